This is an optimization exercise on Yosys and OpenROAD, whose aim is small area and a short achievable clock period, not a production implementation. Where RTL was checked, it was by simulation tests only, not by an equivalence proof against the original. Runs are listed by start time; runs that overlapped did not see each other's results, and the first one shown may already differ from the original design. Not every run is shown, and edits may drop behaviour that the tests do not exercise. Only the layout flow was run in run 3; the RTL was not checked for function there.

[config.mk]
export PLATFORM = sky130hd
export DESIGN_NAME = mul32
export DESIGN_NICKNAME = mul32
export VERILOG_FILES = /design/flow/design.v
export SDC_FILE = /design/flow/constraint.sdc
export NUM_CORES = 4
export LEC_CHECK = 0
export CAP_MARGIN = 20
export CORE_MARGIN = 2
export CORE_UTILIZATION = 40
export SLEW_MARGIN = 20
[constraint.sdc]
create_clock -name core_clock -period 10.5 [get_ports {clk}]
set_input_delay 2.1000 -clock core_clock [delete_from_list [all_inputs] [get_ports {clk}]]
set_output_delay 2.1000 -clock core_clock [all_outputs]
set_load 0.01 [all_outputs]
[design.v]
module mul32 (
    input  wire         clk,
    input  wire [31:0]  A,
    input  wire [31:0]  B,
    output reg  [63:0]  C
);
    wire signed [32:0] a_signed = {1'b0, A};
    wire signed [33:0] b_signed_padded = {{1'b0, B}, 1'b0};
    wire signed [65:0] pp [0:16];
    reg signed [65:0] stage1_sum_reg;
    reg signed [65:0] pp_stage2_reg [9:16]; 
    genvar i;
    generate
        for (i = 0; i < 16; i = i + 1) begin : booth_pp_gen
            assign pp[i] = (b_signed_padded[2*i+2:2*i] == 3'b000) ? 66'd0 :
                           (b_signed_padded[2*i+2:2*i] == 3'b001) ? {{33{a_signed[32]}}, a_signed} << (2*i) :
                           (b_signed_padded[2*i+2:2*i] == 3'b010) ? {{33{a_signed[32]}}, a_signed} << (2*i) :
                           (b_signed_padded[2*i+2:2*i] == 3'b011) ? {{32{a_signed[32]}}, a_signed, 1'b0} << (2*i) :
                           (b_signed_padded[2*i+2:2*i] == 3'b100) ? -({{32{a_signed[32]}}, a_signed, 1'b0} << (2*i)) :
                           (b_signed_padded[2*i+2:2*i] == 3'b101) ? -({{33{a_signed[32]}}, a_signed} << (2*i)) :
                           (b_signed_padded[2*i+2:2*i] == 3'b110) ? -({{33{a_signed[32]}}, a_signed} << (2*i)) :
                           66'd0;
        end
    endgenerate
    wire signed [2:0] final_window = {b_signed_padded[33], b_signed_padded[33], b_signed_padded[32]};
    assign pp[16] = (final_window == 3'b000) ? 66'd0 :
                    (final_window == 3'b001) ? {{33{a_signed[32]}}, a_signed} << 32 :
                    (final_window == 3'b010) ? {{33{a_signed[32]}}, a_signed} << 32 :
                    (final_window == 3'b011) ? {{32{a_signed[32]}}, a_signed, 1'b0} << 32 :
                    (final_window == 3'b100) ? -({{32{a_signed[32]}}, a_signed, 1'b0} << 32) :
                    (final_window == 3'b101) ? -({{33{a_signed[32]}}, a_signed} << 32) :
                    (final_window == 3'b110) ? -({{33{a_signed[32]}}, a_signed} << 32) :
                    66'd0;
    always @(posedge clk) begin
        stage1_sum_reg <= pp[0] + pp[1] + pp[2] + pp[3] + pp[4] +
                          pp[5] + pp[6] + pp[7] + pp[8];
        pp_stage2_reg[9]  <= pp[9];
        pp_stage2_reg[10] <= pp[10];
        pp_stage2_reg[11] <= pp[11];
        pp_stage2_reg[12] <= pp[12];
        pp_stage2_reg[13] <= pp[13];
        pp_stage2_reg[14] <= pp[14];
        pp_stage2_reg[15] <= pp[15];
        pp_stage2_reg[16] <= pp[16];
    end
    always @(posedge clk) begin
        C <= (stage1_sum_reg + pp_stage2_reg[9]  + pp_stage2_reg[10] + 
                               pp_stage2_reg[11] + pp_stage2_reg[12] +
                               pp_stage2_reg[13] + pp_stage2_reg[14] + 
                               pp_stage2_reg[15] + pp_stage2_reg[16]);
    end
endmodule
[run.sh]
#!/bin/bash
# synth_recipe.tcl (not shown) runs the flow's synth.tcl, then flattens the netlist and writes it again
# the make line also repeats each setting of config.mk as NAME=value (left out here)
make -C /OpenROAD-flow-scripts/flow DESIGN_CONFIG=/design/flow/config.mk WORK_HOME=/design/flow/orfs CLKGATE_MAP_FILE= SYNTH_SCRIPT=/design/flow/synth_recipe.tcl finish
==> flow_summary.ini, run 1 <==
[yosys]
synth_top_area_share_pct = 24.1
yosys.area_share.simple_pct = 11.6
synth_top_family_by_area = compound AO/OA/AOI/OAI gates
synth_top_area_cell = fa_1
seq_area_frac_synth_pct = 16.9
yosysWarnings = 2
synth_fa_ha_area_share_pct = 28.6
synth-compound-area-share_pct = 29.0
synthXorXnorAreaFrac_pct = 3.50
async_reset_ff_share_pct = 0
syn_area_per_cell_um2 = 7.97
synthFlopType = dfxtp_1
synth_edf_count = 0
synth_area_leaders = fa_1, dfxtp_1, o21ai_0, a21oi_1, clkbuf_1
synth_area_um2 = 52100
synth_seq_cells = 440
synth_cell_types = 86
synth_cells = 6534
synthMuxAreaShare_pct = 0.778

[sta]
finalSetupViolations = 0
hold_ws_ps = 326
finalClockSkew_ps = 27.3
timing.final.crit_share_pct = 96.4
layout_min_cycle_time_ps = 10120
layout_setup_ws_ps = 376
worst_slew_pin_slew_ps = 1220
max_freq_mhz = 98.8
slew_violations = 0
grt_setup_unrepaired = false
relSlewSlack_pct = 18.3
hold_viol_final = 0

[worst_setup_path]
crit_fanout = 6
critPathSlowestCell = or4_4
cp_common_cell = fa_1
cp-startpoint = A[13]
cp.arrival_ps = 10700
regToRegSetupSlack_ps = 4230
r2r-start = stage1_sum_reg[29]
slowest_delay_ps = 600
endpoint_kind = register
r2r_cells = 13
r2r-end = C[63]
startpoint_type = primary input
cp-endpoint = stage1_sum_reg[62]
cp_data_required_time_ps = 11080
worstSetupPathType = in -> reg

[route]
first_pass_iters = 9
drc = 0
avgRoutedWirePerCell_um = 29.0
drt-initial-drc-count = 8689
via_per_inst = 6.35
finalWirelength_um = 244000
final_antenna_net_count = 0
vias = 53500

[clock_tree]
insertion_delay_ps = 660
postCtsSetupBuffers = 0
htree_levels = 2
cts_hold_buf = 0
numCtsBuffers = 53
cts_buffer_depth = 3
cts_tree = done
cts_root_buffer = clkbuf_16
cts.sinks = 440
cts.clk_slew.worst_paths_ps = 60
cts_resized = 0

[run]
maxCapViolations = 0

[floorplanning]
dieArea_um2 = 133000
std_cell_rows = 132
fp.dieW_um = 365
io_pins = 129
floorplan.initialDensity_pct = 40.3
core_area_um2 = 129000
die_y_um = 365

[global_route]
grt_pass1_vias = 50800
antenna_found_initial = 9
grt_overflow = 0
grt_pass1_wl_um = 353000
grt_max_degree = 71
grt.total_usage_pct = 35.9

[placement]
placed_cells = 8319
post-place-ws_ps = -213
numPortBuffers = 128
place.gp.congestion = 1.02
detailed_place_hpwl_um = 182000

[layout]
area_growth_pct = 14.9
drive_gt1_share_pct = 13.4
final_nets = 7473
instances_no_fill = 8418
largest_reg_flops = 312

[status]
status = finished clean

[hold_path]
hold_class = reg -> reg
## how the worst min path moves through the flow
| stage | startpoint | to | slack (ps) | cells past startpoint |
|---|---|---|---|---|
| global placement | stage1_sum_reg[0] | C[0] | 310 | 0 |
| detailed placement | stage1_sum_reg[8] | C[8] | 310 | 0 |
| global route | stage1_sum_reg[10] | C[10] | 330 | 0 |
| finish | stage1_sum_reg[10] | C[10] | 330 | 0 |
| floorplan | stage1_sum_reg[0] | C[0] | 310 | 0 |
| CTS | stage1_sum_reg[8] | C[8] | 330 | 0 |
## synth_stat cells, types with 68 or more instances
master / count
nor2_1: 613
xor2_1: 72
xnor2_1: 127
a221o_1: 84
and2_1: 85
a211oi_1: 88
buf_1: 68
ha_1: 150
clkbuf_1: 643
nand2_1: 342
o22ai_1: 247
a21oi_1: 594
a22oi_1: 71
fa_1: 626
inv_1: 573
dfxtp_1: 440
a221oi_1: 183
o21ai_0: 623
## cells in the final DEF (no fill, tap or decap), drive strengths merged, types with 183 or more instances in the layout
cell | netlist | layout
o22ai | 247 | 247
inv | 574 | 578
fa | 626 | 626
nand2 | 342 | 342
nor2 | 613 | 613
o21ai | 638 | 638
dfxtp | 440 | 440
a21oi | 595 | 595
buf | 95 | 696
a221oi | 183 | 183
## worst max-delay path, delay by kind of cell
family | cells | cell delay, ps
xor gates and xnor gates | 1 | 340
AOI/OAI and AO/OA | 8 | 1710
and+or+nand+nor | 7 | 2760
buffers and inverters | 8 | 1360
adders and majority gates | 5 | 2410
## cells by family after synthesis
family / after synthesis
simple gates: 1353
buf+inv: 1315
mux: 39
xor+xnor: 204
compound gates: 2356
flops: 440
fa+ha+maj: 827
## per-layer routing
layer	vias to the layer above	global-route usage (%)	routed length [um]
met2	3814	53.6	102000
li1	23000	-	-
met4	8	15.2	12700
met5	-	0	55
met1	26000	49.3	99200
met3	633	8.63	29500
## final cells by class
type / count / area [um^2]
Sequential cell: 440 / 8810
Antenna cell: 1 / 2.50
Clock inverter: 33 / 448
Clock buffer: 65 / 1440
Tap cell: 1742 / 2180
Timing Repair Buffer: 781 / 6240
Inverter: 577 / 2170
Fill cell: 12800 / 69500
Multi-Input combinational cell: 4779 / 38600
## through the flow
step           setup TNS [ps]  utilization [%]  instance area (um^2)
2_1_floorplan               0                -                 52100
3_3_place_gp             -213             44.8                 57900
3_5_place_dp             -816             44.8                 57900
4_1_cts                     0             46.3                 59800
5_1_grt                     0             46.3                 59800
6_report                    0             46.3                 59800
Power of run 1 is not shown: the default activity estimate is doubtful for this run.
## Run 2: large edit since run 1, in outline
design.v: 52 -> 2815 lines; modules unchanged: 0
  mul32: edited, 52 -> 2811 lines, shown in part
  mul32_fa: new, 4 lines
==> module mul32 as of run 2, first 102 of 2811 lines <==
module mul32 (
    input  wire         clk,
    input  wire [31:0]  A,
    input  wire [31:0]  B,
    output wire [63:0]  C
);
    wire [33:0] bp = {2'b00, B};
    wire [32:0] bx = {B, 1'b0};
    reg  [31:0] ra;
    reg  [15:0] one, two, neg;
    reg         rb31;
    integer k;
    always @(posedge clk) begin
        ra   <= A;
        rb31 <= B[31];
        for (k = 0; k < 16; k = k + 1) begin
            one[k] <= bx[2*k+1] ^ bx[2*k];
            two[k] <= (bx[2*k+2] & ~bx[2*k+1] & ~bx[2*k]) | (~bx[2*k+2] & bx[2*k+1] & bx[2*k]);
            neg[k] <= bx[2*k+2];
        end
    end
    wire pp1;
    wire pp2;
    wire pp3;
    wire pp4;
    wire pp5;
    wire pp6;
    wire pp7;
    wire pp8;
    wire pp9;
    wire pp10;
    wire pp11;
    wire pp12;
    wire pp13;
    wire pp14;
    wire pp15;
    wire pp16;
    wire pp17;
    wire pp18;
    wire pp19;
    wire pp20;
    wire pp21;
    wire pp22;
    wire pp23;
    wire pp24;
    wire pp25;
    wire pp26;
    wire pp27;
    wire pp28;
    wire pp29;
    wire pp30;
    wire pp31;
    wire pp32;
    wire pp33;
    wire ns34;
    wire pp35;
    wire pp36;
    wire pp37;
    wire pp38;
    wire pp39;
    wire pp40;
    wire pp41;
    wire pp42;
    wire pp43;
    wire pp44;
    wire pp45;
    wire pp46;
    wire pp47;
    wire pp48;
    wire pp49;
    wire pp50;
    wire pp51;
    wire pp52;
    wire pp53;
    wire pp54;
    wire pp55;
    wire pp56;
    wire pp57;
    wire pp58;
    wire pp59;
    wire pp60;
    wire pp61;
    wire pp62;
    wire pp63;
    wire pp64;
    wire pp65;
    wire pp66;
    wire pp67;
    wire ns68;
    wire pp69;
    wire pp70;
    wire pp71;
    wire pp72;
    wire pp73;
    wire pp74;
    wire pp75;
    wire pp76;
    wire pp77;
    wire pp78;
    wire pp79;
    wire pp80;
    wire pp81;
==> module mul32_fa as of run 2 <==
module mul32_fa (input wire a, input wire b, input wire c, output wire s, output wire co);
    assign s = a ^ b ^ c;
    assign co = (a & b) | (a & c) | (b & c);
endmodule
--- a/config.mk
+++ b/config.mk
@@ -10,2 +10,4 @@
 export CORE_UTILIZATION = 40
+export SETUP_SLACK_MARGIN = 5
 export SLEW_MARGIN = 20
+export SYNTH_HIERARCHICAL = 1
==> run 2 against run 1 <==
Against the previous run:
- still clean
- setup slack improved by 4700 ps
- global-route usage down 9.8 points
- first-iteration DRC count decreased by 71%
- wire length fell by 63%
- critical path depth shrank 16
- flip-flop and latch count decreased by 255
- clock skew is 7.5 ps lower
- sequential share of layout area is 2.3 points lower
- worst hold slack gained 360 ps
- core utilization fell by 1.9 points
- area after synthesis shrank 47%
- register-to-register slack better by 860 ps
==> flow_summary.ini, run 2 <==
[yosys]
synth_cells = 2655
synth_top_area_share_pct = 34.8
synth_seq_cells = 185
yosysWarnings = 7
synthFlopType = dfxtp_1
syn_area_per_cell_um2 = 10.4
ys_top_cells_by_count = xnor2_1, a22oi_1, fa_1
synth_top_area_cell = fa_1
async_reset_ff_share_pct = 0
synth_most_common_cell = xnor2_1
synth_edf_count = 0
synth_area_um2 = 27700
synth_cell_types = 70
seq_area_frac_synth_pct = 13.4
synth_area_leaders = fa_1, xnor2_1, a22oi_1, dfxtp_1, ha_1

[route]
final_antenna_net_count = 0
via_per_inst = 6.13
finalWirelength_um = 91300
first_pass_iters = 6
vias = 21500
drc = 0
avgRoutedWirePerCell_um = 26.0
drt-initial-drc-count = 2539

[global_route]
grt_overflow = 0
grt_pass1_vias = 23700
antenna_found_initial = 2
grt.total_usage_pct = 26.1
grt_pass1_wl_um = 141000
grt_max_degree = 46

[hold_path]
hold_class = reg -> reg

[sta]
slew_violations = 0
grt_setup_unrepaired = true
worst_slew_pin_slew_ps = 1020
relSlewSlack_pct = 31.9
max_freq_mhz = 184
timing.final.crit_share_pct = 51.8
layout_setup_ws_ps = 5060
finalClockSkew_ps = 19.8
hold_viol_final = 0
finalSetupViolations = 0
layout_min_cycle_time_ps = 5440
tns_ps = 0
hold_ws_ps = 682

[worst_setup_path]
slowest_delay_ps = 330
endpoint_kind = output pin
critPathSlowestCell = dfxtp_2
startpoint_type = register
crit_family = compound AO/OA/AOI/OAI gates
cp.arrival_ps = 3340
worstSetupPathType = reg -> out
cp_data_required_time_ps = 8400
worstPathCellList = ha_4, a21o_1, or3_4, o2111a_2, o31ai_4, a21oi_4, buf_12, a311oi_4, buf_4, buf_4, nand4b_1, o311ai_1, buf_2
cp_common_cell = buf_4
crit_fanout = 4
cp.buffers_inverters = 4

[clock_tree]
insertion_delay_ps = 500
cts_root_buffer = clkbuf_16
htree_levels = 4
cts_buffer_depth = 2
cts_tree = done
numCtsBuffers = 17
cts.clk_slew.worst_paths_ps = 80
cts.sinks = 185
cts_hold_buf = 0

[floorplanning]
die_y_um = 267
io_pins = 129
dieArea_um2 = 71400
std_cell_rows = 96
fp.dieW_um = 267
core_area_um2 = 68600
floorplan.initialDensity_pct = 40.4

[layout]
final_nets = 3220
antenna_cells = 0
layout_commonest_cell = xnor2_1
area_growth_pct = 9.97
drive_gt1_share_pct = 8.33
layout_common_cells = xnor2_1, a22oi_1, fa_1
post-route-util_pct = 44.4

[placement]
place.gp.congestion = 0.868
numPortBuffers = 128
detailed_place_hpwl_um = 58300
post-place-ws_ps = 4540

[status]
status = finished clean

[run]
maxCapViolations = 0
-- run 2: cell count changes in the layout (fill, tap and decap cells not counted), moves of 245 or more --
| cell | change |
|---|---|
| a21oi_1 | -558 |
| inv_1 | -543 |
| o22ai_1 | -245 |
| buf_4 | -593 |
| xnor2_1 | +446 |
| nor2_1 | -571 |
| nand2_1 | -278 |
| o21ai_0 | -581 |
| a22oi_1 | +425 |
| dfxtp_1 | -305 |
-- run 2: per-module statistics from Yosys (local to each module, per instance) --
module	cells inside	times used
mul32	2175	1
mul32_fa	1	480
-- run 2: worst paths after layout --
kind	startpoint	endpoint	slack (ps)	cells past startpoint
max reg2reg	ra[7]	rlo[23]	5090	15
min reg2reg	neg[0]	rlo[0]	680	1
min	neg[0]	rlo[0]	680	1
max	rx[28]	C[57]	5060	13
-- run 2: per-stage QoR --
stage	std cells	area [um^2]
after floorplan	2668	27700
after global placement	3462	29400
after detailed placement	3462	29400
after CTS	3502	30200
after global routing	3511	30500
final	3511	30500
-- run 2: cell families (layout without fill, tap and decap cells) --
| group | after synthesis | count (layout) | share of synthesized area, % |
|---|---|---|---|
| fa+ha+maj | 588 | 588 | 39.6 |
| flops | 185 | 185 | 13.4 |
| simple gates | 231 | 231 | 4.43 |
| compound gates | 696 | 696 | 18.4 |
| mux | 2 | 2 | 0.0903 |
| other cells | 1 | 14 | 0.0135 |
| buf+inv | 355 | 267 | 5.21 |
| xor+xnor | 597 | 597 | 18.9 |
-- run 2: area by class of cell --
cell class	instances	area, um^2
Clock buffer	19	453
Tap cell	931	1160
Inverter	30	113
Sequential cell	185	3790
Fill cell	6387	38100
Clock inverter	13	131
Multi-Input combinational cell	2128	22800
Timing Repair Buffer	205	1960
-- run 2: layer usage --
metal / part of all wire [%] / GRT usage (%)
met1: 41 / 34.7
met2: 44 / 39.7
met3: 12 / 8.34
met4: 2.8 / 9.66
met5: 0.030 / 0
-- run 2: what timing repair did --
action                                  4_1_cts  5_1_grt
endpoints found under the setup margin       24       19
gates resized for setup                      67       47
pin swaps                                    17        9
buffers inserted                              8        9
Power of run 2 is not shown: the default activity estimate is doubtful for this run.
## Run 3: large edit since run 2, in outline
design.v: 2815 -> 2044 lines; modules unchanged: 0
  mul32: edited, 2811 -> 2034 lines, shown in part
  mul32_fa: edited, 4 -> 10 lines
==> module mul32, changes in run 3, first 66 of 3239 lines <==
@@ -6,16 +6,26 @@
 );
-    wire [33:0] bp = {2'b00, B};
-    wire [32:0] bx = {B, 1'b0};
     reg  [31:0] ra;
-    reg  [15:0] one, two, neg;
-    reg         rb31;
+    wire [35:0] bx = {3'b000, B, 1'b0};
+    reg  [33:0] r3a;
+    reg  [10:0] one, two, three, four;
+    reg  [9:0]  neg;
+    wire [32:0] yb;    
+    genvar gi;
+    generate
+        for (gi = 0; gi < 11; gi = gi + 1) begin : rec
+            assign yb[3*gi+2 -: 3] = bx[3*gi+2 -: 3] ^ {3{bx[3*gi+3]}};
+        end
+    endgenerate
     integer k;
     always @(posedge clk) begin
-        ra   <= A;
-        rb31 <= B[31];
-        for (k = 0; k < 16; k = k + 1) begin
-            one[k] <= bx[2*k+1] ^ bx[2*k];
-            two[k] <= (bx[2*k+2] & ~bx[2*k+1] & ~bx[2*k]) | (~bx[2*k+2] & bx[2*k+1] & bx[2*k]);
-            neg[k] <= bx[2*k+2];
+        ra  <= A;
+        r3a <= {2'b00, A} + {1'b0, A, 1'b0};
+        for (k = 0; k < 11; k = k + 1) begin
+            one[k]   <= ~yb[3*k+2] & (yb[3*k+1] ^ yb[3*k]);
+            two[k]   <= (yb[3*k+2] & ~yb[3*k+1] & ~yb[3*k]) | (~yb[3*k+2] & yb[3*k+1] & yb[3*k]);
+            three[k] <= yb[3*k+2] & (yb[3*k+1] ^ yb[3*k]);
+            four[k]  <= yb[3*k+2] & yb[3*k+1] & yb[3*k];
         end
+        for (k = 0; k < 10; k = k + 1)
+            neg[k] <= bx[3*k+3];
     end
@@ -54,4 +64,4 @@
     wire pp33;
-    wire ns34;
-    wire pp35;
+    wire pp34;
+    wire ns35;
     wire pp36;
@@ -88,5 +98,5 @@
     wire pp67;
-    wire ns68;
+    wire pp68;
     wire pp69;
-    wire pp70;
+    wire ns70;
     wire pp71;
@@ -122,6 +132,6 @@
     wire pp101;
-    wire ns102;
+    wire pp102;
     wire pp103;
     wire pp104;
-    wire pp105;
+    wire ns105;
     wire pp106;
@@ -156,3 +166,3 @@
     wire pp135;
-    wire ns136;
+    wire pp136;
     wire pp137;
==> module mul32_fa as of run 3 <==
module mul32_fa (
    input  wire a,
    input  wire b,
    input  wire c,
    output wire s,
    output wire co
);
    assign s  = a ^ b ^ c;
    assign co = (a & b) | (a & c) | (b & c);
endmodule
==> run 3 against run 2 <==
Against the previous run:
- die area fell by 4.6%
- critical endpoint is now C[50]
- still clean on timing, DRC and antenna
- critical path depth fell by 3
- wire length rose by 6.6%
- highest routed layer is now met4
- register-to-register slack improved by 500 ps
==> flow_summary.ini, run 3 <==
[yosys]
seq_area_frac_synth_pct = 14.8
synth_edf_count = 0
synth-compound-area-share_pct = 28.0
ys_top_cells_by_count = xnor2_1, clkbuf_1, a221oi_1
yosysWarnings = 7
synth_cells = 2758
synth_area_um2 = 26400
syn_area_per_cell_um2 = 9.58
synthXorXnorAreaFrac_pct = 15.3
synthFlopType = dfxtp_1
async_reset_ff_share_pct = 0
synth_fa_ha_area_share_pct = 29.4
synth_cell_types = 59
synth_most_common_cell = xnor2_1
synth_top_area_cell = fa_1
synth_top_area_share_pct = 21.7
synth_top_family_by_area = adder cells
synth_seq_cells = 195
yosys.area_share.simple_pct = 5.21
synth_area_leaders = fa_1, dfxtp_1, xnor2_1, a221oi_1, a22o_1
synthMuxAreaShare_pct = 0

[sta]
finalClockSkew_ps = 27.1
grt_setup_unrepaired = true
max_freq_mhz = 185
tns_ps = 0
hold_viol_final = 0
relSlewSlack_pct = 26.2
layout_min_cycle_time_ps = 5410
timing.final.crit_share_pct = 51.6
finalSetupViolations = 0
slew_violations = 0
worst_slew_pin_slew_ps = 1110

[global_route]
grt_pass1_wl_um = 147000
antenna_found_initial = 0
grt_pass1_vias = 23600
grt.total_usage_pct = 28.2
grt_overflow = 0
grt_max_degree = 37

[floorplanning]
dieArea_um2 = 68100
fp.dieW_um = 261
std_cell_rows = 94
core_area_um2 = 65500
die_y_um = 261
io_pins = 129
floorplan.initialDensity_pct = 40.3

[worst_setup_path]
cp.arrival_ps = 3310
crit_fanout = 6
startpoint_type = register
endpoint_kind = output pin
worstSetupPathType = reg -> out
cp_data_required_time_ps = 8400

[layout]
layout_commonest_cell = xnor2_1
drive_gt1_share_pct = 6.41
layout_common_cells = xnor2_1, a221oi_1, a22o_1
largest_reg_flops = 64
area_growth_pct = 8.26
antenna_cells = 0
final_nets = 3123

[clock_tree]
cts.clk_slew.worst_paths_ps = 90
cts.sinks = 195
numCtsBuffers = 17
cts_tree = done
htree_levels = 4
cts_buffer_depth = 2
cts_root_buffer = clkbuf_16
insertion_delay_ps = 530
cts_hold_buf = 0

[placement]
detailed_place_hpwl_um = 62200
place.gp.congestion = 0.910
numPortBuffers = 128

[route]
finalWirelength_um = 97300
vias = 23500
final_antenna_net_count = 0
first_pass_iters = 9
avgRoutedWirePerCell_um = 27.9
drc = 0
drt-initial-drc-count = 3264
via_per_inst = 6.75

[hold_path]
hold_class = reg -> reg

[status]
status = finished clean

[run]
maxCapViolations = 0
## run 3: cell count changes in the layout (fill, tap and decap cells not counted), moves of 28 or more
| cell | before | now |
|---|---|---|
| a22oi_1 | 496 | 57 |
| ha_1 | 97 | 164 |
| inv_1 | 30 | 125 |
| a221oi_1 | 2 | 309 |
| a22o_1 | 0 | 307 |
| xnor2_1 | 561 | 414 |
| and2_1 | 36 | 8 |
| fa_1 | 481 | 286 |
## run 3: timing repair
item / in CTS / in global routing
setup endpoints to repair: 21 / 8
pin swaps: 2 / 0
setup buffers: 1 / 0
resized for setup: 7 / 6
## run 3: routing by layer
metal / vias to the layer above / GRT usage [%] / part of all wire, %
met5: - / 0 / 0
met4: 0 / 11.3 / 3.9
met3: 312 / 11.8 / 14
met2: 1696 / 41.6 / 42
met1: 11700 / 36.6 / 40
li1: 9822 / - / -
## run 3: layout make-up
cell class                      count  area, um^2
Tap cell                          864        1080
Multi-Input combinational cell   2069       20600
Inverter                          125         469
Clock inverter                     15         204
Fill cell                        6213       36900
Timing Repair Buffer              200        1840
Sequential cell                   195        3950
Clock buffer                       17         425
## run 3: cells by family (layout without fill, tap and decap cells)
family,Yosys count,count (layout)
simple gates,253,253
buf+inv,494,357
compound gates,904,904
flops,195,195
fa+ha+maj,450,450
xor+xnor,462,462
## run 3: worst max-delay path, cell delays in order, from the launching register on
cell and delay [ps]:
dfxtp_1 360, and4_2 280, and3_4 210, o21ai_4 90, a211oi_4 290, buf_12 160, nor2_1 70, o21a_2 280
o31ai_1 310, xor2_1 170, clkdlybuf4s50_1 550
## run 3: worst paths after layout
kind | startpoint | slack [ps] | depth (start not counted) | endpoint
setup / recovery | s0[18] | 5090 | 10 | C[50]
hold / removal | neg[0] | 890 | 2 | s0[0]
setup reg to reg | ra[16] | 5590 | 14 | g[5]
hold reg to reg | neg[0] | 890 | 2 | s0[0]
## run 3: metrics by stage
step           worst slack [ps]  area [um^2]  hold WS, ps  cells  util, %
2_1_floorplan              6030        26400          548   2758        -
3_3_place_gp               5120        27900          876   3452     42.6
3_5_place_dp               5060        27900          890   3452     42.6
4_1_cts                    5010        28600          903   3485     43.6
5_1_grt                    4950        28600          917   3485     43.6
6_report                   5090        28600          886   3485     43.6
## run 3: per-module statistics from Yosys (local to each module, per instance)
module	cells	times used	cell area, um^2
mul32_fa	1	273	20.0
mul32	2485	1	20900
Power of run 3 is not shown: the default activity estimate is doubtful for this run.
==> inputs of run 4 (changes only) <==
--- a/design.v
+++ b/design.v
@@ -1861,56 +1861,28 @@
     reg  [63:0] s0;
-    reg  [11:0] g;
-    wire [16:0] bs0 = x[15:0] + y[15:0];
-    wire [4:0] bs1 = x[19:16] + y[19:16];
-    wire [4:0] bs2 = x[23:20] + y[23:20];
-    wire [4:0] bs3 = x[27:24] + y[27:24];
-    wire [4:0] bs4 = x[31:28] + y[31:28];
-    wire [4:0] bs5 = x[35:32] + y[35:32];
-    wire [4:0] bs6 = x[39:36] + y[39:36];
-    wire [4:0] bs7 = x[43:40] + y[43:40];
-    wire [4:0] bs8 = x[47:44] + y[47:44];
-    wire [4:0] bs9 = x[51:48] + y[51:48];
-    wire [4:0] bs10 = x[55:52] + y[55:52];
-    wire [4:0] bs11 = x[59:56] + y[59:56];
-    wire [4:0] bs12 = x[63:60] + y[63:60];
+    reg  [4:0] g;
+    wire [24:0] bs0 = x[23:0] + y[23:0];
+    wire [8:0] bs1 = x[31:24] + y[31:24];
+    wire [8:0] bs2 = x[39:32] + y[39:32];
+    wire [8:0] bs3 = x[47:40] + y[47:40];
+    wire [8:0] bs4 = x[55:48] + y[55:48];
+    wire [8:0] bs5 = x[63:56] + y[63:56];
     always @(posedge clk) begin
-        s0[15:0] <= bs0[15:0];
-        g[0] <= bs0[16];
-        s0[19:16] <= bs1[3:0];
-        g[1] <= bs1[4];
-        s0[23:20] <= bs2[3:0];
-        g[2] <= bs2[4];
-        s0[27:24] <= bs3[3:0];
-        g[3] <= bs3[4];
-        s0[31:28] <= bs4[3:0];
-        g[4] <= bs4[4];
-        s0[35:32] <= bs5[3:0];
-        g[5] <= bs5[4];
-        s0[39:36] <= bs6[3:0];
-        g[6] <= bs6[4];
-        s0[43:40] <= bs7[3:0];
-        g[7] <= bs7[4];
-        s0[47:44] <= bs8[3:0];
-        g[8] <= bs8[4];
-        s0[51:48] <= bs9[3:0];
-        g[9] <= bs9[4];
-        s0[55:52] <= bs10[3:0];
-        g[10] <= bs10[4];
-        s0[59:56] <= bs11[3:0];
-        g[11] <= bs11[4];
-        s0[63:60] <= bs12[3:0];
+        s0[23:0] <= bs0[23:0];
+        g[0] <= bs0[24];
+        s0[31:24] <= bs1[7:0];
+        g[1] <= bs1[8];
+        s0[39:32] <= bs2[7:0];
+        g[2] <= bs2[8];
+        s0[47:40] <= bs3[7:0];
+        g[3] <= bs3[8];
+        s0[55:48] <= bs4[7:0];
+        g[4] <= bs4[8];
+        s0[63:56] <= bs5[7:0];
     end
-    wire [11:0] p;
-    assign p[0] = &s0[15:0];
-    assign p[1] = &s0[19:16];
-    assign p[2] = &s0[23:20];
-    assign p[3] = &s0[27:24];
-    assign p[4] = &s0[31:28];
-    assign p[5] = &s0[35:32];
-    assign p[6] = &s0[39:36];
-    assign p[7] = &s0[43:40];
-    assign p[8] = &s0[47:44];
-    assign p[9] = &s0[51:48];
-    assign p[10] = &s0[55:52];
-    assign p[11] = &s0[59:56];
+    wire [4:0] p;
+    assign p[0] = &s0[23:0];
+    assign p[1] = &s0[31:24];
+    assign p[2] = &s0[39:32];
+    assign p[3] = &s0[47:40];
+    assign p[4] = &s0[55:48];
     wire g1_1 = g[1] | (p[1] & g[0]);
@@ -1922,16 +1894,2 @@
     wire p1_4 = p[4] & p[3];
-    wire g1_5 = g[5] | (p[5] & g[4]);
-    wire p1_5 = p[5] & p[4];
-    wire g1_6 = g[6] | (p[6] & g[5]);
-    wire p1_6 = p[6] & p[5];
-    wire g1_7 = g[7] | (p[7] & g[6]);
-    wire p1_7 = p[7] & p[6];
-    wire g1_8 = g[8] | (p[8] & g[7]);
-    wire p1_8 = p[8] & p[7];
-    wire g1_9 = g[9] | (p[9] & g[8]);
-    wire p1_9 = p[9] & p[8];
-    wire g1_10 = g[10] | (p[10] & g[9]);
-    wire p1_10 = p[10] & p[9];
-    wire g1_11 = g[11] | (p[11] & g[10]);
-    wire p1_11 = p[11] & p[10];
     wire g2_2 = g1_2 | (p1_2 & g[0]);
@@ -1940,33 +1898,4 @@
     wire p2_4 = p1_4 & p1_2;
-    wire g2_5 = g1_5 | (p1_5 & g1_3);
-    wire p2_5 = p1_5 & p1_3;
-    wire g2_6 = g1_6 | (p1_6 & g1_4);
-    wire p2_6 = p1_6 & p1_4;
-    wire g2_7 = g1_7 | (p1_7 & g1_5);
-    wire p2_7 = p1_7 & p1_5;
-    wire g2_8 = g1_8 | (p1_8 & g1_6);
-    wire p2_8 = p1_8 & p1_6;
-    wire g2_9 = g1_9 | (p1_9 & g1_7);
-    wire p2_9 = p1_9 & p1_7;
-    wire g2_10 = g1_10 | (p1_10 & g1_8);
-    wire p2_10 = p1_10 & p1_8;
-    wire g2_11 = g1_11 | (p1_11 & g1_9);
-    wire p2_11 = p1_11 & p1_9;
     wire g3_4 = g2_4 | (p2_4 & g[0]);
-    wire g3_5 = g2_5 | (p2_5 & g1_1);
-    wire g3_6 = g2_6 | (p2_6 & g2_2);
-    wire g3_7 = g2_7 | (p2_7 & g2_3);
-    wire g3_8 = g2_8 | (p2_8 & g2_4);
-    wire p3_8 = p2_8 & p2_4;
-    wire g3_9 = g2_9 | (p2_9 & g2_5);
-    wire p3_9 = p2_9 & p2_5;
-    wire g3_10 = g2_10 | (p2_10 & g2_6);
-    wire p3_10 = p2_10 & p2_6;
-    wire g3_11 = g2_11 | (p2_11 & g2_7);
-    wire p3_11 = p2_11 & p2_7;
-    wire g4_8 = g3_8 | (p3_8 & g[0]);
-    wire g4_9 = g3_9 | (p3_9 & g1_1);
-    wire g4_10 = g3_10 | (p3_10 & g2_2);
-    wire g4_11 = g3_11 | (p3_11 & g2_3);
-    wire [12:0] cin;
+    wire [5:0] cin;
     assign cin[0] = 1'b0;
@@ -1977,58 +1906,43 @@
     assign cin[5] = g3_4;
-    assign cin[6] = g3_5;
-    assign cin[7] = g3_6;
-    assign cin[8] = g3_7;
-    assign cin[9] = g4_8;
-    assign cin[10] = g4_9;
-    assign cin[11] = g4_10;
-    assign cin[12] = g4_11;
-    assign C[15:0] = s0[15:0];
-    assign C[16] = s0[16] ^ cin[1];
-    assign C[17] = s0[17] ^ (cin[1] & (&s0[16:16]));
-    assign C[18] = s0[18] ^ (cin[1] & (&s0[17:16]));
-    assign C[19] = s0[19] ^ (cin[1] & (&s0[18:16]));
-    assign C[20] = s0[20] ^ cin[2];
-    assign C[21] = s0[21] ^ (cin[2] & (&s0[20:20]));
-    assign C[22] = s0[22] ^ (cin[2] & (&s0[21:20]));
-    assign C[23] = s0[23] ^ (cin[2] & (&s0[22:20]));
-    assign C[24] = s0[24] ^ cin[3];
-    assign C[25] = s0[25] ^ (cin[3] & (&s0[24:24]));
-    assign C[26] = s0[26] ^ (cin[3] & (&s0[25:24]));
-    assign C[27] = s0[27] ^ (cin[3] & (&s0[26:24]));
-    assign C[28] = s0[28] ^ cin[4];
-    assign C[29] = s0[29] ^ (cin[4] & (&s0[28:28]));
-    assign C[30] = s0[30] ^ (cin[4] & (&s0[29:28]));
-    assign C[31] = s0[31] ^ (cin[4] & (&s0[30:28]));
-    assign C[32] = s0[32] ^ cin[5];
-    assign C[33] = s0[33] ^ (cin[5] & (&s0[32:32]));
-    assign C[34] = s0[34] ^ (cin[5] & (&s0[33:32]));
-    assign C[35] = s0[35] ^ (cin[5] & (&s0[34:32]));
-    assign C[36] = s0[36] ^ cin[6];
-    assign C[37] = s0[37] ^ (cin[6] & (&s0[36:36]));
-    assign C[38] = s0[38] ^ (cin[6] & (&s0[37:36]));
-    assign C[39] = s0[39] ^ (cin[6] & (&s0[38:36]));
-    assign C[40] = s0[40] ^ cin[7];
-    assign C[41] = s0[41] ^ (cin[7] & (&s0[40:40]));
-    assign C[42] = s0[42] ^ (cin[7] & (&s0[41:40]));
-    assign C[43] = s0[43] ^ (cin[7] & (&s0[42:40]));
-    assign C[44] = s0[44] ^ cin[8];
-    assign C[45] = s0[45] ^ (cin[8] & (&s0[44:44]));
-    assign C[46] = s0[46] ^ (cin[8] & (&s0[45:44]));
-    assign C[47] = s0[47] ^ (cin[8] & (&s0[46:44]));
-    assign C[48] = s0[48] ^ cin[9];
-    assign C[49] = s0[49] ^ (cin[9] & (&s0[48:48]));
-    assign C[50] = s0[50] ^ (cin[9] & (&s0[49:48]));
-    assign C[51] = s0[51] ^ (cin[9] & (&s0[50:48]));
-    assign C[52] = s0[52] ^ cin[10];
-    assign C[53] = s0[53] ^ (cin[10] & (&s0[52:52]));
-    assign C[54] = s0[54] ^ (cin[10] & (&s0[53:52]));
-    assign C[55] = s0[55] ^ (cin[10] & (&s0[54:52]));
-    assign C[56] = s0[56] ^ cin[11];
-    assign C[57] = s0[57] ^ (cin[11] & (&s0[56:56]));
-    assign C[58] = s0[58] ^ (cin[11] & (&s0[57:56]));
-    assign C[59] = s0[59] ^ (cin[11] & (&s0[58:56]));
-    assign C[60] = s0[60] ^ cin[12];
-    assign C[61] = s0[61] ^ (cin[12] & (&s0[60:60]));
-    assign C[62] = s0[62] ^ (cin[12] & (&s0[61:60]));
-    assign C[63] = s0[63] ^ (cin[12] & (&s0[62:60]));
+    assign C[23:0] = s0[23:0];
+    assign C[24] = s0[24] ^ cin[1];
+    assign C[25] = s0[25] ^ (cin[1] & (&s0[24:24]));
+    assign C[26] = s0[26] ^ (cin[1] & (&s0[25:24]));
+    assign C[27] = s0[27] ^ (cin[1] & (&s0[26:24]));
+    assign C[28] = s0[28] ^ (cin[1] & (&s0[27:24]));
+    assign C[29] = s0[29] ^ (cin[1] & (&s0[28:24]));
+    assign C[30] = s0[30] ^ (cin[1] & (&s0[29:24]));
+    assign C[31] = s0[31] ^ (cin[1] & (&s0[30:24]));
+    assign C[32] = s0[32] ^ cin[2];
+    assign C[33] = s0[33] ^ (cin[2] & (&s0[32:32]));
+    assign C[34] = s0[34] ^ (cin[2] & (&s0[33:32]));
+    assign C[35] = s0[35] ^ (cin[2] & (&s0[34:32]));
+    assign C[36] = s0[36] ^ (cin[2] & (&s0[35:32]));
+    assign C[37] = s0[37] ^ (cin[2] & (&s0[36:32]));
+    assign C[38] = s0[38] ^ (cin[2] & (&s0[37:32]));
+    assign C[39] = s0[39] ^ (cin[2] & (&s0[38:32]));
+    assign C[40] = s0[40] ^ cin[3];
+    assign C[41] = s0[41] ^ (cin[3] & (&s0[40:40]));
+    assign C[42] = s0[42] ^ (cin[3] & (&s0[41:40]));
+    assign C[43] = s0[43] ^ (cin[3] & (&s0[42:40]));
+    assign C[44] = s0[44] ^ (cin[3] & (&s0[43:40]));
+    assign C[45] = s0[45] ^ (cin[3] & (&s0[44:40]));
+    assign C[46] = s0[46] ^ (cin[3] & (&s0[45:40]));
+    assign C[47] = s0[47] ^ (cin[3] & (&s0[46:40]));
+    assign C[48] = s0[48] ^ cin[4];
+    assign C[49] = s0[49] ^ (cin[4] & (&s0[48:48]));
+    assign C[50] = s0[50] ^ (cin[4] & (&s0[49:48]));
+    assign C[51] = s0[51] ^ (cin[4] & (&s0[50:48]));
+    assign C[52] = s0[52] ^ (cin[4] & (&s0[51:48]));
+    assign C[53] = s0[53] ^ (cin[4] & (&s0[52:48]));
+    assign C[54] = s0[54] ^ (cin[4] & (&s0[53:48]));
+    assign C[55] = s0[55] ^ (cin[4] & (&s0[54:48]));
+    assign C[56] = s0[56] ^ cin[5];
+    assign C[57] = s0[57] ^ (cin[5] & (&s0[56:56]));
+    assign C[58] = s0[58] ^ (cin[5] & (&s0[57:56]));
+    assign C[59] = s0[59] ^ (cin[5] & (&s0[58:56]));
+    assign C[60] = s0[60] ^ (cin[5] & (&s0[59:56]));
+    assign C[61] = s0[61] ^ (cin[5] & (&s0[60:56]));
+    assign C[62] = s0[62] ^ (cin[5] & (&s0[61:56]));
+    assign C[63] = s0[63] ^ (cin[5] & (&s0[62:56]));
 endmodule
==> run 4 against run 3 <==
Against the previous run:
- die area decreased by 0.16%
- largest cell class unchanged
- flip-flop and latch count down 7
- synthesized cell count up 1.3%
- critical endpoint is now C[63]
- area after synthesis down 0.16%
- critical path depth did not move
==> flow_summary.ini, run 4 <==
[sta]
finalClockSkew_ps = 14.5
relSlewSlack_pct = 33.4
finalSetupViolations = 0
hold_viol_final = 0
tns_ps = 0
grt_setup_unrepaired = true
max_freq_mhz = 190
slew_violations = 0
layout_min_cycle_time_ps = 5270
timing.final.crit_share_pct = 50.2
worst_slew_pin_slew_ps = 998

[global_route]
grt_pass1_wl_um = 141000
antenna_found_initial = 0
grt_max_degree = 41
grt.total_usage_pct = 27.0
grt_overflow = 0
grt_pass1_vias = 22800

[floorplanning]
core_area_um2 = 65500
std_cell_rows = 94
io_pins = 129
floorplan.initialDensity_pct = 40.3
die_y_um = 261
dieArea_um2 = 68000
fp.dieW_um = 261

[clock_tree]
cts_root_buffer = clkbuf_16
cts_buffer_depth = 2
cts_tree = done
numCtsBuffers = 17
htree_levels = 4
cts_hold_buf = 0
cts.sinks = 188
insertion_delay_ps = 520
cts.clk_slew.worst_paths_ps = 90

[yosys]
synth_seq_cells = 188
synth_edf_count = 0
ys_top_cells_by_count = xnor2_1, clkbuf_1, a22o_1
yosys.area_share.simple_pct = 5.56
synthXorXnorAreaFrac_pct = 15.6
synth_area_um2 = 26400
seq_area_frac_synth_pct = 14.3
synth_most_common_cell = xnor2_1
synthMuxAreaShare_pct = 0
syn_area_per_cell_um2 = 9.44
synth_top_family_by_area = adder cells
synth_cells = 2793
synthFlopType = dfxtp_1
synth_top_area_share_pct = 21.2
async_reset_ff_share_pct = 0
synth_area_leaders = fa_1, dfxtp_1, xnor2_1, a22o_1, a221oi_1
yosysWarnings = 7
synth_top_area_cell = fa_1
synth-compound-area-share_pct = 28.5
synth_cell_types = 62
synth_fa_ha_area_share_pct = 28.6

[layout]
drive_gt1_share_pct = 6.72
largest_reg_flops = 64
layout_common_cells = xnor2_1, a22o_1, a221oi_1
fin_area_um2 = 28700
area_growth_pct = 8.77
antenna_cells = 0
final_nets = 3153
layout_commonest_cell = xnor2_1

[worst_setup_path]
cp_data_required_time_ps = 8400
endpoint_kind = output pin
worstSetupPathType = reg -> out
startpoint_type = register
crit_fanout = 4
cp.arrival_ps = 3170

[route]
drt-initial-drc-count = 3121
vias = 23200
final_antenna_net_count = 0
drc = 0
via_per_inst = 6.56
first_pass_iters = 7
finalWirelength_um = 91700
avgRoutedWirePerCell_um = 26.0

[run]
maxCapViolations = 0

[placement]
numPortBuffers = 128
postPlaceCellArea_um2 = 27900
detailed_place_hpwl_um = 62900
place.gp.congestion = 0.923

[status]
status = finished clean

[hold_path]
hold_class = reg -> reg
## run 4: routing by layer
metal / vias to the layer above / track usage (%) / part of all wire (%)
met1: 11400 / 36.0 / 41
met3: 270 / 6.73 / 11
met2: 1517 / 41.3 / 44
met5: - / 0 / 0
met4: 0 / 11.5 / 4.2
li1: 9974 / - / -
## run 4: path summary, 6_finish.rpt
path	startpoint	end	slack (ps)	cells after the start
worst max-delay path	s0[28]	C[63]	5230	10
worst min register to register	neg[0]	s0[0]	860	2
worst min-delay path	neg[0]	s0[0]	860	2
worst max register to register	r3a[17]	s0[39]	5240	16
## run 4: repair_timing
item | in CTS | in global routing
pin swaps | 1 | 3
cloned | 0 | 0
resized for setup | 5 | 25
hold endpoints to repair | 0 | 0
setup buffers | 1 | 3
setup endpoints to repair | 18 | 8
## run 4: logic make-up after synthesis
kind of cell | count (synthesis)
flip-flops | 188
adder cells (fa/ha/maj) | 436
buffers and inverters | 494
AND/OR/NAND/NOR | 279
AO/OA/AOI/OAI | 925
XOR/XNOR | 471
## run 4: Yosys stat by module (local to each module, per instance)
module | times used | flip-flops and latches
mul32_fa | 273 | 0
mul32 | 1 | 188
## run 4: stage by stage
step                      util (%)  worst slack (ps)  hold WS (ps)  instances
final                         43.8              5230           862       3529
after global routing          43.8              4990           914       3529
after CTS                     43.6              5070           869       3526
after detailed placement      42.6              5130           869       3493
after global placement        42.6              5150           871       3493
after floorplan                  -              5460           583       2793
## run 4: layout make-up
cell class              instances  area (um^2)
fillers                      6207        36800
multi-input cells            2111        20800
flip-flops and latches        188         3800
repair buffers                217         1970
well taps                     864         1080
inverters                     117          439
clock buffers                  17          425
clock inverters                15          215
## run 4: worst max-delay path, cell delays in order (launching register included)
cell and delay (ps):
dfxtp_1 390, and4_2 290, a31oi_4 130, nor3_4 170, buf_12 140, a22o_2 230, a41o_1 250, and4_4 260
nand3_1 90, xnor2_1 150, clkdlybuf4s50_1 550
Power of run 4 is not shown: the default activity estimate is doubtful for this run.
==> inputs of run 5 (changes only) <==
==> flow/run.sh (new file) <==
#!/bin/bash
# The standard layout, with plain buffers (buf_2) on the ports instead of the
# delay-cell buffers ORFS picks by default. Everything else is the standard flow's flow.
set -euo pipefail
bash standard.sh "BUFFER_PORTS_ARGS=-buffer_cell sky130_fd_sc_hd__buf_2" finish > standard_flow.log 2>&1
==> standard.sh (new file) <==
#!/bin/bash
# synth_recipe.tcl (not shown) runs the flow's synth.tcl, then flattens the netlist and writes it again
# the make line also repeats each setting of config.mk as NAME=value (left out here)
make -C /OpenROAD-flow-scripts/flow DESIGN_CONFIG=/design/flow/config.mk WORK_HOME=/design/flow/orfs CLKGATE_MAP_FILE= SYNTH_SCRIPT=/design/flow/synth_recipe.tcl "${@:-finish}"
removed: run.sh
==> run 5 against run 4 <==
Against the previous run:
- via count down 0.48%
- synthesized cell count did not move
- clock skew is 3.9 ps higher
- critical endpoint is now g[2]
- still clean
- maximum frequency shrank 0.22%
==> flow_summary.ini, run 5 <==
[yosys]
async_reset_ff_share_pct = 0
synth_most_common_cell = xnor2_1
synth_cell_types = 62
synth_top_area_cell = fa_1
synth_top_area_share_pct = 21.2
yosysWarnings = 7
synth_area_um2 = 26400
synth_area_leaders = fa_1, dfxtp_1, xnor2_1, a22o_1, a221oi_1
synth_seq_cells = 188
ys_top_cells_by_count = xnor2_1, clkbuf_1, a22o_1
synth_cells = 2793
syn_area_per_cell_um2 = 9.44
seq_area_frac_synth_pct = 14.3
synth_edf_count = 0
synthFlopType = dfxtp_1

[sta]
finalClockSkew_ps = 18.4
worst_slew_pin_slew_ps = 1010
tns_ps = 0
slew_violations = 0
timing.final.crit_share_pct = 50.3
grt_setup_unrepaired = true
layout_min_cycle_time_ps = 5290
layout_setup_ws_ps = 5210
hold_viol_final = 0
finalSetupViolations = 0
relSlewSlack_pct = 32.9
max_freq_mhz = 189

[global_route]
grt_pass1_wl_um = 141000
antenna_found_initial = 0
grt_overflow = 0
grt_max_degree = 41
grt_pass1_vias = 22800
grt.total_usage_pct = 26.9

[route]
via_per_inst = 6.53
vias = 23000
drc = 0
finalWirelength_um = 92100
avgRoutedWirePerCell_um = 26.1
drt-initial-drc-count = 3342
final_antenna_net_count = 0
first_pass_iters = 9

[floorplanning]
die_y_um = 261
io_pins = 129
dieArea_um2 = 68000
core_area_um2 = 65500
floorplan.initialDensity_pct = 40.3
fp.dieW_um = 261
std_cell_rows = 94

[status]
status = finished clean

[clock_tree]
cts_tree = done
cts.clk_slew.worst_paths_ps = 80
cts_hold_buf = 0
cts.sinks = 188
cts_buffer_depth = 2
insertion_delay_ps = 520
numCtsBuffers = 17
htree_levels = 4
cts_root_buffer = clkbuf_16

[placement]
numPortBuffers = 128
detailed_place_hpwl_um = 63700
place.gp.congestion = 0.911
postPlaceCellArea_um2 = 27300
post-place-ws_ps = 5150

[layout]
largest_reg_flops = 64
final_nets = 3153
layout_commonest_cell = xnor2_1
fin_area_um2 = 28000
nFillCells = 6356
layout_common_cells = xnor2_1, a22o_1, a221oi_1
area_growth_pct = 6.32
drive_gt1_share_pct = 11.3
antenna_cells = 0

[run]
maxCapViolations = 0

[worst_setup_path]
startpoint_type = register
r2r_cells = 19
cp_common_cell = fa_1
endpoint_kind = register
cp_data_required_time_ps = 10950
worstSetupPathType = reg -> reg
critPathSlowestCell = dfxtp_1
cp.arrival_ps = 5740
slowest_delay_ps = 850
worstPathCellList = a22o_1, a221oi_1, xnor2_1, fa_1, fa_1, fa_1, fa_1, fa_1, ha_1, inv_1, fa_1, inv_1, a21oi_1, o21bai_1, a21oi_1, nor2b_1, o21ai_0, nand2b_1, a21o_1
crit_fanout = 11

[hold_path]
hold_class = reg -> reg
hold_path_depth = 2
-- run 5: cell counts after synthesis --
No cell type changed its count.
-- run 5: worst max-delay path, delay by kind of cell, from the launching register on --
| kind | cells | cell delay [ps] |
|---|---|---|
| AO/OA/AOI/OAI | 7 | 850 |
| XOR/XNOR | 1 | 190 |
| adder cells (fa/ha/maj) | 7 | 3000 |
| buffers and inverters | 2 | 130 |
| flip-flops | 1 | 850 |
| AND/OR/NAND/NOR | 2 | 210 |
-- run 5: repair_timing --
| item | 4_1_cts | 5_1_grt |
|---|---|---|
| pin swaps | 1 | 5 |
| resized for setup | 1 | 24 |
| endpoints found under the setup margin | 3 | 8 |
| setup buffers | 0 | 2 |
-- run 5: final timing paths --
kind,slack (ps),startpoint,endpoint
worst min-delay path,880,neg[0],s0[0]
worst min register to register,880,neg[0],s0[0]
worst max-delay path,5210,r3a[22],g[2]
worst max register to register,5210,r3a[22],g[2]
-- run 5: layer usage --
| metal | global-route usage, % | up-vias | part of all wire, % |
|---|---|---|---|
| met5 | 0 | - | 0 |
| met4 | 10.6 | 0 | 4.0 |
| li1 | - | 9971 | - |
| met1 | 36.1 | 11400 | 41 |
| met2 | 41.3 | 1392 | 44 |
| met3 | 6.93 | 278 | 11 |
-- run 5: Yosys stat by module (local to each module, per instance) --
module,copies in the design,area [um^2],flip-flops and latches
mul32,1,20900,188
mul32_fa,273,20.0,0
-- run 5: logic make-up (layout without fill, tap and decap cells) --
group	after synthesis	count (layout)	synth area share (%)
compound gates	925	925	28.5
buf+inv	494	366	7.38
xor+xnor	471	471	15.6
fa+ha+maj	436	436	28.6
simple gates	279	279	5.56
flops	188	188	14.3
-- run 5: cell type report --
class,instances,area (um^2),area share [%]
multi-input combinational,2111,20700,74.0
clock inverter,15,215,0.768
clock buffer,17,425,1.52
sequential,188,3790,13.5
timing repair buffer,217,1340,4.79
tap,864,1080,3.86
inverter,117,439,1.57
-- run 5: stage by stage --
| stage | utilization (%) | instances | hold slack, ps |
|---|---|---|---|
| 5_1_grt | 42.8 | 3529 | 935 |
| 4_1_cts | 42.6 | 3527 | 903 |
| 3_3_place_gp | 41.6 | 3495 | 879 |
| 2_1_floorplan | - | 2793 | 583 |
| 3_5_place_dp | 41.6 | 3495 | 890 |
| 6_report | 42.8 | 3529 | 882 |
Power of run 5 is not shown: the default activity estimate is doubtful for this run.
==> inputs of run 6 (changes only) <==
--- a/config.mk
+++ b/config.mk
@@ -9,3 +9,3 @@
 export CORE_MARGIN = 2
-export CORE_UTILIZATION = 40
+export CORE_UTILIZATION = 70
 export SETUP_SLACK_MARGIN = 5
==> run 6 against run 5 <==
Against the previous run:
- die area shrank 42%
- via count rose by 5.4%
- flip-flop and latch count stayed put
==> flow_summary.ini, run 6 <==
[worst_setup_path]
worstPathCellList = a22o_1, a221oi_1, xnor2_1, fa_1, fa_1, fa_1, fa_1, fa_1, ha_1, a21o_1, a21oi_1, o21bai_1, a21oi_1, o21bai_1, a21oi_1, xnor2_1
worstSetupPathType = reg -> reg
cp_common_cell = fa_1
r2r-start = r3a[17]
regToRegSetupSlack_ps = 5100
slowest_delay_ps = 950
r2r_cells = 16
endpoint_kind = register
r2r-end = s0[39]
cp.arrival_ps = 5820
cp_data_required_time_ps = 10930
crit_fanout = 11
startpoint_type = register
critPathSlowestCell = dfxtp_1

[sta]
grt_setup_unrepaired = true
max_freq_mhz = 185
relSlewSlack_pct = 29.6
worst_slew_pin_slew_ps = 1050
layout_min_cycle_time_ps = 5400
layout_setup_ws_ps = 5100
slew_violations = 0
timing.final.crit_share_pct = 51.4
finalClockSkew_ps = 24.1
finalSetupViolations = 0
hold_viol_final = 0
tns_ps = 0

[floorplanning]
std_cell_rows = 71
die_y_um = 198
io_pins = 129
fp.dieW_um = 198
core_area_um2 = 37400
floorplan.initialDensity_pct = 70.5
dieArea_um2 = 39200

[yosys]
synth_fa_ha_area_share_pct = 28.6
synth_cell_types = 62
synth_top_area_cell = fa_1
synth_cells = 2793
synth_area_leaders = fa_1, dfxtp_1, xnor2_1, a22o_1, a221oi_1
synth-compound-area-share_pct = 28.5
synth_edf_count = 0
yosys.area_share.simple_pct = 5.56
synthXorXnorAreaFrac_pct = 15.6
yosysWarnings = 7
ys_top_cells_by_count = xnor2_1, clkbuf_1, a22o_1
synth_top_area_share_pct = 21.2
synth_seq_cells = 188
syn_area_per_cell_um2 = 9.44
synthFlopType = dfxtp_1
seq_area_frac_synth_pct = 14.3
synth_most_common_cell = xnor2_1
synth_top_family_by_area = adder cells
synth_area_um2 = 26400
synthMuxAreaShare_pct = 0
async_reset_ff_share_pct = 0

[clock_tree]
insertion_delay_ps = 510
cts.sinks = 188
cts_tree = done
cts_resized = 0
cts_buffer_depth = 2
cts.clk_slew.worst_paths_ps = 80
htree_levels = 4
numCtsBuffers = 17
cts_hold_buf = 0
postCtsSetupBuffers = 0
cts_root_buffer = clkbuf_16

[layout]
area.sequential_um2 = 3800
multi_input_area_um2 = 20700
largest_reg_flops = 64
drive_gt1_share_pct = 11.3
final_nets = 3148
area_growth_pct = 4.26
nFillCells = 2765
layout_common_cells = xnor2_1, a22o_1, a221oi_1
antenna_cells = 0
fin_area_um2 = 27500
layout_commonest_cell = xnor2_1

[run]
maxCapViolations = 0

[route]
avgRoutedWirePerCell_um = 28.2
final_antenna_net_count = 0
drc = 0
first_pass_iters = 15
finalWirelength_um = 89400
via_per_inst = 7.66
vias = 24300
drt-initial-drc-count = 4044

[status]
status = finished clean

[hold_path]
whs_endpoint = s0[3]
hold_class = reg -> reg
hold_start = neg[1]
hold_path_depth = 2

[placement]
place.gp.congestion = 1.00
detailed_place_hpwl_um = 59500
post-place-ws_ps = 5180
numPortBuffers = 128
postPlaceCellArea_um2 = 26800

[global_route]
globalRouteMet1Util_pct = 60.7
antenna_found_initial = 1
grtUsageMet2_pct = 65.1
grt_overflow = 0
grt_pass1_vias = 23700
grt_max_degree = 41
grtUsageMet3_pct = 19.5
top_usage_layer = met2
grt_pass1_wl_um = 138000
grt.total_usage_pct = 46.3
[run 6: per-layer routing]
metal	wire, um	vias to the layer above
met3	14100	539
met1	33600	11700
met2	36300	2085
li1	-	9967
met4	5440	4
met5	34	-
[run 6: cells by family (layout without fill, tap and decap cells)]
family	Yosys count	count (layout)
flops	188	188
buf+inv	494	361
simple gates	279	279
xor+xnor	471	471
fa+ha+maj	436	436
compound gates	925	925
[run 6: cell type report]
| class | instances | area share, % |
|---|---|---|
| clock buffer | 18 | 1.56 |
| clock inverter | 14 | 0.646 |
| inverter | 117 | 1.60 |
| multi-input combinational | 2111 | 75.4 |
| sequential | 188 | 13.8 |
| tap | 511 | 2.33 |
| timing repair buffer | 212 | 4.68 |
[run 6: how the worst max path moves through the flow]
| stage | startpoint | to | slack [ps] | depth (start not counted) |
|---|---|---|---|---|
| after floorplan | neg[0] | g[2] | 5460 | 19 |
| after global placement | one[4] | g[2] | 4990 | 18 |
| after detailed placement | ra[29] | g[2] | 5180 | 20 |
| after CTS | g[0] | C[63] | 5060 | 9 |
| after global routing | ra[26] | g[2] | 4950 | 20 |
| final | r3a[17] | s0[39] | 5100 | 16 |
[run 6: stage by stage]
step                hold WS [ps]  util [%]  cells
finish                       742      73.5   3171
global route                 770      73.5   3171
CTS                          732      73.3   3171
detailed placement           715      71.6   3139
global placement             718      71.6   3139
floorplan                    583         -   2793
[run 6: worst max-delay path: cells and delay by family, from the launching register on]
| family | cells | cell delay [ps] |
|---|---|---|
| flip-flops | 1 | 950 |
| XOR/XNOR | 2 | 350 |
| AO/OA/AOI/OAI | 8 | 1380 |
| adder cells (fa/ha/maj) | 6 | 2620 |
[run 6: Yosys stat by module (local to each module, per instance)]
module,flip-flops and latches,cells,times used,area [um^2]
mul32_fa,0,1,273,20.0
mul32,188,2520,1,20900
Power of run 6 is left out: the tool's default activity adds up to more than one toggle a clock period on the data nets, which glitch-free logic cannot reach.
==> inputs of run 7 (changes only) <==
--- a/config.mk
+++ b/config.mk
@@ -9,3 +9,3 @@
 export CORE_MARGIN = 2
-export CORE_UTILIZATION = 70
+export CORE_UTILIZATION = 60
 export SETUP_SLACK_MARGIN = 5
==> run 7 against run 6 <==
Against the previous run:
- count of clock-buffer cells in the layout down 1
- sequential share of layout area decreased by 0.14 points
- register-to-register slack got worse by 40 ps
- clock skew grew 1.3 ps
- area after synthesis is the same
==> flow_summary.ini, run 7 <==
[yosys]
seq_area_frac_synth_pct = 14.3
ys_top_cells_by_count = xnor2_1, clkbuf_1, a22o_1
synth_top_area_share_pct = 21.2
synth_top_area_cell = fa_1
synth_area_leaders = fa_1, dfxtp_1, xnor2_1, a22o_1, a221oi_1
synth_edf_count = 0
synth_cell_types = 62
yosysWarnings = 7
synth_area_um2 = 26400
synth_cells = 2793
synthFlopType = dfxtp_1
synth_seq_cells = 188
syn_area_per_cell_um2 = 9.44
synth_most_common_cell = xnor2_1
async_reset_ff_share_pct = 0

[global_route]
top_usage_layer = met2
grt.total_usage_pct = 38.9
grt_pass1_vias = 22500
grt_overflow = 0
globalRouteMet1Util_pct = 54.3
grt_pass1_wl_um = 135000
grt_max_degree = 41
antenna_found_initial = 1
grtUsageMet2_pct = 56.2
grtUsageMet3_pct = 12.2

[clock_tree]
htree_levels = 4
insertion_delay_ps = 510
cts.clk_slew.worst_paths_ps = 90
cts.sinks = 188
numCtsBuffers = 17
cts_root_buffer = clkbuf_16
cts_tree = done
cts_buffer_depth = 2

[placement]
numPortBuffers = 128
place.gp.congestion = 0.973
detailed_place_hpwl_um = 61500
postPlaceCellArea_um2 = 26900

[worst_setup_path]
cp.arrival_ps = 5890
crit_fanout = 34
cp-endpoint = g[3]
r2r-start = three[4]
cp-startpoint = three[4]
endpoint_kind = register
cp_data_required_time_ps = 10940
startpoint_type = register
r2r-end = g[3]
regToRegSetupSlack_ps = 5060
worstSetupPathType = reg -> reg
r2r_cells = 20

[layout]
fin_area_um2 = 27600
area_growth_pct = 4.76
layout_commonest_cell = xnor2_1
final_nets = 3150
largest_reg_flops = 64
drive_gt1_share_pct = 11.0
layout_common_cells = xnor2_1, a22o_1, a221oi_1

[sta]
hold_viol_final = 0
relSlewSlack_pct = 32.7
tns_ps = 0
slew_violations = 0
timing.final.crit_share_pct = 51.8
grt_setup_unrepaired = true
hold_ws_ps = 910
layout_min_cycle_time_ps = 5440
finalClockSkew_ps = 25.4
worst_slew_pin_slew_ps = 1010
max_freq_mhz = 184
finalSetupViolations = 0

[route]
drt-initial-drc-count = 3300
finalWirelength_um = 88100
vias = 23300
avgRoutedWirePerCell_um = 27.1
via_per_inst = 7.17
first_pass_iters = 7
final_antenna_net_count = 0
drc = 0

[floorplanning]
die_y_um = 214
fp.dieW_um = 214
core_area_um2 = 43300
dieArea_um2 = 45600
io_pins = 129
floorplan.initialDensity_pct = 60.9
std_cell_rows = 76

[hold_path]
hold_class = reg -> reg

[run]
maxCapViolations = 0

[status]
status = finished clean
## run 7: cell types whose count changed in the layout (fill, tap and decap cells not counted), sizes merged
cell	change
buf	+2
diode	+1
clkbuf	-1
inv	+3
bufinv	-1
clkinv	-1
## run 7: stage by stage
stage	instances	setup WS [ps]	utilization [%]
finish	3248	5060	63.9
global route	3248	4990	63.9
CTS	3246	5050	63.6
detailed placement	3214	5180	62.1
global placement	3214	5190	62.1
floorplan	2793	5460	-
## run 7: metal layers
| metal | up-vias | part of all wire, % | wire length, um |
|---|---|---|---|
| met5 | - | 0 | 0 |
| met4 | 0 | 4.1 | 3650 |
| met3 | 303 | 13 | 11700 |
| met2 | 1680 | 42 | 37100 |
| met1 | 11300 | 40 | 35700 |
| li1 | 9978 | - | - |
## run 7: worst min-delay path by stage
stage	cells past startpoint	slack, ps	end	startpoint
floorplan	2	580	s0[0]	neg[0]
global placement	4	890	s0[2]	four[0]
CTS	4	920	s0[2]	four[0]
finish	4	910	s0[2]	four[0]
detailed placement	4	900	s0[2]	four[0]
global route	2	980	s0[0]	neg[0]
## run 7: final cells by class
cell class                      count  area, um^2
Tap cell                          585         732
Multi-Input combinational cell   2111       20700
Clock buffer                       17         425
Fill cell                        3653       15600
Inverter                          117         439
Sequential cell                   188        3780
Timing Repair Buffer              214        1290
Clock inverter                     15         216
Antenna cell                        1        2.50
## run 7: cell families after synthesis
family | Yosys count | synth area share [%]
XOR/XNOR | 471 | 15.6
flip-flops | 188 | 14.3
buffers and inverters | 494 | 7.38
adder cells (fa/ha/maj) | 436 | 28.6
AND/OR/NAND/NOR | 279 | 5.56
AO/OA/AOI/OAI | 925 | 28.5
## run 7: per-module statistics from Yosys (local to each module, per instance)
module | flops+latches | times used
mul32 | 188 | 1
mul32_fa | 0 | 273
## run 7: what timing repair did
action,in CTS,in global routing
setup buffers,0,1
endpoints found under the setup margin,0,9
hold buffers,0,0
gates resized for setup,0,18
## run 7: worst max-delay path, cell delays in order, from the launching register on
cell and delay, ps:
dfxtp_1 300, buf_4 240, a22o_1 280, a221oi_1 540, xnor2_1 220, fa_1 460, fa_1 470, fa_1 410
fa_1 420, fa_1 520, ha_1 170, inv_1 60, fa_1 390, inv_1 70, a21oi_1 60, o21bai_1 220
a21oi_1 100, nor2b_1 150, o21ai_0 100, nand2b_1 80, a21o_1 100
Power of run 7 is left out for the same reason.
## Run 8: large edit since run 7, in outline
design.v: 1958 -> 3469 lines; modules unchanged: 1
  mul32: edited, 1948 -> 3459 lines, shown in part
==> module mul32, changes in run 8, first 57 of 3682 lines <==
@@ -7,13 +7,389 @@
     reg  [31:0] ra;
-    wire [35:0] bx = {3'b000, B, 1'b0};
     reg  [33:0] r3a;
-    reg  [10:0] one, two, three, four;
-    reg  [9:0]  neg;
-    wire [32:0] yb;    
-    genvar gi;
-    generate
-        for (gi = 0; gi < 11; gi = gi + 1) begin : rec
-            assign yb[3*gi+2 -: 3] = bx[3*gi+2 -: 3] ^ {3{bx[3*gi+3]}};
-        end
-    endgenerate
+    reg  [15:0] s1, s2, s3;
+    wire t1_g0 = 1'b0;
+    wire t1_p0 = A[0];
+    wire t1_g1 = A[1] & A[0];
+    wire t1_p1 = A[1] ^ A[0];
+    wire t1_g2 = A[2] & A[1];
+    wire t1_p2 = A[2] ^ A[1];
+    wire t1_g3 = A[3] & A[2];
+    wire t1_p3 = A[3] ^ A[2];
+    wire t1_g4 = A[4] & A[3];
+    wire t1_p4 = A[4] ^ A[3];
+    wire t1_g5 = A[5] & A[4];
+    wire t1_p5 = A[5] ^ A[4];
+    wire t1_g6 = A[6] & A[5];
+    wire t1_p6 = A[6] ^ A[5];
+    wire t1_g7 = A[7] & A[6];
+    wire t1_p7 = A[7] ^ A[6];
+    wire t1_g8 = A[8] & A[7];
+    wire t1_p8 = A[8] ^ A[7];
+    wire t1_g9 = A[9] & A[8];
+    wire t1_p9 = A[9] ^ A[8];
+    wire t1_g10 = A[10] & A[9];
+    wire t1_p10 = A[10] ^ A[9];
+    wire t1_g11 = A[11] & A[10];
+    wire t1_p11 = A[11] ^ A[10];
+    wire t1_g12 = A[12] & A[11];
+    wire t1_p12 = A[12] ^ A[11];
+    wire t1_g13 = A[13] & A[12];
+    wire t1_p13 = A[13] ^ A[12];
+    wire t1_g14 = A[14] & A[13];
+    wire t1_p14 = A[14] ^ A[13];
+    wire t1_g15 = A[15] & A[14];
+    wire t1_p15 = A[15] ^ A[14];
+    wire t1_g16 = A[16] & A[15];
+    wire t1_p16 = A[16] ^ A[15];
+    wire t1_g17 = A[17] & A[16];
+    wire t1_p17 = A[17] ^ A[16];
+    wire t1_g18 = A[18] & A[17];
+    wire t1_p18 = A[18] ^ A[17];
+    wire t1_g19 = A[19] & A[18];
+    wire t1_p19 = A[19] ^ A[18];
+    wire t1_g20 = A[20] & A[19];
+    wire t1_p20 = A[20] ^ A[19];
+    wire t1_g21 = A[21] & A[20];
--- a/config.mk
+++ b/config.mk
@@ -9,3 +9,3 @@
 export CORE_MARGIN = 2
-export CORE_UTILIZATION = 60
+export CORE_UTILIZATION = 40
 export SETUP_SLACK_MARGIN = 5
==> run 8 against run 7 <==
Against the previous run:
- still clean on timing, DRC and antenna
- first-iteration DRC count up 120%
- global-route usage down 7.6 points
- clock skew down 4.8 ps
- cell count down 11%
- register-to-register slack better by 40 ps
- critical path depth down 6
- final area down 6.4%
- non-clock buffer count down 3
- critical endpoint is now s0[39]
- highest routed layer is now met5
==> flow_summary.ini, run 8 <==
[yosys]
synth_top_area_cell = fa_1
synth_area_leaders = fa_1, a222oi_1, dfxtp_1, ha_1, clkbuf_1
synth_area_um2 = 23800
syn_area_per_cell_um2 = 11.1
seq_area_frac_synth_pct = 15.6
synth_top_area_share_pct = 38.1
synth_most_common_cell = a222oi_1
async_reset_ff_share_pct = 0
synth_cells = 2143
yosysWarnings = 7
synthFlopType = dfxtp_1
synth_seq_cells = 186
ys_top_cells_by_count = a222oi_1, fa_1, clkbuf_1
synth_cell_types = 53
synth_edf_count = 0

[route]
maxUsedRoutingLayer = met5
final_antenna_net_count = 0
met1_length_um = 32700
drt-initial-drc-count = 7265
vias = 22200
drc = 0
first_pass_iters = 22
finalWirelength_um = 96200
via_per_inst = 7.67
wl_met2_um = 41100
wl_met3_um = 15100
avgRoutedWirePerCell_um = 33.3

[clock_tree]
cts_hold_buf = 0
cts.sinks = 186
cts_root_buffer = clkbuf_16
htree_levels = 4
cts.clk_slew.worst_paths_ps = 70
cts_buffer_depth = 2
insertion_delay_ps = 500
cts_tree = done
numCtsBuffers = 17

[sta]
tns_ps = 0
slew_violations = 0
max_freq_mhz = 185
layout_min_cycle_time_ps = 5400
hold_viol_final = 0
finalSetupViolations = 0
finalClockSkew_ps = 20.6
relSlewSlack_pct = 18.3
grt_setup_unrepaired = true
worst_slew_pin_slew_ps = 1220
timing.final.crit_share_pct = 51.4
layout_setup_ws_ps = 5100

[placement]
placed_cells = 2856
post-place-ws_ps = 4590
numPortBuffers = 128
place.gp.congestion = 0.952
detailed_place_hpwl_um = 59700

[layout]
largest_reg_flops = 64
multi_input_area_um2 = 18900
drive_gt1_share_pct = 14.0
layout_common_cells = a222oi_1, fa_1, dfxtp_1
final_nets = 2721
layout_commonest_cell = a222oi_1
nFillCells = 5607
instances_no_fill = 2891
area.sequential_um2 = 3800
area_growth_pct = 8.53

[global_route]
grt.total_usage_pct = 31.3
grt_max_degree = 35
antenna_found_initial = 3
grt_pass1_wl_um = 145000
grt_overflow = 0
grt_pass1_vias = 23300

[worst_setup_path]
slowest_delay_ps = 570
worstPathCellList = buf_8, a222oi_1, fa_1, fa_1, fa_1, fa_1, fa_1, fa_1, ha_1, a21oi_2, o21bai_1, a21oi_2, o21ai_0, xor2_1
crit_family = adder cells
cp.arrival_ps = 5780
cp.buffers_inverters = 1
cp_common_cell = fa_1
crit_fanout = 32
critPathSlowestCell = fa_1
endpoint_kind = register
startpoint_type = register
worstSetupPathType = reg -> reg
cp_data_required_time_ps = 10880

[floorplanning]
floorplan.initialDensity_pct = 40.4
fp.dieW_um = 248
core_area_um2 = 59000
die_y_um = 248
dieArea_um2 = 61600
io_pins = 129
std_cell_rows = 89

[status]
status = finished clean

[hold_path]
hold_class = reg -> reg

[run]
maxCapViolations = 0
==> run 8: what timing repair did <==
action | CTS | global route
pin swaps | 3 | 23
buffers inserted | 1 | 1
endpoints found under the setup margin | 13 | 12
gates resized for setup | 15 | 55
==> run 8: worst paths after layout <==
kind              startpoint     end  slack (ps)  depth (start not counted)
hold reg to reg        s1[0]   s0[0]         520                          1
hold / removal         s1[0]   s0[0]         520                          1
setup reg to reg      ra[26]  s0[39]        5100                         14
setup / recovery      ra[26]  s0[39]        5100                         14
==> run 8: modules after synthesis, one instance, submodules excluded <==
module | copies in the design | cell area [um^2] | cells | flip-flops and latches
mul32 | 1 | 14900 | 1695 | 186
mul32_fa | 448 | 20.0 | 1 | 0
==> run 8: cell type report <==
| type | instances | area share [%] |
|---|---|---|
| well taps | 773 | 3.74 |
| clock inverters | 14 | 0.677 |
| flip-flops and latches | 186 | 14.7 |
| multi-input cells | 1611 | 72.9 |
| inverters | 77 | 1.12 |
| repair buffers | 211 | 5.22 |
| clock buffers | 18 | 1.66 |
| diodes | 1 | 0.00967 |
==> run 8: metal layers <==
layer | vias to the layer above | GRT usage [%]
met3 | 598 | 12.3
met5 | - | 0.397
met4 | 2 | 19.4
li1 | 8438 | -
met2 | 2314 | 46.8
met1 | 10800 | 37.9
==> run 8: cells by family (layout without fill, tap and decap cells) <==
group	after synthesis	in the layout	share of synthesized area, %
multiplexers	2	2	0.0840
adder cells (fa/ha/maj)	552	552	43.3
XOR/XNOR	108	108	3.97
flip-flops	186	186	15.6
buffers and inverters	373	320	5.88
AO/OA/AOI/OAI	711	711	26.6
AND/OR/NAND/NOR	210	210	4.57
other	1	29	0.0157
==> run 8: through the flow <==
step | util (%) | instance area [um^2] | hold slack (ps)
floorplan | - | 23900 | 502
global placement | 42.5 | 25100 | 477
detailed placement | 42.5 | 25100 | 492
CTS | 43.5 | 25700 | 503
global route | 43.8 | 25900 | 538
finish | 43.8 | 25900 | 518
Power of run 8 is left out for the same reason.
==> inputs of run 9 (changes only) <==
--- a/design.v
+++ b/design.v
@@ -2888,2 +2888,18 @@
     wire b2_p24 = c1362 ^ s1363;
+    wire b2_g25 = c1364 & s1365;
+    wire b2_p25 = c1364 ^ s1365;
+    wire b2_g26 = c1366 & s1367;
+    wire b2_p26 = c1366 ^ s1367;
+    wire b2_g27 = c1368 & s1369;
+    wire b2_p27 = c1368 ^ s1369;
+    wire b2_g28 = c1370 & s1371;
+    wire b2_p28 = c1370 ^ s1371;
+    wire b2_g29 = c1372 & s1373;
+    wire b2_p29 = c1372 ^ s1373;
+    wire b2_g30 = c1374 & s1375;
+    wire b2_p30 = c1374 ^ s1375;
+    wire b2_g31 = c1376 & s1377;
+    wire b2_p31 = c1376 ^ s1377;
+    wire b2_g32 = c1378 & s1379;
+    wire b2_p32 = c1378 ^ s1379;
     wire b2_G1_1 = b2_g1 | (b2_p1 & b2_g0);
@@ -2936,2 +2952,18 @@
     wire b2_P1_24 = b2_p24 & b2_p23;
+    wire b2_G1_25 = b2_g25 | (b2_p25 & b2_g24);
+    wire b2_P1_25 = b2_p25 & b2_p24;
+    wire b2_G1_26 = b2_g26 | (b2_p26 & b2_g25);
+    wire b2_P1_26 = b2_p26 & b2_p25;
+    wire b2_G1_27 = b2_g27 | (b2_p27 & b2_g26);
+    wire b2_P1_27 = b2_p27 & b2_p26;
+    wire b2_G1_28 = b2_g28 | (b2_p28 & b2_g27);
+    wire b2_P1_28 = b2_p28 & b2_p27;
+    wire b2_G1_29 = b2_g29 | (b2_p29 & b2_g28);
+    wire b2_P1_29 = b2_p29 & b2_p28;
+    wire b2_G1_30 = b2_g30 | (b2_p30 & b2_g29);
+    wire b2_P1_30 = b2_p30 & b2_p29;
+    wire b2_G1_31 = b2_g31 | (b2_p31 & b2_g30);
+    wire b2_P1_31 = b2_p31 & b2_p30;
+    wire b2_G1_32 = b2_g32 | (b2_p32 & b2_g31);
+    wire b2_P1_32 = b2_p32 & b2_p31;
     wire b2_G2_2 = b2_G1_2 | (b2_P1_2 & b2_g0);
@@ -2982,2 +3014,18 @@
     wire b2_P2_24 = b2_P1_24 & b2_P1_22;
+    wire b2_G2_25 = b2_G1_25 | (b2_P1_25 & b2_G1_23);
+    wire b2_P2_25 = b2_P1_25 & b2_P1_23;
+    wire b2_G2_26 = b2_G1_26 | (b2_P1_26 & b2_G1_24);
+    wire b2_P2_26 = b2_P1_26 & b2_P1_24;
+    wire b2_G2_27 = b2_G1_27 | (b2_P1_27 & b2_G1_25);
+    wire b2_P2_27 = b2_P1_27 & b2_P1_25;
+    wire b2_G2_28 = b2_G1_28 | (b2_P1_28 & b2_G1_26);
+    wire b2_P2_28 = b2_P1_28 & b2_P1_26;
+    wire b2_G2_29 = b2_G1_29 | (b2_P1_29 & b2_G1_27);
+    wire b2_P2_29 = b2_P1_29 & b2_P1_27;
+    wire b2_G2_30 = b2_G1_30 | (b2_P1_30 & b2_G1_28);
+    wire b2_P2_30 = b2_P1_30 & b2_P1_28;
+    wire b2_G2_31 = b2_G1_31 | (b2_P1_31 & b2_G1_29);
+    wire b2_P2_31 = b2_P1_31 & b2_P1_29;
+    wire b2_G2_32 = b2_G1_32 | (b2_P1_32 & b2_G1_30);
+    wire b2_P2_32 = b2_P1_32 & b2_P1_30;
     wire b2_G3_4 = b2_G2_4 | (b2_P2_4 & b2_g0);
@@ -3024,2 +3072,18 @@
     wire b2_P3_24 = b2_P2_24 & b2_P2_20;
+    wire b2_G3_25 = b2_G2_25 | (b2_P2_25 & b2_G2_21);
+    wire b2_P3_25 = b2_P2_25 & b2_P2_21;
+    wire b2_G3_26 = b2_G2_26 | (b2_P2_26 & b2_G2_22);
+    wire b2_P3_26 = b2_P2_26 & b2_P2_22;
+    wire b2_G3_27 = b2_G2_27 | (b2_P2_27 & b2_G2_23);
+    wire b2_P3_27 = b2_P2_27 & b2_P2_23;
+    wire b2_G3_28 = b2_G2_28 | (b2_P2_28 & b2_G2_24);
+    wire b2_P3_28 = b2_P2_28 & b2_P2_24;
+    wire b2_G3_29 = b2_G2_29 | (b2_P2_29 & b2_G2_25);
+    wire b2_P3_29 = b2_P2_29 & b2_P2_25;
+    wire b2_G3_30 = b2_G2_30 | (b2_P2_30 & b2_G2_26);
+    wire b2_P3_30 = b2_P2_30 & b2_P2_26;
+    wire b2_G3_31 = b2_G2_31 | (b2_P2_31 & b2_G2_27);
+    wire b2_P3_31 = b2_P2_31 & b2_P2_27;
+    wire b2_G3_32 = b2_G2_32 | (b2_P2_32 & b2_G2_28);
+    wire b2_P3_32 = b2_P2_32 & b2_P2_28;
     wire b2_G4_8 = b2_G3_8 | (b2_P3_8 & b2_g0);
@@ -3058,2 +3122,18 @@
     wire b2_P4_24 = b2_P3_24 & b2_P3_16;
+    wire b2_G4_25 = b2_G3_25 | (b2_P3_25 & b2_G3_17);
+    wire b2_P4_25 = b2_P3_25 & b2_P3_17;
+    wire b2_G4_26 = b2_G3_26 | (b2_P3_26 & b2_G3_18);
+    wire b2_P4_26 = b2_P3_26 & b2_P3_18;
+    wire b2_G4_27 = b2_G3_27 | (b2_P3_27 & b2_G3_19);
+    wire b2_P4_27 = b2_P3_27 & b2_P3_19;
+    wire b2_G4_28 = b2_G3_28 | (b2_P3_28 & b2_G3_20);
+    wire b2_P4_28 = b2_P3_28 & b2_P3_20;
+    wire b2_G4_29 = b2_G3_29 | (b2_P3_29 & b2_G3_21);
+    wire b2_P4_29 = b2_P3_29 & b2_P3_21;
+    wire b2_G4_30 = b2_G3_30 | (b2_P3_30 & b2_G3_22);
+    wire b2_P4_30 = b2_P3_30 & b2_P3_22;
+    wire b2_G4_31 = b2_G3_31 | (b2_P3_31 & b2_G3_23);
+    wire b2_P4_31 = b2_P3_31 & b2_P3_23;
+    wire b2_G4_32 = b2_G3_32 | (b2_P3_32 & b2_G3_24);
+    wire b2_P4_32 = b2_P3_32 & b2_P3_24;
     wire b2_G5_16 = b2_G4_16 | (b2_P4_16 & b2_g0);
@@ -3076,2 +3156,20 @@
     wire b2_P5_24 = b2_P4_24 & b2_P4_8;
+    wire b2_G5_25 = b2_G4_25 | (b2_P4_25 & b2_G4_9);
+    wire b2_P5_25 = b2_P4_25 & b2_P4_9;
+    wire b2_G5_26 = b2_G4_26 | (b2_P4_26 & b2_G4_10);
+    wire b2_P5_26 = b2_P4_26 & b2_P4_10;
+    wire b2_G5_27 = b2_G4_27 | (b2_P4_27 & b2_G4_11);
+    wire b2_P5_27 = b2_P4_27 & b2_P4_11;
+    wire b2_G5_28 = b2_G4_28 | (b2_P4_28 & b2_G4_12);
+    wire b2_P5_28 = b2_P4_28 & b2_P4_12;
+    wire b2_G5_29 = b2_G4_29 | (b2_P4_29 & b2_G4_13);
+    wire b2_P5_29 = b2_P4_29 & b2_P4_13;
+    wire b2_G5_30 = b2_G4_30 | (b2_P4_30 & b2_G4_14);
+    wire b2_P5_30 = b2_P4_30 & b2_P4_14;
+    wire b2_G5_31 = b2_G4_31 | (b2_P4_31 & b2_G4_15);
+    wire b2_P5_31 = b2_P4_31 & b2_P4_15;
+    wire b2_G5_32 = b2_G4_32 | (b2_P4_32 & b2_G4_16);
+    wire b2_P5_32 = b2_P4_32 & b2_P4_16;
+    wire b2_G6_32 = b2_G5_32 | (b2_P5_32 & b2_g0);
+    wire b2_P6_32 = b2_P5_32 & b2_p0;
     wire b2_s0 = b2_p0;
@@ -3101,18 +3199,26 @@
     wire b2_s24 = b2_p24 ^ b2_G5_23;
-    wire b3_g0 = c1364 & s1365;
-    wire b3_p0 = c1364 ^ s1365;
-    wire b3_g1 = c1366 & s1367;
-    wire b3_p1 = c1366 ^ s1367;
-    wire b3_g2 = c1368 & s1369;
-    wire b3_p2 = c1368 ^ s1369;
-    wire b3_g3 = c1370 & s1371;
-    wire b3_p3 = c1370 ^ s1371;
-    wire b3_g4 = c1372 & s1373;
-    wire b3_p4 = c1372 ^ s1373;
-    wire b3_g5 = c1374 & s1375;
-    wire b3_p5 = c1374 ^ s1375;
-    wire b3_g6 = c1376 & s1377;
-    wire b3_p6 = c1376 ^ s1377;
-    wire b3_g7 = c1378 & s1379;
-    wire b3_p7 = c1378 ^ s1379;
+    wire b2_s25 = b2_p25 ^ b2_G5_24;
+    wire b2_s26 = b2_p26 ^ b2_G5_25;
+    wire b2_s27 = b2_p27 ^ b2_G5_26;
+    wire b2_s28 = b2_p28 ^ b2_G5_27;
+    wire b2_s29 = b2_p29 ^ b2_G5_28;
+    wire b2_s30 = b2_p30 ^ b2_G5_29;
+    wire b2_s31 = b2_p31 ^ b2_G5_30;
+    wire b2_s32 = b2_p32 ^ b2_G5_31;
+    wire b3_g0 = c1380 & s1381;
+    wire b3_p0 = c1380 ^ s1381;
+    wire b3_g1 = c1382 & s1383;
+    wire b3_p1 = c1382 ^ s1383;
+    wire b3_g2 = c1384 & s1385;
+    wire b3_p2 = c1384 ^ s1385;
+    wire b3_g3 = c1386 & s1387;
+    wire b3_p3 = c1386 ^ s1387;
+    wire b3_g4 = c1388 & s1389;
+    wire b3_p4 = c1388 ^ s1389;
+    wire b3_g5 = c1390 & s1391;
+    wire b3_p5 = c1390 ^ s1391;
+    wire b3_g6 = c1392 & s1393;
+    wire b3_p6 = c1392 ^ s1393;
+    wire b3_g7 = c1394 & s1395;
+    wire b3_p7 = c1394 ^ s1395;
     wire b3_G1_1 = b3_g1 | (b3_p1 & b3_g0);
@@ -3159,18 +3265,18 @@
     wire b3_s7 = b3_p7 ^ b3_G3_6;
-    wire b4_g0 = c1380 & s1381;
-    wire b4_p0 = c1380 ^ s1381;
-    wire b4_g1 = c1382 & s1383;
-    wire b4_p1 = c1382 ^ s1383;
-    wire b4_g2 = c1384 & s1385;
-    wire b4_p2 = c1384 ^ s1385;
-    wire b4_g3 = c1386 & s1387;
-    wire b4_p3 = c1386 ^ s1387;
-    wire b4_g4 = c1388 & s1389;
-    wire b4_p4 = c1388 ^ s1389;
-    wire b4_g5 = c1390 & s1391;
-    wire b4_p5 = c1390 ^ s1391;
-    wire b4_g6 = c1392 & s1393;
-    wire b4_p6 = c1392 ^ s1393;
-    wire b4_g7 = c1394 & s1395;
-    wire b4_p7 = c1394 ^ s1395;
+    wire b4_g0 = c1396 & s1397;
+    wire b4_p0 = c1396 ^ s1397;
+    wire b4_g1 = c1398 & s1399;
+    wire b4_p1 = c1398 ^ s1399;
+    wire b4_g2 = c1400 & s1401;
+    wire b4_p2 = c1400 ^ s1401;
+    wire b4_g3 = c1402 & s1403;
+    wire b4_p3 = c1402 ^ s1403;
+    wire b4_g4 = c1404 & s1405;
+    wire b4_p4 = c1404 ^ s1405;
+    wire b4_g5 = c1406 & s1407;
+    wire b4_p5 = c1406 ^ s1407;
+    wire b4_g6 = c1408 & s1409;
+    wire b4_p6 = c1408 ^ s1409;
+    wire b4_g7 = c1410 & s1411;
+    wire b4_p7 = c1410 ^ s1411;
     wire b4_G1_1 = b4_g1 | (b4_p1 & b4_g0);
@@ -3217,18 +3323,18 @@
     wire b4_s7 = b4_p7 ^ b4_G3_6;
-    wire b5_g0 = c1396 & s1397;
-    wire b5_p0 = c1396 ^ s1397;
-    wire b5_g1 = c1398 & s1399;
-    wire b5_p1 = c1398 ^ s1399;
-    wire b5_g2 = c1400 & s1401;
-    wire b5_p2 = c1400 ^ s1401;
-    wire b5_g3 = c1402 & s1403;
-    wire b5_p3 = c1402 ^ s1403;
-    wire b5_g4 = c1404 & s1405;
-    wire b5_p4 = c1404 ^ s1405;
-    wire b5_g5 = c1406 & s1407;
-    wire b5_p5 = c1406 ^ s1407;
-    wire b5_g6 = c1408 & s1409;
-    wire b5_p6 = c1408 ^ s1409;
-    wire b5_g7 = c1410 & s1411;
-    wire b5_p7 = c1410 ^ s1411;
+    wire b5_g0 = c1412 & s1413;
+    wire b5_p0 = c1412 ^ s1413;
+    wire b5_g1 = c1414 & s1415;
+    wire b5_p1 = c1414 ^ s1415;
+    wire b5_g2 = c1416 & s1417;
+    wire b5_p2 = c1416 ^ s1417;
+    wire b5_g3 = c1418 & s1419;
+    wire b5_p3 = c1418 ^ s1419;
+    wire b5_g4 = c1420 & s1421;
+    wire b5_p4 = c1420 ^ s1421;
+    wire b5_g5 = c1422 & s1423;
+    wire b5_p5 = c1422 ^ s1423;
+    wire b5_g6 = c1424 & s1425;
+    wire b5_p6 = c1424 ^ s1425;
+    wire b5_g7 = c1426 & s1427;
+    wire b5_p7 = c1426 ^ s1427;
     wire b5_G1_1 = b5_g1 | (b5_p1 & b5_g0);
@@ -3275,18 +3381,18 @@
     wire b5_s7 = b5_p7 ^ b5_G3_6;
-    wire b6_g0 = c1412 & s1413;
-    wire b6_p0 = c1412 ^ s1413;
-    wire b6_g1 = c1414 & s1415;
-    wire b6_p1 = c1414 ^ s1415;
-    wire b6_g2 = c1416 & s1417;
-    wire b6_p2 = c1416 ^ s1417;
-    wire b6_g3 = c1418 & s1419;
-    wire b6_p3 = c1418 ^ s1419;
-    wire b6_g4 = c1420 & s1421;
-    wire b6_p4 = c1420 ^ s1421;
-    wire b6_g5 = c1422 & s1423;
-    wire b6_p5 = c1422 ^ s1423;
-    wire b6_g6 = c1424 & s1425;
-    wire b6_p6 = c1424 ^ s1425;
-    wire b6_g7 = c1426 & s1427;
-    wire b6_p7 = c1426 ^ s1427;
+    wire b6_g0 = c1428 & s1429;
+    wire b6_p0 = c1428 ^ s1429;
+    wire b6_g1 = c1430 & s1431;
+    wire b6_p1 = c1430 ^ s1431;
+    wire b6_g2 = c1432 & s1433;
+    wire b6_p2 = c1432 ^ s1433;
+    wire b6_g3 = c1434 & s1435;
+    wire b6_p3 = c1434 ^ s1435;
+    wire b6_g4 = c1436 & s1437;
+    wire b6_p4 = c1436 ^ s1437;
+    wire b6_g5 = c1438 & s1439;
+    wire b6_p5 = c1438 ^ s1439;
+    wire b6_g6 = c1440 & pp543;
+    wire b6_p6 = c1440 ^ pp543;
+    wire b6_g7 = pp544 & 1'b1;
+    wire b6_p7 = pp544 ^ 1'b1;
     wire b6_G1_1 = b6_g1 | (b6_p1 & b6_g0);
@@ -3333,67 +3439,9 @@
     wire b6_s7 = b6_p7 ^ b6_G3_6;
-    wire b7_g0 = c1428 & s1429;
-    wire b7_p0 = c1428 ^ s1429;
-    wire b7_g1 = c1430 & s1431;
-    wire b7_p1 = c1430 ^ s1431;
-    wire b7_g2 = c1432 & s1433;
-    wire b7_p2 = c1432 ^ s1433;
-    wire b7_g3 = c1434 & s1435;
-    wire b7_p3 = c1434 ^ s1435;
-    wire b7_g4 = c1436 & s1437;
-    wire b7_p4 = c1436 ^ s1437;
-    wire b7_g5 = c1438 & s1439;
-    wire b7_p5 = c1438 ^ s1439;
-    wire b7_g6 = c1440 & pp543;
-    wire b7_p6 = c1440 ^ pp543;
-    wire b7_g7 = pp544 & 1'b1;
-    wire b7_p7 = pp544 ^ 1'b1;
-    wire b7_G1_1 = b7_g1 | (b7_p1 & b7_g0);
-    wire b7_P1_1 = b7_p1 & b7_p0;
-    wire b7_G1_2 = b7_g2 | (b7_p2 & b7_g1);
-    wire b7_P1_2 = b7_p2 & b7_p1;
-    wire b7_G1_3 = b7_g3 | (b7_p3 & b7_g2);
-    wire b7_P1_3 = b7_p3 & b7_p2;
-    wire b7_G1_4 = b7_g4 | (b7_p4 & b7_g3);
-    wire b7_P1_4 = b7_p4 & b7_p3;
-    wire b7_G1_5 = b7_g5 | (b7_p5 & b7_g4);
-    wire b7_P1_5 = b7_p5 & b7_p4;
-    wire b7_G1_6 = b7_g6 | (b7_p6 & b7_g5);
-    wire b7_P1_6 = b7_p6 & b7_p5;
-    wire b7_G1_7 = b7_g7 | (b7_p7 & b7_g6);
-    wire b7_P1_7 = b7_p7 & b7_p6;
-    wire b7_G2_2 = b7_G1_2 | (b7_P1_2 & b7_g0);
-    wire b7_P2_2 = b7_P1_2 & b7_p0;
-    wire b7_G2_3 = b7_G1_3 | (b7_P1_3 & b7_G1_1);
-    wire b7_P2_3 = b7_P1_3 & b7_P1_1;
-    wire b7_G2_4 = b7_G1_4 | (b7_P1_4 & b7_G1_2);
-    wire b7_P2_4 = b7_P1_4 & b7_P1_2;
-    wire b7_G2_5 = b7_G1_5 | (b7_P1_5 & b7_G1_3);
-    wire b7_P2_5 = b7_P1_5 & b7_P1_3;
-    wire b7_G2_6 = b7_G1_6 | (b7_P1_6 & b7_G1_4);
-    wire b7_P2_6 = b7_P1_6 & b7_P1_4;
-    wire b7_G2_7 = b7_G1_7 | (b7_P1_7 & b7_G1_5);
-    wire b7_P2_7 = b7_P1_7 & b7_P1_5;
-    wire b7_G3_4 = b7_G2_4 | (b7_P2_4 & b7_g0);
-    wire b7_P3_4 = b7_P2_4 & b7_p0;
-    wire b7_G3_5 = b7_G2_5 | (b7_P2_5 & b7_G1_1);
-    wire b7_P3_5 = b7_P2_5 & b7_P1_1;
-    wire b7_G3_6 = b7_G2_6 | (b7_P2_6 & b7_G2_2);
-    wire b7_P3_6 = b7_P2_6 & b7_P2_2;
-    wire b7_G3_7 = b7_G2_7 | (b7_P2_7 & b7_G2_3);
-    wire b7_P3_7 = b7_P2_7 & b7_P2_3;
-    wire b7_s0 = b7_p0;
-    wire b7_s1 = b7_p1 ^ b7_g0;
-    wire b7_s2 = b7_p2 ^ b7_G1_1;
-    wire b7_s3 = b7_p3 ^ b7_G2_2;
-    wire b7_s4 = b7_p4 ^ b7_G2_3;
-    wire b7_s5 = b7_p5 ^ b7_G3_4;
-    wire b7_s6 = b7_p6 ^ b7_G3_5;
-    wire b7_s7 = b7_p7 ^ b7_G3_6;
     reg  [63:0] s0;
-    reg  [4:0] g;
-    reg  [4:1] p;
+    reg  [3:0] g;
+    reg  [3:1] p;
     always @(posedge clk) begin
-        s0 <= {b7_s7, b7_s6, b7_s5, b7_s4, b7_s3, b7_s2, b7_s1, b7_s0, b6_s7, b6_s6, b6_s5, b6_s4, b6_s3, b6_s2, b6_s1, b6_s0, b5_s7, b5_s6, b5_s5, b5_s4, b5_s3, b5_s2, b5_s1, b5_s0, b4_s7, b4_s6, b4_s5, b4_s4, b4_s3, b4_s2, b4_s1, b4_s0, b3_s7, b3_s6, b3_s5, b3_s4, b3_s3, b3_s2, b3_s1, b3_s0, b2_s24, b2_s23, b2_s22, b2_s21, b2_s20, b2_s19, b2_s18, b2_s17, b2_s16, b2_s15, b2_s14, b2_s13, b2_s12, b2_s11, b2_s10, b2_s9, b2_s8, b2_s7, b2_s6, b2_s5, b2_s4, b2_s3, b2_s2, b2_s1};
-        g <= {b6_G3_7, b5_G3_7, b4_G3_7, b3_G3_7, b2_G5_24};
-        p <= {b6_P3_7, b5_P3_7, b4_P3_7, b3_P3_7};
+        s0 <= {b6_s7, b6_s6, b6_s5, b6_s4, b6_s3, b6_s2, b6_s1, b6_s0, b5_s7, b5_s6, b5_s5, b5_s4, b5_s3, b5_s2, b5_s1, b5_s0, b4_s7, b4_s6, b4_s5, b4_s4, b4_s3, b4_s2, b4_s1, b4_s0, b3_s7, b3_s6, b3_s5, b3_s4, b3_s3, b3_s2, b3_s1, b3_s0, b2_s32, b2_s31, b2_s30, b2_s29, b2_s28, b2_s27, b2_s26, b2_s25, b2_s24, b2_s23, b2_s22, b2_s21, b2_s20, b2_s19, b2_s18, b2_s17, b2_s16, b2_s15, b2_s14, b2_s13, b2_s12, b2_s11, b2_s10, b2_s9, b2_s8, b2_s7, b2_s6, b2_s5, b2_s4, b2_s3, b2_s2, b2_s1};
+        g <= {b5_G3_7, b4_G3_7, b3_G3_7, b2_G6_32};
+        p <= {b5_P3_7, b4_P3_7, b3_P3_7};
     end
@@ -3404,10 +3452,5 @@
     wire cp1_3 = p[3] & p[2];
-    wire cg1_4 = g[4] | (p[4] & g[3]);
-    wire cp1_4 = p[4] & p[3];
     wire cg2_2 = cg1_2 | (cp1_2 & g[0]);
     wire cg2_3 = cg1_3 | (cp1_3 & cg1_1);
-    wire cg2_4 = cg1_4 | (cp1_4 & cg1_2);
-    wire cp2_4 = cp1_4 & cp1_2;
-    wire cg3_4 = cg2_4 | (cp2_4 & g[0]);
-    wire [5:1] cin;
+    wire [4:1] cin;
     assign cin[1] = g[0];
@@ -3416,44 +3459,35 @@
     assign cin[4] = cg2_3;
-    assign cin[5] = cg3_4;
-    assign C[23:0] = ~s0[23:0];
-    assign C[24] = ~s0[24] ^ cin[1];
-    assign C[25] = ~s0[25] ^ (cin[1] & (&s0[24:24]));
-    assign C[26] = ~s0[26] ^ (cin[1] & (&s0[25:24]));
-    assign C[27] = ~s0[27] ^ (cin[1] & (&s0[26:24]));
-    assign C[28] = ~s0[28] ^ (cin[1] & (&s0[27:24]));
-    assign C[29] = ~s0[29] ^ (cin[1] & (&s0[28:24]));
-    assign C[30] = ~s0[30] ^ (cin[1] & (&s0[29:24]));
-    assign C[31] = ~s0[31] ^ (cin[1] & (&s0[30:24]));
-    assign C[32] = ~s0[32] ^ cin[2];
-    assign C[33] = ~s0[33] ^ (cin[2] & (&s0[32:32]));
-    assign C[34] = ~s0[34] ^ (cin[2] & (&s0[33:32]));
-    assign C[35] = ~s0[35] ^ (cin[2] & (&s0[34:32]));
-    assign C[36] = ~s0[36] ^ (cin[2] & (&s0[35:32]));
-    assign C[37] = ~s0[37] ^ (cin[2] & (&s0[36:32]));
-    assign C[38] = ~s0[38] ^ (cin[2] & (&s0[37:32]));
-    assign C[39] = ~s0[39] ^ (cin[2] & (&s0[38:32]));
-    assign C[40] = ~s0[40] ^ cin[3];
-    assign C[41] = ~s0[41] ^ (cin[3] & (&s0[40:40]));
-    assign C[42] = ~s0[42] ^ (cin[3] & (&s0[41:40]));
-    assign C[43] = ~s0[43] ^ (cin[3] & (&s0[42:40]));
-    assign C[44] = ~s0[44] ^ (cin[3] & (&s0[43:40]));
-    assign C[45] = ~s0[45] ^ (cin[3] & (&s0[44:40]));
-    assign C[46] = ~s0[46] ^ (cin[3] & (&s0[45:40]));
-    assign C[47] = ~s0[47] ^ (cin[3] & (&s0[46:40]));
-    assign C[48] = ~s0[48] ^ cin[4];
-    assign C[49] = ~s0[49] ^ (cin[4] & (&s0[48:48]));
-    assign C[50] = ~s0[50] ^ (cin[4] & (&s0[49:48]));
-    assign C[51] = ~s0[51] ^ (cin[4] & (&s0[50:48]));
-    assign C[52] = ~s0[52] ^ (cin[4] & (&s0[51:48]));
-    assign C[53] = ~s0[53] ^ (cin[4] & (&s0[52:48]));
-    assign C[54] = ~s0[54] ^ (cin[4] & (&s0[53:48]));
-    assign C[55] = ~s0[55] ^ (cin[4] & (&s0[54:48]));
-    assign C[56] = ~s0[56] ^ cin[5];
-    assign C[57] = ~s0[57] ^ (cin[5] & (&s0[56:56]));
-    assign C[58] = ~s0[58] ^ (cin[5] & (&s0[57:56]));
-    assign C[59] = ~s0[59] ^ (cin[5] & (&s0[58:56]));
-    assign C[60] = ~s0[60] ^ (cin[5] & (&s0[59:56]));
-    assign C[61] = ~s0[61] ^ (cin[5] & (&s0[60:56]));
-    assign C[62] = ~s0[62] ^ (cin[5] & (&s0[61:56]));
-    assign C[63] = ~s0[63] ^ (cin[5] & (&s0[62:56]));
+    assign C[31:0] = ~s0[31:0];
+    assign C[32] = ~s0[32] ^ cin[1];
+    assign C[33] = ~s0[33] ^ (cin[1] & (&s0[32:32]));
+    assign C[34] = ~s0[34] ^ (cin[1] & (&s0[33:32]));
+    assign C[35] = ~s0[35] ^ (cin[1] & (&s0[34:32]));
+    assign C[36] = ~s0[36] ^ (cin[1] & (&s0[35:32]));
+    assign C[37] = ~s0[37] ^ (cin[1] & (&s0[36:32]));
+    assign C[38] = ~s0[38] ^ (cin[1] & (&s0[37:32]));
+    assign C[39] = ~s0[39] ^ (cin[1] & (&s0[38:32]));
+    assign C[40] = ~s0[40] ^ cin[2];
+    assign C[41] = ~s0[41] ^ (cin[2] & (&s0[40:40]));
+    assign C[42] = ~s0[42] ^ (cin[2] & (&s0[41:40]));
+    assign C[43] = ~s0[43] ^ (cin[2] & (&s0[42:40]));
+    assign C[44] = ~s0[44] ^ (cin[2] & (&s0[43:40]));
+    assign C[45] = ~s0[45] ^ (cin[2] & (&s0[44:40]));
+    assign C[46] = ~s0[46] ^ (cin[2] & (&s0[45:40]));
+    assign C[47] = ~s0[47] ^ (cin[2] & (&s0[46:40]));
+    assign C[48] = ~s0[48] ^ cin[3];
+    assign C[49] = ~s0[49] ^ (cin[3] & (&s0[48:48]));
+    assign C[50] = ~s0[50] ^ (cin[3] & (&s0[49:48]));
+    assign C[51] = ~s0[51] ^ (cin[3] & (&s0[50:48]));
+    assign C[52] = ~s0[52] ^ (cin[3] & (&s0[51:48]));
+    assign C[53] = ~s0[53] ^ (cin[3] & (&s0[52:48]));
+    assign C[54] = ~s0[54] ^ (cin[3] & (&s0[53:48]));
+    assign C[55] = ~s0[55] ^ (cin[3] & (&s0[54:48]));
+    assign C[56] = ~s0[56] ^ cin[4];
+    assign C[57] = ~s0[57] ^ (cin[4] & (&s0[56:56]));
+    assign C[58] = ~s0[58] ^ (cin[4] & (&s0[57:56]));
+    assign C[59] = ~s0[59] ^ (cin[4] & (&s0[58:56]));
+    assign C[60] = ~s0[60] ^ (cin[4] & (&s0[59:56]));
+    assign C[61] = ~s0[61] ^ (cin[4] & (&s0[60:56]));
+    assign C[62] = ~s0[62] ^ (cin[4] & (&s0[61:56]));
+    assign C[63] = ~s0[63] ^ (cin[4] & (&s0[62:56]));
 endmodule
==> run 9 against run 8 <==
Against the previous run:
- sequential share of layout area is 0.25 points lower
- still clean
- die area is 0.43% lower
- core utilization is 0.16 points higher
- maximum frequency is 0.57% lower
- cell count hardly changed
- first-iteration DRC count is 3.5% higher
- critical path depth is 1 lower
- non-clock buffer count is 4 higher
==> flow_summary.ini, run 9 <==
[sta]
relSlewSlack_pct = 21.0
tns_ps = 0
finalClockSkew_ps = 18.4
grt_setup_unrepaired = true
max_freq_mhz = 184
slew_violations = 0
layout_min_cycle_time_ps = 5430
finalSetupViolations = 0
hold_viol_final = 0
worst_slew_pin_slew_ps = 1180
timing.final.crit_share_pct = 51.7

[layout]
layout_common_cells = a222oi_1, fa_1, dfxtp_1
largest_reg_flops = 64
layout_commonest_cell = a222oi_1
drive_gt1_share_pct = 15.0
area_growth_pct = 9.00
nFillCells = 5531
final_nets = 2716

[worst_setup_path]
cp_data_required_time_ps = 10900
crit_fanout = 16
worstSetupPathType = reg -> reg
cp.arrival_ps = 5830
r2r_cells = 13
r2r-end = g[0]
regToRegSetupSlack_ps = 5070
endpoint_kind = register
startpoint_type = register
cp-endpoint = g[0]
cp-startpoint = r3a[7]
r2r-start = r3a[7]

[hold_path]
hold_class = reg -> reg
hold_start = s3[0]

[yosys]
synthFlopType = dfxtp_1
synth_area_um2 = 23700
synth_most_common_cell = a222oi_1
seq_area_frac_synth_pct = 15.5
syn_area_per_cell_um2 = 11.1
ys_top_cells_by_count = a222oi_1, fa_1, clkbuf_1
synth_seq_cells = 184
synth_area_leaders = fa_1, a222oi_1, dfxtp_1, ha_1, clkbuf_1
synth_cell_types = 56
synth_top_area_share_pct = 38.2
synth_top_area_cell = fa_1
synth_edf_count = 0
async_reset_ff_share_pct = 0
synth_cells = 2133
yosysWarnings = 7

[global_route]
grt_pass1_wl_um = 143000
antenna_found_initial = 1
grt_overflow = 0
grt_max_degree = 35
grt_pass1_vias = 23700
grt.total_usage_pct = 31.1

[clock_tree]
cts_tree = done
htree_levels = 4
cts.sinks = 184
cts_buffer_depth = 2
cts_root_buffer = clkbuf_16
numCtsBuffers = 17
insertion_delay_ps = 520
cts.clk_slew.worst_paths_ps = 70

[floorplanning]
die_y_um = 248
floorplan.initialDensity_pct = 40.4
io_pins = 129
core_area_um2 = 58800
fp.dieW_um = 248
std_cell_rows = 89
dieArea_um2 = 61300

[route]
drc = 0
drt-initial-drc-count = 7518
final_antenna_net_count = 0
avgRoutedWirePerCell_um = 32.5
finalWirelength_um = 94100
vias = 22100
first_pass_iters = 22
via_per_inst = 7.66

[placement]
numPortBuffers = 128
place.gp.congestion = 0.929
detailed_place_hpwl_um = 57900

[run]
maxCapViolations = 0

[status]
status = finished clean
[run 9: worst min path at each step]
stage	slack, ps	cells past startpoint	endpoint
finish	700	2	s0[0]
global route	740	2	s0[0]
CTS	710	2	s0[0]
detailed placement	700	2	s0[0]
global placement	700	2	s0[0]
floorplan	500	1	s0[1]
[run 9: per-module statistics from Yosys, one instance, submodules excluded]
module	cell area [um^2]	copies in the design	flip-flops and latches
mul32	14800	1	184
mul32_fa	20.0	448	0
[run 9: worst max-delay path, cell delays in order, from the launching register on]
cell and delay [ps]:
dfxtp_1 1110, a222oi_1 270, fa_1 520, fa_1 450, fa_1 480, fa_1 530
fa_1 420, ha_1 350, a21o_1 190, a21oi_1 180, o21ai_0 150, a211oi_4 360
o21ai_2 130, a21o_1 180
[run 9: through the flow]
step           cells  hold slack, ps  worst slack (ps)  utilization (%)  area, um^2
6_report        2890             705              5070             44.0       25900
5_1_grt         2887             744              4930             44.0       25900
4_1_cts         2886             712              4990             43.5       25600
3_5_place_dp    2854             705              4660             42.5       25000
3_3_place_gp    2854             697              4680             42.5       25000
2_1_floorplan   2160             502              5340                -       23800
[run 9: repair_timing]
item,in CTS,in global routing
endpoints found under the hold margin,0,0
hold buffers,0,0
gates resized for setup,12,74
setup buffers,0,1
setup endpoints to repair,15,17
pin swaps,0,45
[run 9: final cells by class]
class	count	area, um^2	share of cell area (%)
repair buffers	215	1450	5.59
flip-flops and latches	184	3740	14.5
multi-input cells	1598	18800	72.7
diodes	3	7.51	0.0290
well taps	773	967	3.74
clock buffers	19	453	1.75
inverters	85	319	1.23
clock inverters	13	130	0.503
[run 9: cells by family after synthesis]
logic type / synth area share (%)
buffers and inverters: 5.98
flip-flops: 15.5
XOR/XNOR: 3.80
adder cells (fa/ha/maj): 43.3
AO/OA/AOI/OAI: 26.9
other: 0.0158
multiplexers: 0.127
AND/OR/NAND/NOR: 4.37
[run 9: routing by layer]
| metal | up-vias | wire, um | GRT usage, % |
|---|---|---|---|
| li1 | 8409 | - | - |
| met1 | 10800 | 31300 | 37.1 |
| met5 | - | 37 | 0.636 |
| met4 | 2 | 7340 | 20.6 |
| met3 | 606 | 15100 | 13.6 |
| met2 | 2367 | 40300 | 45.2 |
Power of run 9 is left out for the same reason.

-- afterwards: timing with drivers on the ports --
In the flow no input, the clock included, has a driving cell. The finished layouts below were timed again as built, in two steps. Step 1 (the two cells are an assumption about what drives the block):
set clk [get_ports {clk}]
set_driving_cell -lib_cell sky130_fd_sc_hd__clkbuf_16 $clk
set_driving_cell -lib_cell sky130_fd_sc_hd__buf_2 [delete_from_list [all_inputs] $clk]
Step 2 times the ports against the registers' clock, not the clock port: input delays grow and output delays shrink by t, the midpoint of the rising clock arrivals with the driver on. Slacks: ideal ports / drivers / drivers and shift; pairs: ideal ports / drivers.
| run | t, ns | setup WS [ns] | latest minus earliest clock arrival (ns) |
|---|---|---|---|
| run 1 | 0.721 | 0.376 / 0.420 / -0.301 | 0.033 / 0.032 |
| run 2 | 0.553 | 5.059 / 4.998 / 5.087 | 0.020 / 0.020 |
| run 3 | 0.577 | 5.086 / 5.026 / 5.238 | 0.027 / 0.027 |
| run 4 | 0.573 | 5.226 / 5.165 / 5.237 | 0.014 / 0.014 |
| run 5 | 0.573 | 5.215 / 5.209 / 5.215 | 0.022 / 0.021 |
| run 6 | 0.555 | 5.103 / 5.090 / 5.103 | 0.024 / 0.024 |
| run 7 | 0.554 | 5.058 / 5.058 / 5.058 | 0.028 / 0.027 |
| run 8 | 0.554 | 5.099 / 5.099 / 4.778 | 0.020 / 0.021 |
| run 9 | 0.575 | 5.068 / 5.068 / 5.068 | 0.018 / 0.019 |
With both steps, setup timing fails in run 1, where it was met with ideal ports. For run 1, which loses most, drivers alone change the setup slack by +0.044 ns; drivers and shift together by -0.677 ns.
